This design comes from an exercise in tuning for small area on the open sky130 flow, not from production work. Function was checked by simulation only, so behaviour that the tests miss may differ from the original. The runs stand in the order in which they began. Some may have run side by side, so a run need not build on the results above it, and the first need not be the original design. The series may have gaps, and a smaller design here may also do less where the tests do not look. Power figures rest on the tool's default switching activity, not on a simulated workload.

==> design/flow/design.v <==
module top(
    input	wire		    clk		,
    input	wire		    rst_n	,
    input   wire            dq_in   ,
    output  wire            dq_oe   ,
    input   wire            rx      ,
    output  wire            tx      ,
    output  wire            SH_CP   ,
    output  wire            ST_CP   ,
    output  wire            DS      
);
    wire    [1:0]   key_out     ;
    wire    [24:0]  temp_data   ;
    wire    [5:0]   dot         ;
    wire            tx_idle     ;
    wire            tx_done     ;
    wire    [7:0]   tx_data     ;
    wire            tx_start    ;
    wire    [7:0]   sel         ;
    wire    [7:0]   seg         ;
    wire    [1:0]   ratio_num   ;
    wire            ratio_en    ;
    wire            sign        ;
    ds18b20_ctrl #(.TIME_750ms(28'd99_999)) ds18b20_ctrl_inst(
        .clk            (clk            ),
        .rst_n          (rst_n          ),
        .ratio_num      (ratio_num      ), 
        .ratio_en       (ratio_en       ), 
        .dq             (dq_in          ),
        .dq_oe_o        (dq_oe          ),
        .sign           (sign           ), 
        .dot            (dot            ), 
        .temp_data      (temp_data      )  
    );
    seg_driver seg_driver_inst(
          .clk		    (clk		    ),
          .rst_n	        (rst_n	        ),
           .seg_value      (temp_data      ), 
           .dot            (dot            ), 
          .sel	        (sel	        ), 
          .seg	        (seg	        )  
    );
    data_ctrl #(.TIME_1s(28'd399_999)) data_ctrl_inst(
             .clk            (clk	        ),
             .rst_n          (rst_n	        ),
             .rx             (rx             ), 
             .sign           (sign           ),
             .temp_data      (temp_data      ), 
             .ratio_num      (ratio_num      ), 
             .ratio_en       (ratio_en       ), 
             .tx             (tx             )
    );
    HC595_Driver u_HC595_Driver(
        .clk            (clk                ),
        .rst_n          (rst_n              ),
        .Data           ({seg,sel }         ),
        .S_EN           (1'b1               ),
        .SH_CP          (SH_CP              ),
        .ST_CP          (ST_CP              ),
        .DS             (DS                 )
    );
endmodule
module ds18b20_ctrl(
    input	wire		    clk		    ,
    input	wire		    rst_n	    ,
    input   wire            dq          ,
    output  wire            dq_oe_o     ,
    input   wire    [1:0]   ratio_num   , 
    input   wire            ratio_en    ,
    output  wire            sign        ,
    output  reg     [5:0]   dot         ,
    output  reg     [24:0]  temp_data
);
    parameter   TIME_750ms  = 28'd37_499_999    ; 
    parameter   TIME_1ms   = 20'd49_999        ; 
    localparam 
                IDLE        = 8'b00_000_001,
                INIT        = 8'b00_000_010,
                SKROM       = 8'b00_000_100,
                SET         = 8'b00_001_000,
                CONVERT     = 8'b00_010_000,
                WAIT        = 8'b00_100_000,
                READ        = 8'b01_000_000,
                READ_TEMP   = 8'b10_000_000;
    localparam 
                SKIP_ROM            =   8'hcc       ,
                WRITE_SCRATCHPAD    =   8'h4e       , 
                CONVERT_T           =   8'h44       , 
                READ_SCRATCHPAD     =   8'hbe       , 
                temp_hight          =   8'h2d       , 
                temp_low            =   8'hf6       ; 
    reg     [7:0]   cstate,nstate   ;
    wire            idle2init       ;
    wire            init2skrom      ;
    wire            init2idle       ;
    wire            skrom2set       ;
    wire            set2idle        ;
    wire            skrom2convert   ;
    wire            convert2wait    ;
    wire            wait2idle       ;
    wire            skrom2read      ;
    wire            read2read_temp  ;
    wire            read_temp2idle  ;
    reg     [1:0]   cmd             ; 
    wire    [2:0]   cmd_ok          ;
    wire            dq_in           ; 
    wire            dq_out          ;
    wire            dq_oe           ;
    wire    [15:0]  rec_data        ; 
    reg     [7:0]   send_data       ; 
    wire            end_init        ; 
    wire            end_bit         ; 
    reg     [19:0]  cnt_1ms         ; 
    wire            add_cnt_1ms     ;
    wire            end_cnt_1ms     ;
    reg     [27:0]  cnt_750ms       ; 
    wire            add_cnt_750ms   ;
    wire            end_cnt_750ms   ;
    wire    [10:0]  neg_mag         ;
    reg             convert_read    ; 
    reg             set_flag        ; 
    reg     [7:0]   ratio           ;
    reg     [1:0]   set_byte        ; 
    wire            add_byte        ;
    wire            end_byte        ;
    one_wire one_wire_inst(
      .clk		(clk	    ),
      .rst_n	    (rst_n	    ),
      .cmd	    (cmd	    ),
      .dq_in	    (dq_in	    ),
       .data       (send_data  ),
      .end_init   (end_init   ),
      .end_bit    (end_bit    ),
       .cmd_ok     (cmd_ok     ),
       .rec_data   (rec_data   ),
      .dq_out	    (dq_out	    ),
      .dq_oe	    (dq_oe	    )    	
    );
    always @(posedge clk or negedge rst_n) begin
        if (!rst_n) begin
            cstate <= IDLE;
        end
        else begin
            cstate <= nstate;
        end
    end
    always @(*) begin
        case (cstate)
            IDLE    :begin
                if (idle2init) begin
                    nstate = INIT;
                end
                else begin
                    nstate = IDLE;
                end
            end
            INIT    :begin
                if (init2idle) begin
                    nstate = IDLE;
                end
                else if (init2skrom) begin
                    nstate = SKROM;
                end
                else begin
                    nstate = INIT;
                end
            end
            SKROM   :begin
                if (skrom2set) begin
                    nstate = SET;
                end
                else if (skrom2convert) begin
                    nstate = CONVERT;
                end
                else if (skrom2read) begin
                    nstate = READ;
                end
                else begin
                    nstate = SKROM;
                end
            end
            SET     :begin
                if (set2idle) begin
                    nstate = IDLE;
                end
                else begin
                    nstate = SET;
                end
            end
            CONVERT :begin
                if (convert2wait) begin
                    nstate = WAIT;
                end
                else begin
                    nstate = CONVERT;
                end
            end
            WAIT    :begin
                if (wait2idle) begin
                    nstate = IDLE;
                end
                else begin
                    nstate = WAIT;
                end
            end
            READ    :begin
                if (read2read_temp) begin
                    nstate = READ_TEMP;
                end
                else begin
                    nstate = READ;
                end
            end
            READ_TEMP:begin
                if (read_temp2idle) begin
                    nstate = IDLE;
                end
                else begin
                    nstate = READ_TEMP;
                end
            end
            default: nstate = IDLE;
        endcase
    end
    assign idle2init        = cstate == IDLE        && end_cnt_1ms                  ;
    assign init2idle        = cstate == INIT        && !cmd_ok[0]    && end_init    ;
    assign init2skrom       = cstate == INIT        && cmd_ok[0]     && end_init    ;
    assign skrom2set        = cstate == SKROM       && set_flag      && end_bit     ;
    assign set2idle         = cstate == SET         && end_byte                     ;
    assign skrom2convert    = cstate == SKROM       && !convert_read && end_bit     ;
    assign convert2wait     = cstate == CONVERT     && cmd_ok[1]                    ;
    assign wait2idle        = cstate == WAIT        && end_cnt_750ms                ;
    assign skrom2read       = cstate == SKROM       && convert_read  && end_bit     ;
    assign read2read_temp   = cstate == READ        && cmd_ok[1]                    ;
    assign read_temp2idle   = cstate == READ_TEMP   && cmd_ok[2]                    ;
    always @(posedge clk or negedge rst_n) begin
        if (!rst_n) begin
            set_flag <= 1'b0;
        end
        else if (ratio_en) begin
            set_flag <= 1'b1;
        end
        else if (set2idle) begin
            set_flag <= 1'b0;
        end
        else begin
            set_flag <= set_flag;
        end
    end
    always @(*) begin
        case (ratio_num)
            2'd0: ratio = 8'h7f;
            2'd1: ratio = 8'h5f;
            2'd2: ratio = 8'h3f;
            2'd3: ratio = 8'h1f;
            default: ratio = 8'h7f;
        endcase
    end
    always @(posedge clk or negedge rst_n) begin
        if (!rst_n) begin
            set_byte <= 2'd0;
        end
        else begin
            if (add_byte) begin
                if (end_byte) begin
                    set_byte <= 2'd0;
                end
                else begin
                    set_byte <= set_byte + 2'd1;
                end
            end
            else begin
                set_byte <= set_byte;
            end
        end
    end
    assign add_byte = cstate == SET && end_bit;
    assign end_byte = add_byte && set_byte == 2'd3;
    always @(posedge clk or negedge rst_n) begin
        if (!rst_n) begin
            send_data <= 8'h0;
        end
        else begin
            case (nstate)
                IDLE,INIT,WAIT,READ_TEMP    : send_data <= 8'h0             ;
                SKROM                       : send_data <= SKIP_ROM         ;
                CONVERT                     : send_data <= CONVERT_T        ;
                READ                        : send_data <= READ_SCRATCHPAD  ;
                SET                         :begin
                    case (set_byte)
                        2'd0: send_data <= WRITE_SCRATCHPAD ;
                        2'd1: send_data <= temp_hight       ;
                        2'd2: send_data <= temp_low         ;
                        2'd3: send_data <= ratio            ;
                        default: send_data <= send_data;
                    endcase
                end
                default : send_data <= 8'h0  ;
            endcase
        end
    end
    always @(posedge clk or negedge rst_n) begin
        if (!rst_n) begin
            cmd <= 2'd0;
        end
        else if (idle2init) begin
            cmd <= 2'd1;
        end
        else if (init2skrom || skrom2convert || skrom2read || skrom2set || add_byte) begin
            cmd <= 2'd2;
        end
        else if (read2read_temp) begin
            cmd <= 2'd3;
        end
        else begin
            cmd <= 2'd0;
        end
    end
    always @(posedge clk or negedge rst_n) begin
        if (!rst_n) begin
            cnt_1ms <= 20'd0;
        end
        else begin
            if (add_cnt_1ms) begin
                if (end_cnt_1ms) begin
                    cnt_1ms <= 20'd0;
                end
                else begin
                    cnt_1ms <= cnt_1ms + 20'd1;
                end
            end
            else begin
                cnt_1ms <= cnt_1ms;
            end
        end
    end
    assign add_cnt_1ms = cstate == IDLE;
    assign end_cnt_1ms = add_cnt_1ms && cnt_1ms == TIME_1ms;
    always @(posedge clk or negedge rst_n) begin
        if (!rst_n) begin
            cnt_750ms <= 28'd0;
        end
        else begin
            if (add_cnt_750ms) begin
                if (end_cnt_750ms) begin
                    cnt_750ms <= 28'd0;
                end
                else begin
                    cnt_750ms <= cnt_750ms + 28'd1;
                end
            end
            else begin
                cnt_750ms <= cnt_750ms;
            end
        end
    end
    assign add_cnt_750ms = cstate == WAIT;
    assign end_cnt_750ms = add_cnt_750ms && cnt_750ms == TIME_750ms;
    always @(posedge clk or negedge rst_n) begin
        if (!rst_n) begin
            convert_read <= 1'b0;
        end
        else if (set2idle) begin
            convert_read <= 1'b0;
        end
        else if (wait2idle) begin
            convert_read <= 1'b1;
        end
        else if (read_temp2idle) begin
            convert_read <= 1'b0;
        end
        else begin
            convert_read <= convert_read;
        end
    end
    always @(posedge clk or negedge rst_n) begin
        if (!rst_n) begin
            temp_data <= 25'd0;
        end
        else if (!rec_data[15]) begin
            temp_data <= rec_data[10:0] * 11'd625 ;
            dot <= 6'b111_101;
        end
        else if (rec_data[15]) begin
            temp_data <= neg_mag * 11'd625  ;
            dot <= 6'b111_101;
        end
        else begin
            temp_data <= temp_data;
            dot <= dot;
        end
    end
    assign neg_mag = ~rec_data[10:0] + 11'd1;
    assign dq_in = dq;
    assign dq_oe_o = dq_oe;
    assign sign = rec_data[15];
endmodule
module one_wire(
    input	wire		    clk		,
    input	wire		    rst_n	,
    input	wire	[1:0]   cmd	    ,
    input	wire            dq_in	,
    input   wire    [7:0]   data    ,
    output  reg     [2:0]   cmd_ok  ,
    output  reg     [15:0]  rec_data,
    output  reg             end_init,
    output  reg             end_bit ,
    output	reg             dq_out	,
    output	reg		        dq_oe	        	
);
    parameter   TIME_1000us = 16'd49999 ; 
    parameter   TIME_500us  = 16'd24999 ; 
    parameter   TIME_80us   = 12'd3999  ; 
    parameter   TIME_70us   = 12'd3499  ; 
    parameter   TIME_60us   = 12'd2999  ; 
    parameter   TIME_12us   = 12'd599   ; 
    parameter   TIME_7us    = 12'd349   ; 
    parameter   TIME_3us    = 8'd150    ; 
    reg     [15:0]  cnt_1000us      ;
    wire            add_cnt_1000us  ;
    wire            end_cnt_1000us  ;
    reg     [15:0]  cnt_60us        ;
    wire            add_cnt_60us    ;
    wire            end_cnt_60us    ;
    reg     [15:0]  cnt_us          ; 
    wire            add_cnt_us      ;
    wire            end_cnt_us      ;
    reg     [3:0]   cnt_bit         ; 
    wire            add_cnt_bit     ;
    wire            end_cnt_bit     ;
    reg             start_flag      ; 
    reg     [1:0]   cmd_r           ;
    reg             cnt_byte        ; 
    always @(posedge clk or negedge rst_n) begin
        if (!rst_n) begin
            cmd_r <= 2'd0;
        end
        else begin
            case (cmd)
                2'd0: cmd_r <= cmd_r;
                2'd1: cmd_r <= 2'd1 ;
                2'd2: cmd_r <= 2'd2 ;
                2'd3: cmd_r <= 2'd3 ;
                default: cmd_r <= 2'd0;
            endcase
        end
    end
    always @(posedge clk or negedge rst_n) begin
        if (!rst_n) begin
            cnt_1000us <= 16'd0;
        end
        else if (cmd_r != 2'd1) begin
            cnt_1000us <= 16'd0;
        end
        else begin
            if (add_cnt_1000us) begin
                if (end_cnt_1000us) begin
                    cnt_1000us <= 16'd0;
                end
                else begin
                    cnt_1000us <= cnt_1000us + 16'd1;
                end
            end
            else begin
                cnt_1000us <= cnt_1000us;
            end
        end
    end
    assign add_cnt_1000us = cmd_r == 2'd1;
    assign end_cnt_1000us = add_cnt_1000us && cnt_1000us == TIME_1000us;
    always @(posedge clk or negedge rst_n) begin
        if (!rst_n) begin
            cnt_60us <= 16'd0;
        end
        else if (cmd_r != 2'd1) begin
            cnt_60us <= 16'd0;
        end
        else begin
            if (add_cnt_60us) begin
                if (end_cnt_60us) begin
                    cnt_60us <= 16'd0;
                end
                else begin
                    cnt_60us <= cnt_60us + 16'd1;
                end
            end
            else begin
                cnt_60us <= cnt_60us;
            end
        end
    end
    assign add_cnt_60us = cnt_1000us > TIME_500us && dq_in == 1'b0;
    assign end_cnt_60us = add_cnt_60us && end_cnt_1000us;
    always @(posedge clk or negedge rst_n) begin
        if (!rst_n) begin
            end_init <= 1'b0;
        end
        else if (end_cnt_1000us) begin
            end_init <= 1'b1;
        end
        else begin
            end_init <= 1'b0;
        end
    end
    always @(posedge clk or negedge rst_n) begin
        if (!rst_n) begin
            start_flag <= 1'b0;
        end
        else if (end_cnt_bit) begin
            start_flag <= 1'b0;
        end
        else if (cnt_byte) begin
            start_flag <= 1'b1;
        end
        else if (cmd == 2'd2 || cmd == 2'd3) begin
            start_flag <= 1'b1;
        end
        else begin
            start_flag <= start_flag;
        end
    end
    always @(posedge clk or negedge rst_n) begin
        if (!rst_n) begin
            cnt_us <= 15'd0;
        end
        else begin
            if (add_cnt_us) begin
                if (end_cnt_us) begin
                    cnt_us <= 15'd0;
                end
                else begin
                    cnt_us <= cnt_us + 15'd1;
                end
            end
            else begin
                cnt_us <= cnt_us;
            end
        end
    end
    assign add_cnt_us = start_flag;
    assign end_cnt_us = add_cnt_us && cnt_us == TIME_80us;
    always @(posedge clk or negedge rst_n) begin
        if (!rst_n) begin
            cnt_bit <= 3'd0;
        end
        else if (add_cnt_bit) begin
            if (end_cnt_bit) begin
                cnt_bit <= 3'd0;
            end
            else begin
                cnt_bit <= cnt_bit + 3'd1;
            end
        end
        else begin
            cnt_bit <= cnt_bit;
        end
    end
    assign add_cnt_bit = end_cnt_us;
    assign end_cnt_bit = add_cnt_bit && cnt_bit >= 3'd7;
    always @(posedge clk or negedge rst_n) begin
        if (!rst_n) begin
            end_bit <= 1'b0;
        end
        else if (end_cnt_bit) begin
            end_bit <= 1'b1;
        end
        else begin
            end_bit <= 1'b0;
        end
    end
    always @(*) begin
        if (cmd_r == 2'd1) begin
            if (cnt_1000us <= TIME_500us) begin
                dq_oe   = 1'b1;
                dq_out  = 1'b0;
            end
            else begin
                dq_oe   = 1'b0;
                dq_out  = 1'b0;
            end
        end
        else if (cmd_r == 2'd2) begin
            if (data[cnt_bit]) begin  
                if (cnt_us <= TIME_7us) begin  
                    dq_oe  = 1'b1;
                    dq_out = 1'b0;
                end
                else begin
                    dq_oe  = 1'b0;
                    dq_out = 1'b0;
                end
            end
            else begin  
                if (cnt_us <= TIME_70us) begin  
                    dq_oe  = 1'b1;
                    dq_out = 1'b0;
                end
                else begin
                    dq_oe  = 1'b0;
                    dq_out = 1'b0;  
                end
            end
        end
        else if (cmd_r == 2'd3) begin
            if (cnt_us <= TIME_3us) begin
                dq_oe  = 1'b1;
                dq_out = 1'b0;
            end
            else begin
                dq_oe  = 1'b0;
                dq_out = 1'b0;
            end
        end
        else begin
            dq_oe  = 1'b0;
            dq_out = 1'b0;
        end
    end
    always @(posedge clk or negedge rst_n) begin
        if (!rst_n) begin
            cnt_byte <= 1'b0;
        end
        else if (cmd_r != 2'd3) begin
            cnt_byte <= 1'b0;
        end
        else if (end_cnt_bit && cmd_r == 2'd3) begin
            cnt_byte <= ~cnt_byte;
        end
        else begin
            cnt_byte <= cnt_byte;
        end
    end
    always @(posedge clk or negedge rst_n) begin
        if (!rst_n) begin
            rec_data <= 16'd0;
        end
        else if (cmd_r == 2'd3) begin
            if (cnt_us == TIME_12us) begin
                case (cnt_byte)
                    1'b0: rec_data[cnt_bit] <= dq_in;
                    1'b1: rec_data[ 8 + cnt_bit] <= dq_in;   
                    default: rec_data <= 16'd0;
                endcase
            end
        end
    end
    always @(posedge clk or negedge rst_n) begin
        if (!rst_n) begin
            cmd_ok <= 2'd0;
        end
        else if (cmd_r == 2'd1) begin
            if (end_cnt_1000us && cnt_60us >= TIME_60us) begin
                cmd_ok[0] <= 1'b1;
            end
            else begin
                cmd_ok <= 2'd0;
            end
        end
        else if (cmd_r == 2'd2) begin
            if (end_cnt_bit) begin
                cmd_ok[1] <= 1'b1;
            end
            else begin
                cmd_ok <= 2'd0;
            end
        end
        else if (cmd_r == 2'd3) begin
            if (cnt_byte && end_cnt_bit) begin
                cmd_ok[2] <= 1'b1;
            end
            else begin
                cmd_ok <= 2'd0;
            end
        end
        else begin
            cmd_ok <= 2'd0;
        end
    end
endmodule
module data_ctrl(
    input	wire		    clk		    ,
    input	wire		    rst_n	    ,
    input   wire            rx          ,
    input   wire            sign        ,
    input	wire	[24:0]  temp_data   ,
    output  reg     [1:0]   ratio_num   ,
    output  reg             ratio_en    ,
    output	wire			tx	
);
    parameter TIME_1s   = 28'd49_999_999;
    parameter BIT_NUM   = 5'd16;
    localparam 
                ASCII0  = 8'h30, 
                ASCII1  = 8'h31, 
                ASCII2  = 8'h32, 
                ASCII3  = 8'h33, 
                ASCII4  = 8'h34, 
                ASCII5  = 8'h35, 
                ASCII6  = 8'h36, 
                ASCII7  = 8'h37, 
                ASCII8  = 8'h38, 
                ASCII9  = 8'h39, 
                ASCIIdot= 8'h2e, 
                ASCIIhx = 8'h0A, 
                ASCIIw  = 8'hCE, 
                ASCIIe  = 8'hC2,
                ASCIId  = 8'hB6, 
                ASCIIu  = 8'hC8,
                ASCIImh = 8'h3A, 
                ASCIISHE= 8'hA1, 
                ASCIISHI= 8'hE6,
                ASCIIA  = 8'h41, 
                ASCIIB  = 8'h42, 
                ASCIIC  = 8'h43, 
                ASCIIa  = 8'h61, 
                ASCIIb  = 8'h62, 
                ASCIIc  = 8'h63, 
                ASCIIFU = 8'h2D, 
                ASCIIZHE= 8'h2B; 
    reg             tx_start        ;           
    reg     [7:0]   tx_data         ;
    wire            tx_done         ;
    wire            tx_idle         ;
    wire    [1:0]   choose          ;
    wire            rx_done         ;
    wire    [7:0]   rx_data         ;
    reg     [7:0]   rx_data_r       ;
    reg     [5:0]   cnt_bit         ;
    wire            add_cnt_bit     ;
    wire            end_cnt_bit     ;
    reg     [27:0]  cnt_1s          ; 
    wire            add_cnt_1s      ;
    wire            end_cnt_1s      ;
    reg     [24:0]  temp_data_r     ; 
    reg     [7:0]   number          ;
    reg             start_flag      ;
    uart_rx#(
        .CLK_FREQ   (50_000_000 ),  
        .BIT_W      (8          )
    )uart_rx_inst(
          .clk        (clk            ),
          .rst_n      (rst_n          ),
          .rx         (rx             ),
          .BAUD       (115200         ),  
          .key        (1'b0           ),
          .tx_idle    (tx_idle        ),
          .choose     (choose         ),
          .rx_data    (rx_data        ),
          .rx_done    (rx_done        )
    );
    uart_tx#(
        .CLK_FREQ   (28'd50_000_000 ),  
        .BIT_W      (4'd8           )
    )uart_tx_inst(
          .clk        (clk            ),
          .rst_n	    (rst_n	        ),
          .BAUD       (115200         ),  
          .tx_start   (tx_start       ),
          .choose     (choose         ),
          .tx_data    (tx_data        ),
          .tx_idle    (tx_idle        ), 
          .tx_done    (tx_done        ), 
          .tx	    	(tx	    	    )
    );
    always @(posedge clk or negedge rst_n) begin
        if (!rst_n) begin
            rx_data_r <= 8'h0;
        end
        else if (rx_done) begin
            rx_data_r <= rx_data;
        end
        else begin
            rx_data_r <= rx_data_r;
        end
    end
    always @(posedge clk or negedge rst_n) begin
        if (!rst_n) begin
            ratio_num <= 2'd0;
        end
        else begin
            case (rx_data_r)
                ASCII9: ratio_num <= 2'd3;
                ASCIIA,ASCIIa: ratio_num <= 2'd2;
                ASCIIB,ASCIIb: ratio_num <= 2'd1;
                ASCIIC,ASCIIc: ratio_num <= 2'd0;
                default: ratio_num <= ratio_num;
            endcase
        end
    end
    always @(posedge clk or negedge rst_n) begin
        if (!rst_n) begin
            ratio_en <= 1'b0;
        end
        else if (rx_done) begin
            ratio_en <= 1'b1;
        end
        else begin
            ratio_en <= 1'b0;
        end
    end
    always @(posedge clk or negedge rst_n) begin
        if (!rst_n) begin
            cnt_1s <= 28'd0;
        end
        else begin
            if (add_cnt_1s) begin
                if (end_cnt_1s) begin
                    cnt_1s <= 28'd0;
                end
                else begin
                    cnt_1s <= cnt_1s + 28'd1;
                end
            end
            else begin
                cnt_1s <= cnt_1s;
            end
        end
    end
    assign add_cnt_1s = 1'b1;
    assign end_cnt_1s = add_cnt_1s && cnt_1s == TIME_1s;
    always @(posedge clk or negedge rst_n) begin
        if (!rst_n) begin
            tx_start <= 1'b0;
        end
        else if (end_cnt_bit) begin
            tx_start <= 1'b0;
        end
        else if (end_cnt_1s) begin
            tx_start <= 1'b1;
        end
        else begin
            tx_start <= tx_start;
        end
    end
    always @(posedge clk or negedge rst_n) begin
        if (!rst_n) begin
            temp_data_r <= 25'd0;
        end
        else if(end_cnt_bit) begin
            temp_data_r <= temp_data;
        end
        else begin
            temp_data_r <= temp_data_r;
        end
    end
    always @(posedge clk or negedge rst_n)begin 
		if(!rst_n)begin
			start_flag <= 1'b0;
		end  
		else if(end_cnt_bit)begin
			start_flag <= 1'b0;
		end  
		else if(tx_start)begin
			start_flag <= 1'b1;
		end
		else begin
			start_flag <= start_flag;
		end
	end
    always @(posedge clk or negedge rst_n) begin
        if (!rst_n) begin
            cnt_bit <= 5'd0;
        end
        else begin
            if (add_cnt_bit) begin
                if (end_cnt_bit) begin
                    cnt_bit <= 5'd0;
                end
                else begin
                    cnt_bit <= cnt_bit + 5'd1;
                end
            end
            else begin
                cnt_bit <= cnt_bit;
            end
        end
    end
    assign add_cnt_bit = tx_done && start_flag;
    assign end_cnt_bit = add_cnt_bit && cnt_bit == BIT_NUM - 1;
    always @(posedge clk or negedge rst_n) begin
        if (!rst_n) begin
            number <= 5'd0;
        end
        else begin 
            case (cnt_bit)
                5'd0    : number = 8'd30; 
                5'd1    : number = 8'd31;
                5'd2    : number = 8'd32; 
                5'd3    : number = 8'd33;
                5'd4    : number = 8'd34; 
                5'd5    : number = sign?8'd37:8'd38; 
                5'd6    : number = temp_data_r / 100000     ;
                5'd7    : number = temp_data_r / 10000  % 10;
                5'd8    : number = 8'd20; 
                5'd9    : number = temp_data_r / 1000   % 10;
                5'd10   : number = temp_data_r / 100    % 10;
                5'd11   : number = temp_data_r / 10     % 10;
                5'd12   : number = temp_data_r          % 10;
                5'd13   : number = 8'd35; 
                5'd14   : number = 8'd36;
                5'd15   : number = 8'd21; 
                default: number = number;
            endcase
        end
    end
    always @(*) begin
        case (number)
            8'd0    : tx_data <= ASCII0     ;
            8'd1    : tx_data <= ASCII1     ;
            8'd2    : tx_data <= ASCII2     ;
            8'd3    : tx_data <= ASCII3     ;
            8'd4    : tx_data <= ASCII4     ;
            8'd5    : tx_data <= ASCII5     ;
            8'd6    : tx_data <= ASCII6     ;
            8'd7    : tx_data <= ASCII7     ;
            8'd8    : tx_data <= ASCII8     ;
            8'd9    : tx_data <= ASCII9     ;
            8'd20   : tx_data <= ASCIIdot   ;
            8'd21   : tx_data <= ASCIIhx    ;
            8'd30   : tx_data <= ASCIIw     ;
            8'd31   : tx_data <= ASCIIe     ;
            8'd32   : tx_data <= ASCIId     ;
            8'd33   : tx_data <= ASCIIu     ;
            8'd34   : tx_data <= ASCIImh    ;
            8'd35   : tx_data <= ASCIISHE   ;
            8'd36   : tx_data <= ASCIISHI   ;
            8'd37   : tx_data <= ASCIIFU    ;
            8'd38   : tx_data <= ASCIIZHE   ;
            default: tx_data <= 8'h0;
        endcase
    end
endmodule
module seg_driver(
    input	wire		    clk		    ,
    input	wire		    rst_n	    ,
    input   wire    [24:0]  seg_value   ,
    input   wire    [5:0]   dot         ,
    output	reg     [7:0]	sel	        ,
    output	reg		[7:0]	seg	
);
    parameter   TIME_200us   = 9999;
    localparam  N0          = 8'b1100_0000  ,
                N1          = 8'b1111_1001  ,
                N2          = 8'b1010_0100  ,
                N3          = 8'b1011_0000  ,
                N4          = 8'b1001_1001  ,
                N5          = 8'b1001_0010  ,
                N6          = 8'b1000_0010  ,
                N7          = 8'b1111_1000  ,
                N8          = 8'b1000_0000  ,
                N9          = 8'b1001_0000  ,
                NA          = 8'b1000_1000  ,
                NB          = 8'b1000_0011  ,
                NC          = 8'b1100_0110  ,
                ND          = 8'b1010_0001  ,
                NE          = 8'b1000_0110  ,
                NF          = 8'b1000_1110  ;
    reg     [25:0]  cnt_200us        ;
    wire            add_cnt_200us    ;
    wire            end_cnt_200us    ;
    reg             dot_r           ;
    wire    [3:0] 	sel0            ; 
    wire    [3:0] 	sel1            ; 
    wire    [3:0] 	sel2            ; 
    wire    [3:0] 	sel3            ; 
    wire    [3:0] 	sel4            ; 
    wire    [3:0] 	sel5            ; 
    reg     [4:0]   number          ;
    always@(posedge clk or negedge rst_n)begin
        if (!rst_n) begin
            cnt_200us <= 26'd0;
        end
        else begin
            if (add_cnt_200us) begin
                if (end_cnt_200us) begin
                    cnt_200us <= 26'd0;
                end
                else begin
                    cnt_200us <= cnt_200us + 26'd1;
                end
            end
            else begin
                cnt_200us <= cnt_200us;
            end
        end
    end
    assign add_cnt_200us = 1'b1;
    assign end_cnt_200us = add_cnt_200us && cnt_200us == TIME_200us;
    always@(posedge clk or negedge rst_n)begin
        if(!rst_n)begin
            sel <= 8'b00_000_001;                
        end 
        else if(end_cnt_200us)begin
            sel<={sel[6:0],sel[7]};       
        end 
        else begin
            sel <= sel;                      
        end 
    end
    assign sel0    = seg_value % 10             ;    
    assign sel1    = seg_value /10      % 10    ;    
    assign sel2    = seg_value /100     % 10    ;    
    assign sel3    = seg_value /1000    % 10    ;    
    assign sel4    = seg_value /10000   % 10    ;    
    assign sel5    = seg_value /100000          ;    
    always @(*) begin
        case(sel)
            8'b00_000_001: begin
                number = sel0   ;
                dot_r = dot[5];
            end
            8'b00_000_010: begin
                number = sel1   ;
                dot_r = dot[4]  ;
            end
            8'b00_000_100: begin
                number = sel2   ;
                dot_r = dot[3]  ;
            end
            8'b00_001_000: begin
                number = sel3   ;
                dot_r = dot[2]  ;
            end
            8'b00_010_000: begin
                number = sel4   ;
                dot_r = dot[1]  ;
            end
            8'b00_100_000: begin
                number = sel5   ;
                dot_r = dot[0]  ;
            end
            default: begin   
                number = 4'd0  ;
                dot_r = 1'b1;
            end
        endcase 
    end
    always@(posedge clk or negedge rst_n)begin
        if(!rst_n)begin
            seg <= N0; 
        end
        else begin
            case(number)
                5'd0    :	seg <= {dot_r,N0[6:0]};     
                5'd1    :	seg <= {dot_r,N1[6:0]};     
                5'd2    : 	seg <= {dot_r,N2[6:0]};     
                5'd3    : 	seg <= {dot_r,N3[6:0]};     
                5'd4    : 	seg <= {dot_r,N4[6:0]};     
                5'd5    : 	seg <= {dot_r,N5[6:0]};     
                5'd6    : 	seg <= {dot_r,N6[6:0]};     
                5'd7    : 	seg <= {dot_r,N7[6:0]};     
                5'd8    : 	seg <= {dot_r,N8[6:0]};     
                5'd9    :   seg <= {dot_r,N9[6:0]};     
                5'd10   :   seg <= {dot_r,NA[6:0]};
                5'd11   :   seg <= {dot_r,NB[6:0]};
                5'd12   :   seg <= {dot_r,NC[6:0]};
                5'd13   :   seg <= {dot_r,ND[6:0]};
                5'd14   :   seg <= {dot_r,NE[6:0]};
                5'd15   :   seg <= {dot_r,NF[6:0]};
                default:	seg <= {dot_r,N0[6:0]};     
            endcase 
        end
    end
endmodule
module HC595_Driver (
    input           clk     ,
    input           rst_n   ,
    input   [15:0]  Data    ,
    input           S_EN    ,
    output  reg     SH_CP   ,
    output  reg     ST_CP   ,
    output  reg     DS
);
    parameter CNT_MAX = 4;  
    reg [15:0]  divider_cnt; 
    reg [15:0]  r_data;
    always@(posedge clk or negedge rst_n)
    if(!rst_n)
        divider_cnt <= 16'd0;
    else if(divider_cnt == CNT_MAX)
        divider_cnt <= 16'd0;
    else
        divider_cnt <= divider_cnt + 1'b1;
    wire sck_pluse;
    assign sck_pluse = (divider_cnt == CNT_MAX);
    reg [4:0]SHCP_EDGE_CNT; 
   always@(posedge clk or negedge rst_n)
    if(!rst_n)
        SHCP_EDGE_CNT <= 5'd0;
    else if(sck_pluse)begin
        if(SHCP_EDGE_CNT ==  5'd31)
            SHCP_EDGE_CNT <= 5'd0;
        else
            SHCP_EDGE_CNT <= SHCP_EDGE_CNT + 1'd1;
    end
    else
        SHCP_EDGE_CNT <= SHCP_EDGE_CNT;
    always @(posedge clk) begin
        if (S_EN) begin
            r_data <= Data;
        end
        else begin
            r_data <= r_data;
        end
    end
    always@(posedge clk or negedge rst_n)
    if(!rst_n)begin
        SH_CP <= 1'b0;
        ST_CP <= 1'b0;
        DS <= 1'b0;
    end
    else begin
        case(SHCP_EDGE_CNT)
            5'd0:begin SH_CP <= 1'b0; ST_CP <= 1'b1; DS <= r_data[15]; end
            5'd1:begin SH_CP <= 1'b1; ST_CP <= 1'b0;end
            5'd2:begin SH_CP <= 1'b0; DS <= r_data[14];end
            5'd3:begin SH_CP <= 1'b1; end
            5'd4:begin SH_CP <= 1'b0; DS <= r_data[13];end
            5'd5:begin SH_CP <= 1'b1; end
            5'd6:begin SH_CP <= 1'b0; DS <= r_data[12];end
            5'd7:begin SH_CP <= 1'b1; end
            5'd8:begin SH_CP <= 1'b0; DS <= r_data[11];end
            5'd9:begin SH_CP <= 1'b1; end
            5'd10:begin SH_CP <= 1'b0; DS <= r_data[10];end
            5'd11:begin SH_CP <= 1'b1; end
            5'd12:begin SH_CP <= 1'b0; DS <= r_data[9];end
            5'd13:begin SH_CP <= 1'b1; end
            5'd14:begin SH_CP <= 1'b0; DS <= r_data[8];end
            5'd15:begin SH_CP <= 1'b1; end
            5'd16:begin SH_CP <= 1'b0; DS <= r_data[7];end
            5'd17:begin SH_CP <= 1'b1; end
            5'd18:begin SH_CP <= 1'b0; DS <= r_data[6];end
            5'd19:begin SH_CP <= 1'b1; end
            5'd20:begin SH_CP <= 1'b0; DS <= r_data[5];end
            5'd21:begin SH_CP <= 1'b1; end
            5'd22:begin SH_CP <= 1'b0; DS <= r_data[4];end
            5'd23:begin SH_CP <= 1'b1; end
            5'd24:begin SH_CP <= 1'b0; DS <= r_data[3];end
            5'd25:begin SH_CP <= 1'b1; end
            5'd26:begin SH_CP <= 1'b0; DS <= r_data[2];end
            5'd27:begin SH_CP <= 1'b1; end
            5'd28:begin SH_CP <= 1'b0; DS <= r_data[1];end
            5'd29:begin SH_CP <= 1'b1; end
            5'd30:begin SH_CP <= 1'b0; DS <= r_data[0];end
            5'd31:begin SH_CP <= 1'b1; end
        endcase
    end
endmodule
module uart_tx#(
    parameter   CLK_FREQ    =   28'd50_000_000,  
    parameter   BIT_W       =   4'd8
)(
    input	wire		            clk		    ,
    input	wire		            rst_n	    ,
    input   wire    [31:0]          BAUD        , 
    input   wire    [1:0]           choose      ,
    input	wire                    tx_start	, 
    input	wire    [BIT_W - 1:0]   tx_data	    , 
    output	reg		    	        tx_idle	    , 
    output  reg                     tx_done     , 
    output	reg		    	        tx	    	  
);
    localparam     
                IDLE  = 4'b0001 ,
                START = 4'b0010 ,
                SEND  = 4'b0100 ,
                STOP  = 4'b1000 ;
    reg     [3:0]       cstate,nstate   ; 
    wire                idle2start      ;
    wire                start2send      ;
    wire                send2stop       ;
    wire                stop2idle       ;
    wire    [31:0]      MAX_BAUD        ;
    reg     [BIT_W:0]   data_r          ; 
    reg     [23:0]      cnt_baud        ; 
    wire                add_cnt_baud    ;
    wire                end_cnt_baud    ;
    reg     [3:0]       cnt_bit         ; 
    wire                add_cnt_bit     ;
    wire                end_cnt_bit     ;
    assign MAX_BAUD = CLK_FREQ / BAUD - 1;
    always @(posedge clk or negedge rst_n) begin
        if (!rst_n) begin
            cstate <= IDLE;
        end
        else begin
            cstate <= nstate;
        end
    end
    always @(*) begin
        case (cstate)
            IDLE :begin
                if (idle2start) begin
                    nstate = START;
                end
                else begin
                    nstate = IDLE;
                end
            end
            START:begin
                if (start2send) begin
                    nstate = SEND;
                end
                else begin
                    nstate = START;
                end
            end
            SEND :begin
                if (send2stop) begin
                    nstate = STOP;
                end
                else begin
                    nstate = SEND;
                end
            end
            STOP :begin
                if (stop2idle) begin
                    nstate = IDLE;
                end
                else begin
                    nstate = STOP;
                end
            end 
            default: nstate = IDLE;
        endcase
    end
    assign idle2start   = cstate == IDLE    && (tx_start    && tx_idle  );
    assign start2send   = cstate == START   && (end_cnt_baud            );
    assign send2stop    = cstate == SEND    && (end_cnt_bit             );
    assign stop2idle    = cstate == STOP    && (end_cnt_baud            );
    always @(posedge clk or negedge rst_n) begin
        if (!rst_n) begin
            data_r <= 8'd0;
        end
        else if (cstate == START) begin
            data_r <= tx_data;
        end
        else begin
            data_r <= data_r;
        end
    end
    always @(posedge clk or negedge rst_n) begin
        if (!rst_n) begin
            tx_idle <= 1'd1;
        end
        else if (cstate == START) begin
            tx_idle <= 1'b0;
        end
        else if (cstate == STOP && end_cnt_baud) begin
            tx_idle <= 1'd1;
        end
        else begin
            tx_idle <= tx_idle;
        end
    end
    always @(posedge clk or negedge rst_n) begin
        if (!rst_n) begin
            tx_done <= 1'b0;
        end
        else if (cstate == IDLE) begin
            tx_done <= 1'b0;
        end
        else if (cstate == STOP && end_cnt_baud) begin
            tx_done <= 1'b1;
        end
        else begin
            tx_done <= tx_done;
        end
    end
    always @(posedge clk or negedge rst_n) begin
        if (!rst_n) begin
            cnt_baud <= 24'd0;
        end
        else begin
            if (add_cnt_baud) begin
                if (end_cnt_baud) begin
                    cnt_baud <= 24'd0;
                end
                else begin
                    cnt_baud <= cnt_baud + 24'd1;
                end
            end
            else begin
                cnt_baud <= 24'd0;
            end
        end
    end
    assign add_cnt_baud = cstate != IDLE;
    assign end_cnt_baud = add_cnt_baud && cnt_baud == MAX_BAUD;
    always @(posedge clk or negedge rst_n) begin
        if (!rst_n) begin
            cnt_bit <= 4'd0;
        end
        else begin
            if (add_cnt_bit) begin
                if (end_cnt_bit) begin
                    cnt_bit <= 4'd0;
                end
                else begin
                    cnt_bit <= cnt_bit + 4'd1;
                end
            end
            else begin
                cnt_bit <= cnt_bit;
            end
        end
    end
    assign add_cnt_bit = (cstate == SEND) && end_cnt_baud;
    assign end_cnt_bit = add_cnt_bit && cnt_bit == BIT_W -1;
    always @(posedge clk or negedge rst_n) begin
        if (!rst_n) begin
            tx <= 1'b1;
        end
        else begin
            case (cstate)
                IDLE    : tx <= 1'b1;
                START   : tx <= 1'b0;
                SEND    : tx <= data_r[cnt_bit];
                STOP    : tx <= 1'b1;
                default: tx <= 1'b1;
            endcase
        end
    end
endmodule
module uart_rx#(
    parameter   CLK_FREQ    =   50_000_000,  
    parameter   BIT_W   =   8
)(
    input	wire		            clk		    ,
    input	wire		            rst_n	    ,
    input   wire    [31:0]          BAUD        , 
    input	wire                    rx	        , 
    input   wire                    key         , 
    input   wire                    tx_idle     ,
    output	reg     [BIT_W  :0]     rx_data	    , 
    output  reg     [1:0]           choose      , 
    output	reg		    	        rx_done	      
);
    localparam     
                IDLE    = 4'b0001   ,
                START   = 4'b0010   ,
                RECEIVE = 4'b0100   ,
                STOP    = 4'b1000   ;
    reg     [3:0]       cstate,nstate   ; 
    wire                idle2start      ; 
    wire                start2receive   ;
    wire                start2idle      ;
    wire                receive2stop    ;
    wire                receive2idle    ;
    wire                stop2idle       ;
    wire    [31:0]      MAX_BAUD        ; 
    wire    [23:0]      HALF_BAUD       ; 
    reg                 rx_r0           ; 
    reg                 rx_r1           ;
    reg                 rx_r2           ;
    wire                nedge           ; 
    reg     [23:0]      cnt_baud        ; 
    wire                add_cnt_baud    ;
    wire                end_cnt_baud    ;
    reg     [3:0]       cnt_bit         ; 
    wire                add_cnt_bit     ;
    wire                end_cnt_bit     ;
    reg                 check           ; 
    wire                add_choose      ;
    wire                end_choose      ;
    wire                check_bit       ; 
    assign check_bit = 1'b0;
    assign MAX_BAUD = CLK_FREQ / BAUD - 1;
    assign HALF_BAUD = MAX_BAUD / 2 - 1;
    always @(posedge clk or negedge rst_n) begin
        if (!rst_n) begin
            rx_r0 <= 1'b0;
            rx_r1 <= 1'b0;
            rx_r2 <= 1'b0;
        end
        else begin
            rx_r0 <= rx;
            rx_r1 <= rx_r0;
            rx_r2 <= rx_r1;
        end
    end
    assign nedge = (~rx_r1)&&rx_r2;
    always @(posedge clk or negedge rst_n) begin
        if (!rst_n) begin
            cstate <= IDLE;
        end
        else begin
            cstate <= nstate;
        end
    end
    always @(*) begin
        case (cstate)
            IDLE :begin
                if (idle2start) begin
                    nstate = START;
                end
                else begin
                    nstate = IDLE;
                end
            end
            START:begin
                if (start2receive) begin
                    nstate = RECEIVE;
                end
                else if (start2idle) begin
                    nstate = IDLE;
                end
                else begin
                    nstate = START;
                end
            end
            RECEIVE :begin
                if (receive2stop) begin
                    nstate = STOP;
                end
                else begin
                    nstate = RECEIVE;
                end
            end
            STOP :begin
                if (stop2idle) begin
                    nstate = IDLE;
                end
                else begin
                    nstate = STOP;
                end
            end 
            default: nstate = IDLE; 
        endcase
    end
    assign idle2start       = cstate == IDLE    && (nedge                           );
    assign start2receive    = cstate == START   && (end_cnt_baud  && check          );
    assign start2idle       = cstate == START   && (check == 1'b0                   );
    assign receive2stop     = cstate == RECEIVE && (end_cnt_bit                     );
    assign stop2idle        = cstate == STOP    && (end_cnt_baud  || check == 1'b0  );
    always @(posedge clk or negedge rst_n) begin
        if (!rst_n) begin
            choose <= 2'd0;
        end
        else begin
            if (add_choose) begin
                if (end_choose) begin
                    choose <= 2'd0;
                end
                else begin
                    choose <= choose + 2'd1;
                end
            end
            else begin
                choose <= choose;
            end
        end
    end
    assign add_choose = cstate == IDLE && key;
    assign end_choose = add_choose && choose == 2'd2;
    always @(posedge clk or negedge rst_n) begin
        if (!rst_n) begin
            cnt_bit <= 4'd0;
        end
        else if (check == 1'b0) begin
            cnt_bit <= 4'd0;
        end
        else begin
            if (add_cnt_bit) begin
                if (end_cnt_bit) begin
                    cnt_bit <= 4'd0;
                end
                else begin
                    cnt_bit <= cnt_bit + 4'd1;
                end
            end
            else begin
                cnt_bit <= cnt_bit;
            end
        end
    end
    assign add_cnt_bit = (cstate == RECEIVE) && end_cnt_baud;
    assign end_cnt_bit = add_cnt_bit && ((choose== 2'b0) ?( (cnt_bit == BIT_W -1) ? 1'b1:1'b0 ) :( (cnt_bit == BIT_W ) ? 1'b1:1'b0 ));
    always @(posedge clk or negedge rst_n) begin
        if (!rst_n) begin
            rx_data <= 8'd0;
        end
        else if (check == 1'b0) begin
            rx_data <= 8'd0;
        end
        else begin
            case (cstate)
                IDLE    : begin
                    rx_data <= 8'h00;
                end
                START   : begin
                    rx_data <= 8'h00;
                end
                RECEIVE : begin
                    if (cnt_baud == HALF_BAUD) begin
                        rx_data[cnt_bit] = rx_r2;
                    end
                    else begin
                        rx_data <= rx_data;
                    end
                end
                STOP    : begin
                    rx_data <= rx_data;
                end
                default: rx_data <= rx_data; 
            endcase
        end
    end
    always @(posedge clk or negedge rst_n) begin
        if (!rst_n) begin
            check <= 1'd1;
        end
        else begin
            case (cstate)
                IDLE,RECEIVE    : check <= 1'b1;
                START   : begin
                    if (cnt_baud == HALF_BAUD) begin
                        if (rx_r2 == 1'b0) begin
                            check <= 1'b1;
                        end
                        else begin
                            check <= 1'b0;
                        end
                    end
                    else begin
                        check <= check;
                    end
                end
                STOP    : begin
                    if (cnt_baud == HALF_BAUD) begin
                        if (rx_r2 == 1'b1) begin
                            check <= 1'b1;
                        end
                        else begin
                            check <= 1'b0;
                        end
                    end
                    else if ((choose != 2'd0) && (check_bit != rx_data[BIT_W])) begin
                        check <= 1'b0;
                    end
                    else begin
                        check <= check;
                    end
                end
                default: check <= check;
            endcase
        end
    end
    always @(posedge clk or negedge rst_n) begin
        if (!rst_n) begin
            rx_done <= 1'b0;
        end
        else if (cstate == IDLE) begin
            rx_done <= 1'b0;
        end
        else if(cstate == STOP && end_cnt_baud) begin
            rx_done <=  1'b1;
        end
        else begin
            rx_done <= rx_done;
        end
    end
    always @(posedge clk or negedge rst_n) begin
        if (!rst_n) begin
            cnt_baud <= 24'd0;
        end
        else if (cstate == IDLE) begin
            cnt_baud <= 24'd0;
        end
        else begin
            if (add_cnt_baud) begin
                if (end_cnt_baud) begin
                    cnt_baud <= 24'd0;
                end
                else begin
                    cnt_baud <= cnt_baud + 24'd1;
                end
            end
            else begin
                cnt_baud <= 24'd0;
            end
        end
    end
    assign add_cnt_baud = cstate != IDLE;
    assign end_cnt_baud = add_cnt_baud && cnt_baud == MAX_BAUD;
endmodule
==> design/flow/run.sh <==
#!/bin/bash
# synth_recipe.tcl (not shown) runs the flow's synth.tcl, then flattens the netlist and writes it again
# the make line also repeats each setting of config.mk as NAME=value (left out here)
make -C /OpenROAD-flow-scripts/flow DESIGN_CONFIG=/design/flow/config.mk WORK_HOME=/design/flow/orfs CLKGATE_MAP_FILE= SYNTH_SCRIPT=/design/flow/synth_recipe.tcl finish
==> design/flow/config.mk <==
export PLATFORM = sky130hd
export DESIGN_NAME = top
export DESIGN_NICKNAME = top
export VERILOG_FILES = /design/flow/design.v
export SDC_FILE = /design/flow/constraint.sdc
export NUM_CORES = 4
export LEC_CHECK = 0
export CAP_MARGIN = 20
export CORE_MARGIN = 2
export CORE_UTILIZATION = 40
export SLEW_MARGIN = 20
==> design/flow/constraint.sdc <==
create_clock -name core_clock -period 100.0 [get_ports {clk}]
set_input_delay 20.0000 -clock core_clock [delete_from_list [all_inputs] [get_ports {clk}]]
set_output_delay 20.0000 -clock core_clock [all_outputs]
set_load 0.01 [all_outputs]
==> results of run 1 <==
## registers in the layout, summed over array words and instances (netlist names), 12 cells and up
| register | flops |
|---|---|
| ds18b20_ctrl_inst.cnt_1ms | 20 |
| seg_driver_inst.cnt_200us | 26 |
| u_HC595_Driver.r_data | 16 |
| ds18b20_ctrl_inst.one_wire_inst.cnt_1000us | 16 |
| ds18b20_ctrl_inst.one_wire_inst.cnt_60us | 16 |
| ds18b20_ctrl_inst.one_wire_inst.cnt_us | 16 |
| u_HC595_Driver.divider_cnt | 16 |
| data_ctrl_inst.uart_tx_inst.cnt_baud | 24 |
| ds18b20_ctrl_inst.temp_data | 21 |
| ds18b20_ctrl_inst.one_wire_inst.rec_data | 12 |
| data_ctrl_inst.uart_rx_inst.cnt_baud | 24 |
| data_ctrl_inst.temp_data_r | 21 |
| ds18b20_ctrl_inst.cnt_750ms | 28 |
| data_ctrl_inst.cnt_1s | 28 |
## metrics by stage
step / utilization / instance area, µm²
floorplan: - / 69100
global placement: 0.417 / 71600
detailed placement: 0.417 / 71600
CTS: 0.427 / 73200
global route: 0.430 / 73700
finish: 0.430 / 73700
## worst reg2reg max path, delay by kind of cell, from the launching register on
kind | cells | cell delay [ns]
adder cells (fa/ha/maj) | 30 | 8.96
AO/OA/AOI/OAI | 245 | 52.54
XOR/XNOR | 1 | 0.17
AND/OR/NAND/NOR | 103 | 24.48
buffers and inverters | 23 | 3.21
flip-flops | 1 | 0.43
multiplexers | 11 | 3.35
## logic make-up (layout without fill, tap and decap cells)
group,Yosys count,after routing,synth area share
buffers and inverters,717,607,0.0402
multiplexers,260,260,0.0418
adder cells (fa/ha/maj),789,789,0.147
XOR/XNOR,598,598,0.0762
other,1,22,0.0000543
flip-flops,410,410,0.148
AND/OR/NAND/NOR,3709,3710,0.270
AO/OA/AOI/OAI,2814,2815,0.278
## repair_timing
item	4_1_cts	5_1_grt
buffers inserted	0	17
endpoints found under the setup margin	0	15
resized for setup	0	82
## layout make-up
| cell class | count | area, µm² | share of cell area |
|---|---|---|---|
| clock buffers | 61 | 1320 | 0.0179 |
| clock inverters | 27 | 348 | 0.00472 |
| inverters | 399 | 1510 | 0.0204 |
| multi-input cells | 8194 | 56500 | 0.767 |
| flip-flops and latches | 410 | 10200 | 0.138 |
| well taps | 2310 | 2890 | 0.0392 |
| repair buffers | 120 | 935 | 0.0127 |
## metal layers
layer  up-vias  global-route usage  share of wire  wire length [µm]
li1      34600                   -              -                 -
met1     32900               0.304           0.48             95600
met2      1553               0.370           0.46             91800
met3       251              0.0144          0.040              8010
met4         0              0.0532          0.022              4340
met5         -                   0              0                 0
## Yosys cell counts, types with 32 or more instances
master	n
nor2_1	912
a21o_1	129
a21boi_0	43
a21oi_1	605
o31ai_1	213
nor3_1	530
and3_1	107
a211oi_1	76
o21a_1	383
or4_1	52
o31a_1	36
and2_1	96
nor3b_1	32
buf_2	32
o21bai_1	47
xnor2_1	384
a31oi_1	98
o21ai_0	475
mux2_2	149
or2_2	124
clkbuf_1	251
o22ai_1	47
nand2b_1	72
inv_1	393
nor2b_1	69
nand2_1	852
ha_1	739
nand3b_1	35
nand3_1	283
o211ai_1	107
fa_1	39
nor4_1	97
nand4_1	139
dfrtp_1	385
xor2_1	212
mux2i_1	101
or3_1	121
o21ai_1	48
## worst max-delay path by stage
stage                                 startpoint  slack, ns                     end
after floorplan           seg_driver_inst.sel[5]       9.48  seg_driver_inst.seg[0]
after global placement    seg_driver_inst.sel[5]       3.84  seg_driver_inst.seg[1]
after detailed placement  seg_driver_inst.sel[5]       0.70  seg_driver_inst.seg[1]
after CTS                 seg_driver_inst.sel[5]       0.34  seg_driver_inst.seg[1]
after global routing      seg_driver_inst.sel[5]      -0.02  seg_driver_inst.seg[0]
final                     seg_driver_inst.sel[5]       6.88  seg_driver_inst.seg[0]
==> results.cfg, run 1 <==
[outcome]
status = timing/DRC/antenna clean

[drt]
drc = 0
ant_nets = 0
first_pass_iters = 6
vias = 69200
wl_per_cell_um = 17.3
dr.first_iter.drc_count = 4699
drt_wl_total_mm = 200
viasPerCell = 6.01

[worst_hold_path]
hold_class = flip-flop to flip-flop
holdCritStartpoint = data_ctrl_inst.uart_rx_inst.rx_r0
holdPathStages = 0
hold_end = data_ctrl_inst.uart_rx_inst.rx_r1

[sta]
hold_ws_ns = 0.368
hold_viol_final = 0
worst_pin_slew_ns = 1.21
worst_slew_margin_rel = 0.189
clock-skew-final_ns = 0.0213
fin_ws_ns = 6.88
finalCritPeriodShare = 0.931
max_freq_mhz = 10.7
setup_viol = 0
setup_tns_ns = 0
final_max_slew_viol_count = 0
layout_min_cycle_time_ns = 93.12

[global_route]
grt_overflow = 0
grt_pass1_vias = 65300
antenna_found_initial = 2
grt_pass1_wl_mm = 330
grt_max_degree = 77
grt_usage = 0.220

[critical_path]
worstPathRequired_ns = 100.52
critical_path.slowest_cell = or4_1
rrSetupSlack_ns = 6.88
end_kind = flip-flop
crit_type = flip-flop to flip-flop
critical_path.max_stage_delay_ns = 0.74
arrival_ns = 93.65
cp-start-kind = flip-flop
cp.depth = 413
cp.buffers_inverters = 23
r2r_start = seg_driver_inst.sel[5]
cp_common_cell = o21a_1
r2r-end = seg_driver_inst.seg[0]
critPathTopFamily = compound AO/OA/AOI/OAI gates
r2r.worst_path.cells = 413
cp_max_fo = 39

[final_layout]
diodes = 0
final_cell_mix = nor2_1 (906), nand2_1 (842), ha_1 (739)
final_cells = 11500
fill_cells = 17500
final_common_cell = nor2_1
drive_above_1_share = 0.0778
layout.nets = 9955
synthToLayoutAreaGrowth_pct = 6.85

[synth]
synth-seq-area-share = 0.148
synth.distinct_cells = 143
yosys_warnings = 8
syn-mean-instance-area_um2 = 7.42
ys.flop_type = dfrtp_1
ys_seq_elements = 410
yosys.area.top_type = dfrtp_1
synthTopCellsByArea = dfrtp_1 (14%), ha_1 (13%), nor2_1 (5.0%), xnor2_1 (4.9%), nand2_1 (4.6%)
synthCells = 9298
synthArstFlopShare = 0.961
synth-edff-count = 0
yosysTopAreaCellShare = 0.140
netlist_area_um2 = 69000

[clock_tree]
clock_sinks = 410
cts_made_buffers = 48
clk_latency_ns = 0.61
cts_buffer_depth = 3
cts_tree = yes
hold_buffers = 0
root_buffer = clkbuf_16
path_clk_slew_ns = 0.06
htree_num_levels = 2

[placement]
dp.cells = 11400
dp_slack_ns = 0.703
io_buffers = 8
gp_congestion = 0.929
dp_hpwl_mm = 156

[job]
cap_violations = 0

[floorplan]
core_area_um2 = 172000
ios = 9
die_y_um = 419
initial_core_util = 0.402
rows = 152
dieArea_um2 = 176000
die_w_um = 419
Power of run 1 is left out: the tool's default activity adds up to more than one toggle a clock period on the data nets, which glitch-free logic cannot reach.
==> run 2, diff against run 1 <==
==> design/flow/design.v (replaced) <==
module top(
    input  wire clk,
    input  wire rst_n,
    input  wire dq_in,
    output wire dq_oe,
    input  wire rx,
    output wire tx,
    output wire SH_CP,
    output wire ST_CP,
    output wire DS
);
    reg [2:0]  d;
    reg [11:0] b;
    reg [2:0]  p1;
    reg [2:0]  m5;
    wire d_end  = (d == 3'd4);
    wire b_end  = (b == 12'd3999);
    wire t200   = (d == 3'd0) && (b == 12'd0 || b == 12'd2000);    
    wire w200   = d_end && (b == 12'd1999 || b_end);                 
    wire end_1s = w200 && p1 == 3'd7 && m5 == 3'd4;                  
    always @(posedge clk or negedge rst_n)
        if (!rst_n) begin
            d <= 3'd0; b <= 12'd0; p1 <= 3'd7; m5 <= 3'd4;
        end else begin
            d <= d_end ? 3'd0 : d + 3'd1;
            if (d_end) b <= b_end ? 12'd0 : b + 12'd1;
            if (t200) begin
                p1 <= p1 + 3'd1;
                if (p1 == 3'd7) m5 <= (m5 == 3'd4) ? 3'd0 : m5 + 3'd1;
            end
        end
    localparam S_IDLE = 3'd0, S_INIT = 3'd1, S_SKROM = 3'd2, S_SET = 3'd3,
               S_CONV = 3'd4, S_WAIT = 3'd5, S_READ = 3'd6, S_RDT = 3'd7;
    reg [2:0]  cs;
    reg        set_flag, convert_read;
    reg [1:0]  set_byte;
    reg [1:0]  cmd;
    reg [16:0] cw;           
    reg [1:0]  cmd_r;
    reg [15:0] cnt_1000us;
    reg [11:0] cnt_60;       
    reg        end_init, end_bit, start_flag, cnt_byte;
    reg [11:0] cnt_us;
    reg [2:0]  cnt_bit;
    reg [2:0]  cmd_ok;
    reg [1:0]  ratio_num;
    reg        ratio_en;
    reg [11:0] R;            
    reg        samp;
    wire st_idle = cs == S_IDLE;
    wire st_init = cs == S_INIT;
    wire st_skrom = cs == S_SKROM;
    wire st_set  = cs == S_SET;
    wire st_conv = cs == S_CONV;
    wire st_wait = cs == S_WAIT;
    wire st_read = cs == S_READ;
    wire st_rdt  = cs == S_RDT;
    wire end_1ms  = st_idle && cw == 17'd49999;
    wire end_750  = st_wait && cw == 17'd99999;
    wire init2idle  = st_init && !cmd_ok[0] && end_init;
    wire init2skrom = st_init && cmd_ok[0] && end_init;
    wire skrom2set  = st_skrom && set_flag && end_bit;
    wire skrom2conv = st_skrom && !convert_read && end_bit;
    wire skrom2read = st_skrom && convert_read && end_bit;
    wire add_byte   = st_set && end_bit;
    wire set2idle   = add_byte && set_byte == 2'd3;
    wire conv2wait  = st_conv && cmd_ok[1];
    wire read2rdt   = st_read && cmd_ok[1];
    wire rdt2idle   = st_rdt && cmd_ok[2];
    reg [2:0] ns;
    always @(*) begin
        ns = cs;
        case (cs)
            S_IDLE:  if (end_1ms) ns = S_INIT;
            S_INIT:  if (init2idle) ns = S_IDLE; else if (init2skrom) ns = S_SKROM;
            S_SKROM: if (skrom2set) ns = S_SET; else if (skrom2conv) ns = S_CONV;
                     else if (skrom2read) ns = S_READ;
            S_SET:   if (set2idle) ns = S_IDLE;
            S_CONV:  if (conv2wait) ns = S_WAIT;
            S_WAIT:  if (end_750) ns = S_IDLE;
            S_READ:  if (read2rdt) ns = S_RDT;
            S_RDT:   if (rdt2idle) ns = S_IDLE;
        endcase
    end
    reg [7:0] sd;            
    always @(*) begin
        case (cs)
            S_SKROM: sd = 8'hcc;
            S_CONV:  sd = 8'h44;
            S_READ:  sd = 8'hbe;
            S_SET: case (set_byte)
                2'd0: sd = 8'h4e;
                2'd1: sd = 8'h2d;
                2'd2: sd = 8'hf6;
                default: sd = {1'b0, ~ratio_num, 5'h1f};
            endcase
            default: sd = 8'h00;
        endcase
    end
    always @(posedge clk or negedge rst_n)
        if (!rst_n) begin
            cs <= S_IDLE; set_flag <= 1'b0; convert_read <= 1'b0;
            set_byte <= 2'd0; cmd <= 2'd0; cw <= 17'd0;
        end else begin
            cs <= ns;
            if (ratio_en) set_flag <= 1'b1;
            else if (set2idle) set_flag <= 1'b0;
            if (set2idle) convert_read <= 1'b0;
            else if (end_750) convert_read <= 1'b1;
            else if (rdt2idle) convert_read <= 1'b0;
            if (add_byte) set_byte <= set_byte + 2'd1;
            if (end_1ms) cmd <= 2'd1;
            else if (init2skrom || skrom2set || skrom2conv || skrom2read || add_byte) cmd <= 2'd2;
            else if (read2rdt) cmd <= 2'd3;
            else cmd <= 2'd0;
            if (st_idle) cw <= end_1ms ? 17'd0 : cw + 17'd1;
            else if (st_wait) cw <= end_750 ? 17'd0 : cw + 17'd1;
        end
    wire end_1000    = cmd_r == 2'd1 && cnt_1000us == 16'd49999;
    wire add_60      = cnt_1000us > 16'd24999 && !dq_in;
    wire end_us      = start_flag && cnt_us == 12'd3999;
    wire end_cnt_bit = end_us && cnt_bit == 3'd7;
    wire rd_slot     = cmd_r == 2'd3;
    wire [3:0] idx   = {cnt_byte, cnt_bit};
    assign dq_oe = (cmd_r == 2'd1) ? (cnt_1000us <= 16'd24999) :
                   (cmd_r == 2'd2) ? (sd[cnt_bit] ? (cnt_us <= 12'd349) : (cnt_us <= 12'd3499)) :
                   (cmd_r == 2'd3) ? (cnt_us <= 12'd150) : 1'b0;
    always @(posedge clk or negedge rst_n)
        if (!rst_n) begin
            cmd_r <= 2'd0; cnt_1000us <= 16'd0; cnt_60 <= 12'd0; end_init <= 1'b0;
            start_flag <= 1'b0; cnt_us <= 12'd0; cnt_bit <= 3'd0; end_bit <= 1'b0;
            cnt_byte <= 1'b0; cmd_ok <= 3'd0;
        end else begin
            if (cmd != 2'd0) cmd_r <= cmd;
            if (cmd_r != 2'd1) cnt_1000us <= 16'd0;
            else cnt_1000us <= end_1000 ? 16'd0 : cnt_1000us + 16'd1;
            if (cmd_r != 2'd1) cnt_60 <= 12'd0;
            else if (add_60) cnt_60 <= end_1000 ? 12'd0 : (cnt_60 == 12'd2999) ? cnt_60 : cnt_60 + 12'd1;
            end_init <= end_1000;
            if (end_cnt_bit) start_flag <= 1'b0;
            else if (cnt_byte || cmd[1]) start_flag <= 1'b1;
            if (start_flag) cnt_us <= end_us ? 12'd0 : cnt_us + 12'd1;
            if (end_us) cnt_bit <= cnt_bit + 3'd1;
            end_bit <= end_cnt_bit;
            if (!rd_slot) cnt_byte <= 1'b0;
            else if (end_cnt_bit) cnt_byte <= ~cnt_byte;
            if (cmd_r == 2'd1) begin
                if (end_1000 && cnt_60 >= 12'd2999) cmd_ok[0] <= 1'b1; else cmd_ok <= 3'd0;
            end else if (cmd_r == 2'd2) begin
                if (end_cnt_bit) cmd_ok[1] <= 1'b1; else cmd_ok <= 3'd0;
            end else if (cmd_r == 2'd3) begin
                if (cnt_byte && end_cnt_bit) cmd_ok[2] <= 1'b1; else cmd_ok <= 3'd0;
            end else cmd_ok <= 3'd0;
        end
    always @(posedge clk)
        if (rd_slot && cnt_us == 12'd599) samp <= dq_in;
    integer i;
    always @(posedge clk or negedge rst_n)
        if (!rst_n) R <= 12'd0;
        else if (rd_slot && cnt_us == 12'd602) begin
            for (i = 0; i < 11; i = i + 1)
                if (idx == i) R[i] <= samp;
            if (idx == 4'd15) R[11] <= samp;
        end
    wire sign_live = (rd_slot && idx == 4'd15 && cnt_us >= 12'd600 && cnt_us <= 12'd602) ? samp : R[11];
    wire [10:0] mag = R[11] ? (~R[10:0] + 11'd1) : R[10:0];
    wire [3:0]  fr  = mag[3:0];
    wire [6:0]  nn  = mag[10:4];
    wire [3:0]  d5  = nn / 7'd10;
    wire [3:0]  d4  = nn % 7'd10;
    function [3:0] fdig;     
        input [3:0] f;
        input [1:0] k;
        begin
            case (k)
                2'd0: fdig = f[0] ? 4'd5 : 4'd0;
                2'd1: case (f[1:0]) 2'd0: fdig = 4'd0; 2'd1: fdig = 4'd2; 2'd2: fdig = 4'd5; default: fdig = 4'd7; endcase
                2'd2: case (f[2:0]) 3'd0: fdig = 4'd0; 3'd1: fdig = 4'd6; 3'd2: fdig = 4'd2; 3'd3: fdig = 4'd8;
                                    3'd4: fdig = 4'd5; 3'd5: fdig = 4'd1; 3'd6: fdig = 4'd7; default: fdig = 4'd3; endcase
                default: case (f) 4'd0, 4'd1: fdig = 4'd0; 4'd2, 4'd3: fdig = 4'd1; 4'd4: fdig = 4'd2;
                                  4'd5, 4'd6: fdig = 4'd3; 4'd7: fdig = 4'd4; 4'd8, 4'd9: fdig = 4'd5;
                                  4'd10, 4'd11: fdig = 4'd6; 4'd12: fdig = 4'd7; 4'd13, 4'd14: fdig = 4'd8;
                                  default: fdig = 4'd9; endcase
            endcase
        end
    endfunction
    function [6:0] segtab;
        input [3:0] n;
        case (n)
            4'd0: segtab = 7'h40; 4'd1: segtab = 7'h79; 4'd2: segtab = 7'h24; 4'd3: segtab = 7'h30;
            4'd4: segtab = 7'h19; 4'd5: segtab = 7'h12; 4'd6: segtab = 7'h02; 4'd7: segtab = 7'h78;
            4'd8: segtab = 7'h00; 4'd9: segtab = 7'h10; 4'd10: segtab = 7'h08; 4'd11: segtab = 7'h03;
            4'd12: segtab = 7'h46; 4'd13: segtab = 7'h21; 4'd14: segtab = 7'h06; default: segtab = 7'h0e;
        endcase
    endfunction
    reg [3:0] num;
    always @(*) begin
        case (p1)
            3'd0, 3'd1, 3'd2, 3'd3: num = fdig(fr, p1[1:0]);
            3'd4: num = d4;
            3'd5: num = d5;
            default: num = 4'd0;
        endcase
    end
    wire [2:0] bi     = ~b[3:1];
    wire       dot_r  = (p1 != 3'd4) | (d == 3'd1 && b == 12'd0);
    wire [7:0] segv   = {dot_r, segtab(num)};
    wire       segbit = segv[bi];
    wire       selbit = (p1 == bi);
    reg sh_r, st_r, ds_r;
    always @(posedge clk or negedge rst_n)
        if (!rst_n) begin
            sh_r <= 1'b0; st_r <= 1'b0; ds_r <= 1'b0;
        end else begin
            sh_r <= b[0];
            st_r <= (b[4:0] == 5'd0);
            if (!b[0]) ds_r <= b[4] ? selbit : segbit;
        end
    assign SH_CP = sh_r;
    assign ST_CP = st_r;
    assign DS    = ds_r;
    localparam R_IDLE = 2'd0, R_START = 2'd1, R_RECV = 2'd2, R_STOP = 2'd3;
    reg        rx0, rx1, rx2;
    reg [1:0]  rs;
    reg [8:0]  rcnt;
    reg [2:0]  rbit;
    reg        chk, rx_done, ratio_en2;
    reg [7:0]  rxd;
    wire nedge = ~rx1 & rx2;
    wire end_r = rs != R_IDLE && rcnt == 9'd433;
    wire half  = rcnt == 9'd215;
    always @(posedge clk or negedge rst_n)
        if (!rst_n) begin
            rx0 <= 1'b0; rx1 <= 1'b0; rx2 <= 1'b0; rs <= R_IDLE; rcnt <= 9'd0; rbit <= 3'd0;
            chk <= 1'b1; rx_done <= 1'b0; ratio_en <= 1'b0; ratio_en2 <= 1'b0; ratio_num <= 2'd0;
        end else begin
            rx0 <= rx; rx1 <= rx0; rx2 <= rx1;
            rcnt <= (rs == R_IDLE || end_r) ? 9'd0 : rcnt + 9'd1;
            case (rs)
                R_IDLE:  if (nedge) rs <= R_START;
                R_START: if (end_r && chk) rs <= R_RECV; else if (!chk) rs <= R_IDLE;
                R_RECV:  if (end_r && rbit == 3'd7) rs <= R_STOP;
                default: if (end_r || !chk) rs <= R_IDLE;
            endcase
            if (!chk) rbit <= 3'd0;
            else if (rs == R_RECV && end_r) rbit <= rbit + 3'd1;
            case (rs)
                R_IDLE, R_RECV: chk <= 1'b1;
                R_START: if (half) chk <= ~rx2;
                default: if (half) chk <= rx2;
            endcase
            if (rs == R_IDLE) rx_done <= 1'b0;
            else if (rs == R_STOP && end_r) rx_done <= 1'b1;
            ratio_en <= rx_done;
            ratio_en2 <= ratio_en;
            if (ratio_en2)
                case (rxd)
                    8'h39: ratio_num <= 2'd3;
                    8'h41, 8'h61: ratio_num <= 2'd2;
                    8'h42, 8'h62: ratio_num <= 2'd1;
                    8'h43, 8'h63: ratio_num <= 2'd0;
                    default: ;
                endcase
        end
    always @(posedge clk)
        if (rs == R_RECV && half) rxd[rbit] <= rx2;
    localparam T_IDLE = 2'd0, T_START = 2'd1, T_SEND = 2'd2, T_STOP = 2'd3;
    reg [1:0]  ts;
    reg [8:0]  tcnt;
    reg [2:0]  tbit;
    reg        tx_done, tx_r, tx_start, sign_l;
    reg [3:0]  bcnt;
    reg [11:0] mr;           
    wire end_t = ts != T_IDLE && tcnt == 9'd433;
    wire add_b = tx_done && tx_start;
    wire end_b = add_b && bcnt == 4'd15;
    reg [7:0] tbyte;
    always @(*) begin
        case (bcnt)
            4'd0:  tbyte = 8'hce;
            4'd1:  tbyte = 8'hc2;
            4'd2:  tbyte = 8'hb6;
            4'd3:  tbyte = 8'hc8;
            4'd4:  tbyte = 8'h3a;
            4'd5:  tbyte = sign_l ? 8'h2d : 8'h2b;
            4'd6:  tbyte = (mr[11:8] > 4'd9) ? 8'h00 : {4'h3, mr[11:8]};
            4'd7:  tbyte = {4'h3, mr[7:4]};
            4'd8:  tbyte = 8'h2e;
            4'd9:  tbyte = {4'h3, fdig(mr[3:0], 2'd3)};
            4'd10: tbyte = {4'h3, fdig(mr[3:0], 2'd2)};
            4'd11: tbyte = {4'h3, fdig(mr[3:0], 2'd1)};
            4'd12: tbyte = {4'h3, fdig(mr[3:0], 2'd0)};
            4'd13: tbyte = 8'ha1;
            4'd14: tbyte = 8'he6;
            default: tbyte = 8'h0a;
        endcase
    end
    always @(posedge clk or negedge rst_n)
        if (!rst_n) begin
            ts <= T_IDLE; tcnt <= 9'd0; tbit <= 3'd0; tx_done <= 1'b0; tx_r <= 1'b1;
            tx_start <= 1'b0; bcnt <= 4'd0; mr <= 12'd0;
        end else begin
            tcnt <= (ts == T_IDLE || end_t) ? 9'd0 : tcnt + 9'd1;
            case (ts)
                T_IDLE:  if (tx_start) ts <= T_START;
                T_START: if (end_t) ts <= T_SEND;
                T_SEND:  if (end_t && tbit == 3'd7) ts <= T_STOP;
                default: if (end_t) ts <= T_IDLE;
            endcase
            if (ts == T_SEND && end_t) tbit <= tbit + 3'd1;
            if (ts == T_IDLE) tx_done <= 1'b0;
            else if (ts == T_STOP && end_t) tx_done <= 1'b1;
            case (ts)
                T_START: tx_r <= 1'b0;
                T_SEND:  tx_r <= tbyte[tbit];
                default: tx_r <= 1'b1;
            endcase
            if (end_b) tx_start <= 1'b0;
            else if (end_1s) tx_start <= 1'b1;
            if (add_b) bcnt <= bcnt + 4'd1;
            if (ts == T_START && tcnt == 9'd1 && !tx_start) mr <= {d5, d4, fr};
        end
    always @(posedge clk)
        if (ts == T_START && tcnt == 9'd432) sign_l <= sign_live;
    assign tx = tx_r;
endmodule
==> run 2 against run 1 <==
  * Maximum frequency increased to 4.0 times the previous value
  * Synthesized area is 83% lower
  * Critical path depth down 400
  * Routed wire length shrank 88%
  * Die area shrank 82%
  * Sequential share of layout area up 22 points
  * Hold slack worse by 0.012 ns
  * Utilization is 0.48 points higher
  * Via count decreased by 87%
  * Final cell count decreased by 85%
  * Highest routed layer unchanged
==> results.cfg, run 2 <==
[clock_tree]
clk_latency_ns = 0.44
htree_num_levels = 4
hold_buffers = 0
cts_made_buffers = 17
clock_sinks = 180
cts_tree = yes
cts_buffer_depth = 2
cts_resized = 0
post_cts_buffers = 0
path_clk_slew_ns = 0.07
root_buffer = clkbuf_16

[sta]
hold_viol_final = 0
worst_slew_margin_rel = 0.422
rsz0062_at_grt = no
layout_min_cycle_time_ns = 23.46
max_freq_mhz = 42.6
clock-skew-final_ns = 0.00902
finalCritPeriodShare = 0.235
final_max_slew_viol_count = 0
worst_pin_slew_ns = 0.867
fin_ws_ns = 76.54
setup_tns_ns = 0
hold_ws_ns = 0.356
setup_viol = 0

[floorplan]
initial_core_util = 0.404
core_area_um2 = 29500
ios = 9
die_w_um = 177
die_y_um = 177
dieArea_um2 = 31200
rows = 63

[synth]
yosys.area.top_type = dfrtp_1
synth-seq-area-share = 0.383
yosysTopAreaCellShare = 0.345
synthTopCellsByCount = dfrtp_1 (164), nand2_1 (149), nor2_1 (146)
synthCells = 1342
yosys_warnings = 1
synthArstFlopShare = 0.944
netlist_area_um2 = 11900
ys_seq_elements = 180
synthMostInstantiatedCell = dfrtp_1
ys.flop_type = dfrtp_1
syn-mean-instance-area_um2 = 8.88
synth-edff-count = 10
synth.distinct_cells = 100
synthTopCellsByArea = dfrtp_1 (34%), ha_1 (8.1%), nand2_1 (4.7%), nor2_1 (4.6%), o21ai_0 (3.9%)

[final_layout]
final_cells = 1721
final_cell_mix = dfrtp_1 (164), nand2_1 (149), nor2_1 (146)
largest_reg_flops = 17
synthToLayoutAreaGrowth_pct = 7.56
final_area_um2 = 12800
diodes = 0
layout.nets = 1399
regMostFlops = cw
drive_above_1_share = 0.0706
fin_util = 0.435
final_common_cell = dfrtp_1
top_regs = cw x17, cnt_1000us x16

[global_route]
grt_pass1_vias = 8778
grt_pass1_wl_mm = 42.3
grt_usage = 0.163
grt_overflow = 0
grt_max_degree = 70
antenna_found_initial = 0

[critical_path]
cp.buffers_inverters = 2
worstPathRequired_ns = 80.00
critical_path.slowest_cell = clkdlybuf4s50_1
path_cells = inv_1 -> ha_1 -> o31ai_1 -> nand2_1 -> a22oi_1 -> a21oi_1 -> a311o_1 -> nand2_1 -> o21ai_0 -> a21oi_1 -> a21oi_1 -> o311ai_0 -> clkdlybuf4s50_1
r2r-end = ds_r
cp_max_fo = 5
rrSetupSlack_ns = 91.50
arrival_ns = 3.46
critPathTopFamily = compound AO/OA/AOI/OAI gates
end_kind = output pin
critical_path.max_stage_delay_ns = 0.61
r2r.worst_path.cells = 30
crit_type = flip-flop to output pin
cp_common_cell = a21oi_1
cp-start-kind = flip-flop
r2r_start = R[0]

[drt]
first_pass_iters = 5
dr.first_iter.drc_count = 586
drc = 0
wl_per_cell_um = 14.2
ant_nets = 0
viasPerCell = 5.41
vias = 9315
drt_wl_total_mm = 24.4

[worst_hold_path]
hold_class = flip-flop to flip-flop
hold_end = rx1
holdCritStartpoint = rx0
holdPathStages = 0

[placement]
place_area_um2 = 12300
dp_hpwl_mm = 17.3
gp_congestion = 0.830
io_buffers = 8
dp_slack_ns = 77.00
dp.cells = 1689

[pwr]
power_mw = 0.144
pwr_density_cell_nw_per_um2 = 11.2
ir_worst_vdd_mv = 0.0107
p_leak_nw = 5.36

[outcome]
status = timing/DRC/antenna clean

[job]
cap_violations = 0
## run 2: worst max path at each step
stage	start	to	slack, ns	cells past startpoint
after floorplan	set_byte[0]	dq_oe	77.63	12
after global placement	set_byte[0]	dq_oe	76.89	13
after detailed placement	set_byte[0]	dq_oe	77.00	13
after CTS	set_byte[0]	dq_oe	76.48	13
after global routing	set_byte[0]	dq_oe	76.28	13
final	set_byte[0]	dq_oe	76.54	13
## run 2: layout make-up
cell class,instances,area [µm²]
multi-input combinational,1042,6870
inverter,65,244
clock inverter,11,98.8
tap,390,488
fill,2927,16700
timing repair buffer,12,111
clock buffer,21,440
sequential,180,4560
## run 2: worst register-to-register path, delay by kind of cell, from the launching register on
| family | cells | cell delay (ns) |
|---|---|---|
| buf+inv | 3 | 0.58 |
| xor+xnor | 2 | 0.31 |
| mux | 1 | 0.28 |
| simple gates | 4 | 1.10 |
| flops | 1 | 0.47 |
| compound gates | 15 | 4.18 |
| fa+ha+maj | 5 | 1.43 |
## run 2: kinds of logic (layout without fill, tap and decap cells)
logic type / Yosys count / after routing / share of synthesized area
flip-flops: 180 / 180 / 0.383
AND/OR/NAND/NOR: 549 / 549 / 0.229
XOR/XNOR: 87 / 87 / 0.0668
buffers and inverters: 120 / 109 / 0.0410
adder cells (fa/ha/maj): 77 / 77 / 0.0809
AO/OA/AOI/OAI: 287 / 287 / 0.161
multiplexers: 42 / 42 / 0.0385
## run 2: power by group
group / leakage (nW) / switching, mW / internal, mW
registers: 2.37 / 0.000996 / 0.0741
clock network: 0.258 / 0.0306 / 0.0325
logic: 2.73 / 0.00394 / 0.00177
## run 2: layer usage
layer  part of all wire  GRT usage  vias to the layer above  routed length, µm
li1                   -          -                     4733                  -
met1               0.50      0.230                     4416              12200
met2               0.46      0.259                      146              11100
met3              0.033     0.0289                       20                814
met4              0.011     0.0410                        0                275
met5                  0          0                        -                  0
==> run 3, diff against run 2 <==
--- a/design/flow/design.v
+++ b/design/flow/design.v
@@ -35,14 +35,12 @@
     reg        set_flag, convert_read;
     reg [1:0]  set_byte;
     reg [1:0]  cmd;
-    reg [16:0] cw;           
+    reg [16:0] C;
     reg [1:0]  cmd_r;
-    reg [15:0] cnt_1000us;
     reg [11:0] cnt_60;       
     reg        end_init, end_bit, start_flag, cnt_byte;
-    reg [11:0] cnt_us;
     reg [2:0]  cnt_bit;
-    reg [2:0]  cmd_ok;
+    reg        ok;
     reg [1:0]  ratio_num;
     reg        ratio_en;
     reg [11:0] R;            
@@ -55,18 +53,22 @@
     wire st_wait = cs == S_WAIT;
     wire st_read = cs == S_READ;
     wire st_rdt  = cs == S_RDT;
-    wire end_1ms  = st_idle && cw == 17'd49999;
-    wire end_750  = st_wait && cw == 17'd99999;
-    wire init2idle  = st_init && !cmd_ok[0] && end_init;
-    wire init2skrom = st_init && cmd_ok[0] && end_init;
+    wire pres    = cmd_r == 2'd1;
+    wire c_49999 = C[15:0] == 16'd49999;
+    wire end_1000 = pres && c_49999;
+    wire xb       = cmd_r == 2'd2 && !convert_read;
+    wire end_1ms  = st_idle && (pres ? (C[15:0] == 16'd0) : xb ? (C == 17'd21998) : c_49999);
+    wire end_750  = st_wait && C == 17'd99999;
+    wire init2idle  = st_init && !ok && end_init;
+    wire init2skrom = st_init && ok && end_init;
     wire skrom2set  = st_skrom && set_flag && end_bit;
     wire skrom2conv = st_skrom && !convert_read && end_bit;
     wire skrom2read = st_skrom && convert_read && end_bit;
     wire add_byte   = st_set && end_bit;
     wire set2idle   = add_byte && set_byte == 2'd3;
-    wire conv2wait  = st_conv && cmd_ok[1];
-    wire read2rdt   = st_read && cmd_ok[1];
-    wire rdt2idle   = st_rdt && cmd_ok[2];
+    wire conv2wait  = st_conv && ok;
+    wire read2rdt   = st_read && ok;
+    wire rdt2idle   = st_rdt && ok;
     reg [2:0] ns;
     always @(*) begin
         ns = cs;
@@ -97,10 +99,17 @@
             default: sd = 8'h00;
         endcase
     end
+    wire [11:0] cu   = C[11:0];                        
+    wire end_us      = start_flag && cu == 12'd3999;
+    wire end_cnt_bit = end_us && cnt_bit == 3'd7;
+    wire rd_slot     = start_flag && cmd_r == 2'd3;
+    wire [3:0] idx   = {cnt_byte, cnt_bit};
+    wire add_60      = C[15:0] > 16'd24999 && !dq_in;
     always @(posedge clk or negedge rst_n)
         if (!rst_n) begin
             cs <= S_IDLE; set_flag <= 1'b0; convert_read <= 1'b0;
-            set_byte <= 2'd0; cmd <= 2'd0; cw <= 17'd0;
+            set_byte <= 2'd0; cmd <= 2'd0; C <= 17'd0;
+            cmd_r <= 2'd0; start_flag <= 1'b0; cnt_bit <= 3'd0; cnt_byte <= 1'b0;
         end else begin
             cs <= ns;
             if (ratio_en) set_flag <= 1'b1;
@@ -113,56 +122,46 @@
             else if (init2skrom || skrom2set || skrom2conv || skrom2read || add_byte) cmd <= 2'd2;
             else if (read2rdt) cmd <= 2'd3;
             else cmd <= 2'd0;
-            if (st_idle) cw <= end_1ms ? 17'd0 : cw + 17'd1;
-            else if (st_wait) cw <= end_750 ? 17'd0 : cw + 17'd1;
-        end
-    wire end_1000    = cmd_r == 2'd1 && cnt_1000us == 16'd49999;
-    wire add_60      = cnt_1000us > 16'd24999 && !dq_in;
-    wire end_us      = start_flag && cnt_us == 12'd3999;
-    wire end_cnt_bit = end_us && cnt_bit == 3'd7;
-    wire rd_slot     = cmd_r == 2'd3;
-    wire [3:0] idx   = {cnt_byte, cnt_bit};
-    assign dq_oe = (cmd_r == 2'd1) ? (cnt_1000us <= 16'd24999) :
-                   (cmd_r == 2'd2) ? (sd[cnt_bit] ? (cnt_us <= 12'd349) : (cnt_us <= 12'd3499)) :
-                   (cmd_r == 2'd3) ? (cnt_us <= 12'd150) : 1'b0;
-    always @(posedge clk or negedge rst_n)
-        if (!rst_n) begin
-            cmd_r <= 2'd0; cnt_1000us <= 16'd0; cnt_60 <= 12'd0; end_init <= 1'b0;
-            start_flag <= 1'b0; cnt_us <= 12'd0; cnt_bit <= 3'd0; end_bit <= 1'b0;
-            cnt_byte <= 1'b0; cmd_ok <= 3'd0;
-        end else begin
+            if (pres) C <= (cmd[1] || c_49999) ? 17'd0 : C + 17'd1;
+            else if (st_idle) begin
+                if (xb && start_flag) C <= (end_us && cnt_bit != 3'd7) ? 17'd0 : C + 17'd1;
+                else if (xb) C <= (C == 17'd0 || end_1ms) ? 17'd0 : C + 17'd1;
+                else C <= c_49999 ? 17'd0 : C + 17'd1;
+            end
+            else if (st_wait) C <= end_750 ? 17'd0 : C + 17'd1;
+            else if (start_flag) C <= end_us ? 17'd0 : C + 17'd1;
             if (cmd != 2'd0) cmd_r <= cmd;
-            if (cmd_r != 2'd1) cnt_1000us <= 16'd0;
-            else cnt_1000us <= end_1000 ? 16'd0 : cnt_1000us + 16'd1;
-            if (cmd_r != 2'd1) cnt_60 <= 12'd0;
-            else if (add_60) cnt_60 <= end_1000 ? 12'd0 : (cnt_60 == 12'd2999) ? cnt_60 : cnt_60 + 12'd1;
-            end_init <= end_1000;
             if (end_cnt_bit) start_flag <= 1'b0;
             else if (cnt_byte || cmd[1]) start_flag <= 1'b1;
-            if (start_flag) cnt_us <= end_us ? 12'd0 : cnt_us + 12'd1;
             if (end_us) cnt_bit <= cnt_bit + 3'd1;
-            end_bit <= end_cnt_bit;
-            if (!rd_slot) cnt_byte <= 1'b0;
+            if (cmd_r != 2'd3) cnt_byte <= 1'b0;
             else if (end_cnt_bit) cnt_byte <= ~cnt_byte;
-            if (cmd_r == 2'd1) begin
-                if (end_1000 && cnt_60 >= 12'd2999) cmd_ok[0] <= 1'b1; else cmd_ok <= 3'd0;
-            end else if (cmd_r == 2'd2) begin
-                if (end_cnt_bit) cmd_ok[1] <= 1'b1; else cmd_ok <= 3'd0;
-            end else if (cmd_r == 2'd3) begin
-                if (cnt_byte && end_cnt_bit) cmd_ok[2] <= 1'b1; else cmd_ok <= 3'd0;
-            end else cmd_ok <= 3'd0;
         end
+    always @(posedge clk) begin
+        if (!pres) cnt_60 <= 12'd0;
+        else if (add_60) cnt_60 <= end_1000 ? 12'd0 : (cnt_60 == 12'd2999) ? cnt_60 : cnt_60 + 12'd1;
+        end_init <= end_1000;
+        end_bit <= end_cnt_bit;
+        ok <= pres ? (end_1000 && cnt_60 >= 12'd2999) :
+              (cmd_r == 2'd2) ? end_cnt_bit :
+              (cmd_r == 2'd3) ? (cnt_byte && end_cnt_bit) : 1'b0;
+    end
+    assign dq_oe = pres ? (C[15:0] <= 16'd24999) :
+                   (cmd_r == 2'd0) ? 1'b0 :
+                   !start_flag ? 1'b1 :
+                   (cmd_r == 2'd2) ? (sd[cnt_bit] ? (cu <= 12'd349) : (cu <= 12'd3499)) :
+                   (cu <= 12'd150);
     always @(posedge clk)
-        if (rd_slot && cnt_us == 12'd599) samp <= dq_in;
+        if (rd_slot && cu == 12'd599) samp <= dq_in;
     integer i;
     always @(posedge clk or negedge rst_n)
         if (!rst_n) R <= 12'd0;
-        else if (rd_slot && cnt_us == 12'd602) begin
+        else if (rd_slot && cu == 12'd602) begin
             for (i = 0; i < 11; i = i + 1)
                 if (idx == i) R[i] <= samp;
             if (idx == 4'd15) R[11] <= samp;
         end
-    wire sign_live = (rd_slot && idx == 4'd15 && cnt_us >= 12'd600 && cnt_us <= 12'd602) ? samp : R[11];
+    wire sign_live = (rd_slot && idx == 4'd15 && cu >= 12'd600 && cu <= 12'd602) ? samp : R[11];
     wire [10:0] mag = R[11] ? (~R[10:0] + 11'd1) : R[10:0];
     wire [3:0]  fr  = mag[3:0];
     wire [6:0]  nn  = mag[10:4];
@@ -208,14 +207,11 @@
     wire       segbit = segv[bi];
     wire       selbit = (p1 == bi);
     reg sh_r, st_r, ds_r;
-    always @(posedge clk or negedge rst_n)
-        if (!rst_n) begin
-            sh_r <= 1'b0; st_r <= 1'b0; ds_r <= 1'b0;
-        end else begin
-            sh_r <= b[0];
-            st_r <= (b[4:0] == 5'd0);
-            if (!b[0]) ds_r <= b[4] ? selbit : segbit;
-        end
+    always @(posedge clk) begin
+        sh_r <= b[0];
+        st_r <= (b[4:0] == 5'd0);
+        if (!b[0]) ds_r <= b[4] ? selbit : segbit;
+    end
     assign SH_CP = sh_r;
     assign ST_CP = st_r;
     assign DS    = ds_r;
@@ -225,17 +221,16 @@
     reg [8:0]  rcnt;
     reg [2:0]  rbit;
     reg        chk, rx_done, ratio_en2;
-    reg [7:0]  rxd;
+    reg        rb0, rb1, a9, aL;
     wire nedge = ~rx1 & rx2;
     wire end_r = rs != R_IDLE && rcnt == 9'd433;
     wire half  = rcnt == 9'd215;
     always @(posedge clk or negedge rst_n)
         if (!rst_n) begin
-            rx0 <= 1'b0; rx1 <= 1'b0; rx2 <= 1'b0; rs <= R_IDLE; rcnt <= 9'd0; rbit <= 3'd0;
-            chk <= 1'b1; rx_done <= 1'b0; ratio_en <= 1'b0; ratio_en2 <= 1'b0; ratio_num <= 2'd0;
+            rx0 <= 1'b0; rx1 <= 1'b0; rx2 <= 1'b0; rs <= R_IDLE; rbit <= 3'd0;
+            rx_done <= 1'b0; ratio_en <= 1'b0; ratio_en2 <= 1'b0; ratio_num <= 2'd0;
         end else begin
             rx0 <= rx; rx1 <= rx0; rx2 <= rx1;
-            rcnt <= (rs == R_IDLE || end_r) ? 9'd0 : rcnt + 9'd1;
             case (rs)
                 R_IDLE:  if (nedge) rs <= R_START;
                 R_START: if (end_r && chk) rs <= R_RECV; else if (!chk) rs <= R_IDLE;
@@ -244,26 +239,61 @@
             endcase
             if (!chk) rbit <= 3'd0;
             else if (rs == R_RECV && end_r) rbit <= rbit + 3'd1;
-            case (rs)
-                R_IDLE, R_RECV: chk <= 1'b1;
-                R_START: if (half) chk <= ~rx2;
-                default: if (half) chk <= rx2;
-            endcase
             if (rs == R_IDLE) rx_done <= 1'b0;
             else if (rs == R_STOP && end_r) rx_done <= 1'b1;
             ratio_en <= rx_done;
             ratio_en2 <= ratio_en;
-            if (ratio_en2)
-                case (rxd)
-                    8'h39: ratio_num <= 2'd3;
-                    8'h41, 8'h61: ratio_num <= 2'd2;
-                    8'h42, 8'h62: ratio_num <= 2'd1;
-                    8'h43, 8'h63: ratio_num <= 2'd0;
-                    default: ;
-                endcase
+            if (ratio_en2) begin
+                if (a9) ratio_num <= 2'd3;
+                else if (aL && (rb0 || rb1)) ratio_num <= ~{rb1, rb0};
+            end
         end
-    always @(posedge clk)
-        if (rs == R_RECV && half) rxd[rbit] <= rx2;
+    always @(posedge clk) begin
+        rcnt <= (rs == R_IDLE || end_r) ? 9'd0 : rcnt + 9'd1;
+        case (rs)
+            R_IDLE, R_RECV: chk <= 1'b1;
+            R_START: if (half) chk <= ~rx2;
+            default: if (half) chk <= rx2;
+        endcase
+        if (rs == R_RECV && half) begin
+            case (rbit)
+                3'd0: begin rb0 <= rx2; a9 <= rx2; aL <= 1'b1; end
+                3'd1: begin rb1 <= rx2; a9 <= a9 & ~rx2; end
+                3'd2: begin a9 <= a9 & ~rx2; aL <= aL & ~rx2; end
+                3'd3, 3'd4: begin a9 <= a9 & rx2; aL <= aL & ~rx2; end
+                3'd5: a9 <= a9 & rx2;
+                3'd6: begin a9 <= a9 & ~rx2; aL <= aL & rx2; end
+                default: begin a9 <= a9 & ~rx2; aL <= aL & ~rx2; end
+            endcase
+        end
+    end
+    report u_report(.clk(clk), .rst_n(rst_n), .end_1s(end_1s), .sign_live(sign_live),
+                    .dig({d5, d4, fr}), .tx(tx));
+endmodule
+module report(
+    input  wire        clk,
+    input  wire        rst_n,
+    input  wire        end_1s,       
+    input  wire        sign_live,    
+    input  wire [11:0] dig,          
+    output wire        tx
+);
+    function [3:0] fdig;     
+        input [3:0] f;
+        input [1:0] k;
+        begin
+            case (k)
+                2'd0: fdig = f[0] ? 4'd5 : 4'd0;
+                2'd1: case (f[1:0]) 2'd0: fdig = 4'd0; 2'd1: fdig = 4'd2; 2'd2: fdig = 4'd5; default: fdig = 4'd7; endcase
+                2'd2: case (f[2:0]) 3'd0: fdig = 4'd0; 3'd1: fdig = 4'd6; 3'd2: fdig = 4'd2; 3'd3: fdig = 4'd8;
+                                    3'd4: fdig = 4'd5; 3'd5: fdig = 4'd1; 3'd6: fdig = 4'd7; default: fdig = 4'd3; endcase
+                default: case (f) 4'd0, 4'd1: fdig = 4'd0; 4'd2, 4'd3: fdig = 4'd1; 4'd4: fdig = 4'd2;
+                                  4'd5, 4'd6: fdig = 4'd3; 4'd7: fdig = 4'd4; 4'd8, 4'd9: fdig = 4'd5;
+                                  4'd10, 4'd11: fdig = 4'd6; 4'd12: fdig = 4'd7; 4'd13, 4'd14: fdig = 4'd8;
+                                  default: fdig = 4'd9; endcase
+            endcase
+        end
+    endfunction
     localparam T_IDLE = 2'd0, T_START = 2'd1, T_SEND = 2'd2, T_STOP = 2'd3;
     reg [1:0]  ts;
     reg [8:0]  tcnt;
@@ -297,10 +327,9 @@
     end
     always @(posedge clk or negedge rst_n)
         if (!rst_n) begin
-            ts <= T_IDLE; tcnt <= 9'd0; tbit <= 3'd0; tx_done <= 1'b0; tx_r <= 1'b1;
+            ts <= T_IDLE; tbit <= 3'd0;
             tx_start <= 1'b0; bcnt <= 4'd0; mr <= 12'd0;
         end else begin
-            tcnt <= (ts == T_IDLE || end_t) ? 9'd0 : tcnt + 9'd1;
             case (ts)
                 T_IDLE:  if (tx_start) ts <= T_START;
                 T_START: if (end_t) ts <= T_SEND;
@@ -308,19 +337,20 @@
                 default: if (end_t) ts <= T_IDLE;
             endcase
             if (ts == T_SEND && end_t) tbit <= tbit + 3'd1;
-            if (ts == T_IDLE) tx_done <= 1'b0;
-            else if (ts == T_STOP && end_t) tx_done <= 1'b1;
-            case (ts)
-                T_START: tx_r <= 1'b0;
-                T_SEND:  tx_r <= tbyte[tbit];
-                default: tx_r <= 1'b1;
-            endcase
             if (end_b) tx_start <= 1'b0;
             else if (end_1s) tx_start <= 1'b1;
             if (add_b) bcnt <= bcnt + 4'd1;
-            if (ts == T_START && tcnt == 9'd1 && !tx_start) mr <= {d5, d4, fr};
+            if (ts == T_START && tcnt == 9'd1 && !tx_start) mr <= dig;
         end
-    always @(posedge clk)
+    always @(posedge clk) begin
+        tcnt <= (ts == T_IDLE || end_t) ? 9'd0 : tcnt + 9'd1;
+        tx_done <= ts == T_STOP && end_t;
+        case (ts)
+            T_START: tx_r <= 1'b0;
+            T_SEND:  tx_r <= tbyte[tbit];
+            default: tx_r <= 1'b1;
+        endcase
         if (ts == T_START && tcnt == 9'd432) sign_l <= sign_live;
+    end
     assign tx = tx_r;
 endmodule
--- a/design/flow/config.mk
+++ b/design/flow/config.mk
@@ -5,7 +5,8 @@
 export SDC_FILE = /design/flow/constraint.sdc
 export NUM_CORES = 4
 export LEC_CHECK = 0
+export ABC_AREA = 1
 export CAP_MARGIN = 20
 export CORE_MARGIN = 2
-export CORE_UTILIZATION = 40
+export CORE_UTILIZATION = 70
 export SLEW_MARGIN = 20
==> run 3 against run 2 <==
  * Total power decreased by 8.7%
  * Sequential cell count shrank 34
  * Cell area fell by 16%
  * Sequential power is 17% lower
  * Utilization rose by 34 points
  * Clock power shrank 1%
  * Register-to-register slack better by 2.7 ns
  * Hold slack better by 0.017 ns
  * Largest cell class unchanged
==> results.cfg, run 3 <==
[outcome]
status = timing/DRC/antenna clean

[worst_hold_path]
hold_class = flip-flop to flip-flop

[final_layout]
final_cell_mix = inv_1 (225), nand2_1 (210), nor2_1 (173)
final_common_cell = inv_1
diodes = 0
largest_reg_flops = 17
layout.nets = 1441
drive_above_1_share = 0.0718
synthToLayoutAreaGrowth_pct = 8.26
regMostFlops = C
fin_util = 0.775

[pwr]
p_leak_nw = 4.91
power_mw = 0.131
pwr_density_cell_nw_per_um2 = 12.3
ir_worst_vdd_mv = 0.0154

[critical_path]
cp-start-kind = flip-flop
worstPathRequired_ns = 80.00
critical_path.max_stage_delay_ns = 0.57
crit_type = flip-flop to output pin
cp_max_fo = 6
critical_path.slowest_cell = clkdlybuf4s50_1
arrival_ns = 3.10
cp_common_cell = nand2_1
critPathTopFamily = compound AO/OA/AOI/OAI gates
cp.buffers_inverters = 3
end_kind = output pin
path_cells = inv_1 -> ha_1 -> inv_1 -> nand2_1 -> o22ai_1 -> o32ai_1 -> nand2_1 -> o2111ai_1 -> nand2_1 -> o21ai_0 -> a31oi_1 -> o21ai_0 -> nand3_1 -> nand2_1 -> o21ai_0 -> clkdlybuf4s50_1

[job]
cap_violations = 0

[drt]
first_pass_iters = 8
drt_wl_total_mm = 22.1
ant_nets = 0
viasPerCell = 5.72
wl_per_cell_um = 14.2
drc = 0
dr.first_iter.drc_count = 608
vias = 8924

[floorplan]
ios = 9
core_area_um2 = 13800
die_y_um = 123
rows = 43
die_w_um = 123
dieArea_um2 = 15100
initial_core_util = 0.716

[global_route]
grt_usage = 0.307
grt_overflow = 0
use_met3 = 0.0637
grt_pass1_vias = 8421
grt_most_used_layer = met2
grt_max_degree = 69
grt_pass1_wl_mm = 37.2
antenna_found_initial = 0
use_met1 = 0.378
met2_usage = 0.536

[sta]
rsz0062_at_grt = no
max_freq_mhz = 43.3
setup_viol = 0
fin_ws_ns = 76.90
setup_tns_ns = 0
finalCritPeriodShare = 0.231
worst_pin_slew_ns = 1.03
hold_ws_ns = 0.373
worst_slew_margin_rel = 0.312
hold_viol_final = 0
layout_min_cycle_time_ns = 23.10
clock-skew-final_ns = 0.00827
final_max_slew_viol_count = 0

[placement]
dp_hpwl_mm = 16.4
gp_congestion = 0.948
dp_slack_ns = 77.49
io_buffers = 8

[clock_tree]
cts_buffer_depth = 2
cts_resized = 0
cts_made_buffers = 17
clock_sinks = 146
post_cts_buffers = 0
hold_buffers = 0
root_buffer = clkbuf_16
cts_tree = yes
htree_num_levels = 4
clk_latency_ns = 0.43
path_clk_slew_ns = 0.06

[synth]
ys.flop_type = dfrtp_1
synth-edff-count = 8
synthCells = 1354
syn-mean-instance-area_um2 = 7.31
netlist_area_um2 = 9900
synthTopCellsByArea = dfrtp_1 (25%), ha_1 (9.0%), inv_1 (8.5%), nand2_1 (8.0%), dfxtp_1 (7.5%)
yosysTopAreaCellShare = 0.245
synth-seq-area-share = 0.355
ys_seq_elements = 146
yosys.area.top_type = dfrtp_1
synthMostInstantiatedCell = inv_1
yosys_warnings = 2
synthTopCellsByCount = inv_1 (225), nand2_1 (210), nor2_1 (173)
synth.distinct_cells = 61
synthArstFlopShare = 0.692
-- run 3: cell count changes in the layout (fill, tap and decap cells not counted), sizes merged, moves of 27 or more --
cell,change
nor2,+27
nand3,+49
nand2,+88
inv,+173
dfxtp,+37
dfrtp,-67
xnor2,-41
-- run 3: logic make-up after synthesis --
kind of cell / count (synthesis) / synth area share
simple gates: 618 / 0.286
buf+inv: 254 / 0.0986
compound gates: 240 / 0.148
flops: 146 / 0.355
fa+ha+maj: 71 / 0.0898
xor+xnor: 23 / 0.0204
mux: 2 / 0.00228
-- run 3: final timing paths --
path,startpoint,slack (ns),depth (start not counted),to
setup / recovery,set_byte[0],76.90,16,dq_oe
min in group asynchronous,rst_n,19.51,1,C[15]
setup reg to reg,R[0],94.22,46,ds_r
hold / removal,rx0,0.37,0,rx1
hold reg to reg,rx0,0.37,0,rx1
max in group asynchronous,rst_n,79.23,2,b[5]
-- run 3: worst reg2reg max path, delay by kind of cell, from the launching register on --
family / cells / cell delay (ns)
buffers and inverters: 8 / 0.75
DFF: 1 / 0.52
adders and majority gates: 5 / 1.15
AOI/OAI and AO/OA: 1 / 0.33
and+or+nand+nor: 32 / 2.75
-- run 3: report_power, final --
| part | leakage (nW) | internal (mW) | switching, mW |
|---|---|---|---|
| clock network | 0.275 | 0.0349 | 0.0274 |
| logic | 2.91 | 0.00210 | 0.00468 |
| registers | 1.73 | 0.0609 | 0.00130 |
-- run 3: layout make-up --
| cell class | count | area, µm² |
|---|---|---|
| clock buffer | 17 | 425 |
| fill | 1057 | 3110 |
| tap | 180 | 225 |
| clock inverter | 15 | 146 |
| timing repair buffer | 11 | 100 |
| multi-input combinational | 954 | 5410 |
| sequential | 146 | 3510 |
| inverter | 236 | 891 |
-- run 3: layer usage --
| layer | vias up | part of all wire |
|---|---|---|
| met5 | - | 0 |
| met4 | 0 | 0.022 |
| met3 | 44 | 0.042 |
| met2 | 226 | 0.49 |
| met1 | 4140 | 0.44 |
| li1 | 4514 | - |
-- run 3: metrics by stage --
stage	area (µm²)	std cells
after floorplan	9900	1354
after global placement	10100	1527
after detailed placement	10100	1527
after CTS	10700	1559
after global routing	10700	1559
final	10700	1559
==> run 4, diff against run 3 <==
--- a/design/flow/design.v
+++ b/design/flow/design.v
@@ -38,7 +38,7 @@
     reg [16:0] C;
     reg [1:0]  cmd_r;
     reg [11:0] cnt_60;       
-    reg        end_init, end_bit, start_flag, cnt_byte;
+    reg        start_flag, cnt_byte;
     reg [2:0]  cnt_bit;
     reg        ok;
     reg [1:0]  ratio_num;
@@ -59,6 +59,8 @@
     wire xb       = cmd_r == 2'd2 && !convert_read;
     wire end_1ms  = st_idle && (pres ? (C[15:0] == 16'd0) : xb ? (C == 17'd21998) : c_49999);
     wire end_750  = st_wait && C == 17'd99999;
+    wire end_init   = pres && C == 17'd0;
+    wire end_bit    = !start_flag && cmd == 2'd0;
     wire init2idle  = st_init && !ok && end_init;
     wire init2skrom = st_init && ok && end_init;
     wire skrom2set  = st_skrom && set_flag && end_bit;
@@ -66,9 +68,9 @@
     wire skrom2read = st_skrom && convert_read && end_bit;
     wire add_byte   = st_set && end_bit;
     wire set2idle   = add_byte && set_byte == 2'd3;
-    wire conv2wait  = st_conv && ok;
-    wire read2rdt   = st_read && ok;
-    wire rdt2idle   = st_rdt && ok;
+    wire conv2wait  = st_conv && end_bit;
+    wire read2rdt   = st_read && end_bit;
+    wire rdt2idle   = st_rdt && end_bit && !cnt_byte;
     reg [2:0] ns;
     always @(*) begin
         ns = cs;
@@ -123,6 +125,7 @@
             else if (read2rdt) cmd <= 2'd3;
             else cmd <= 2'd0;
             if (pres) C <= (cmd[1] || c_49999) ? 17'd0 : C + 17'd1;
+            else if (cmd == 2'd1) C <= 17'h10000;
             else if (st_idle) begin
                 if (xb && start_flag) C <= (end_us && cnt_bit != 3'd7) ? 17'd0 : C + 17'd1;
                 else if (xb) C <= (C == 17'd0 || end_1ms) ? 17'd0 : C + 17'd1;
@@ -140,11 +143,7 @@
     always @(posedge clk) begin
         if (!pres) cnt_60 <= 12'd0;
         else if (add_60) cnt_60 <= end_1000 ? 12'd0 : (cnt_60 == 12'd2999) ? cnt_60 : cnt_60 + 12'd1;
-        end_init <= end_1000;
-        end_bit <= end_cnt_bit;
-        ok <= pres ? (end_1000 && cnt_60 >= 12'd2999) :
-              (cmd_r == 2'd2) ? end_cnt_bit :
-              (cmd_r == 2'd3) ? (cnt_byte && end_cnt_bit) : 1'b0;
+        ok <= end_1000 && cnt_60 >= 12'd2999;
     end
     assign dq_oe = pres ? (C[15:0] <= 16'd24999) :
                    (cmd_r == 2'd0) ? 1'b0 :
@@ -218,13 +217,28 @@
     localparam R_IDLE = 2'd0, R_START = 2'd1, R_RECV = 2'd2, R_STOP = 2'd3;
     reg        rx0, rx1, rx2;
     reg [1:0]  rs;
-    reg [8:0]  rcnt;
+    function [8:0] lfsr_step;
+        input [8:0] v;
+        lfsr_step = {v[7:0], v[8] ^ v[4]};
+    endfunction
+    function [8:0] lfsr_at;      
+        input integer n;
+        integer k;
+        reg [8:0] v;
+        begin
+            v = 9'h001;
+            for (k = 0; k < n; k = k + 1) v = lfsr_step(v);
+            lfsr_at = v;
+        end
+    endfunction
+    localparam [8:0] L215 = lfsr_at(215), L433 = lfsr_at(433);
+    reg [8:0]  rcnt;         
     reg [2:0]  rbit;
     reg        chk, rx_done, ratio_en2;
     reg        rb0, rb1, a9, aL;
     wire nedge = ~rx1 & rx2;
-    wire end_r = rs != R_IDLE && rcnt == 9'd433;
-    wire half  = rcnt == 9'd215;
+    wire end_r = rs != R_IDLE && rcnt == L433;
+    wire half  = rcnt == L215;
     always @(posedge clk or negedge rst_n)
         if (!rst_n) begin
             rx0 <= 1'b0; rx1 <= 1'b0; rx2 <= 1'b0; rs <= R_IDLE; rbit <= 3'd0;
@@ -249,7 +263,7 @@
             end
         end
     always @(posedge clk) begin
-        rcnt <= (rs == R_IDLE || end_r) ? 9'd0 : rcnt + 9'd1;
+        rcnt <= (rs == R_IDLE || end_r) ? 9'h001 : lfsr_step(rcnt);
         case (rs)
             R_IDLE, R_RECV: chk <= 1'b1;
             R_START: if (half) chk <= ~rx2;
@@ -296,12 +310,27 @@
     endfunction
     localparam T_IDLE = 2'd0, T_START = 2'd1, T_SEND = 2'd2, T_STOP = 2'd3;
     reg [1:0]  ts;
-    reg [8:0]  tcnt;
+    function [8:0] lfsr_step;
+        input [8:0] v;
+        lfsr_step = {v[7:0], v[8] ^ v[4]};
+    endfunction
+    function [8:0] lfsr_at;      
+        input integer n;
+        integer k;
+        reg [8:0] v;
+        begin
+            v = 9'h001;
+            for (k = 0; k < n; k = k + 1) v = lfsr_step(v);
+            lfsr_at = v;
+        end
+    endfunction
+    localparam [8:0] L1 = lfsr_at(1), L432 = lfsr_at(432), L433 = lfsr_at(433);
+    reg [8:0]  tcnt;         
     reg [2:0]  tbit;
     reg        tx_done, tx_r, tx_start, sign_l;
     reg [3:0]  bcnt;
     reg [11:0] mr;           
-    wire end_t = ts != T_IDLE && tcnt == 9'd433;
+    wire end_t = ts != T_IDLE && tcnt == L433;
     wire add_b = tx_done && tx_start;
     wire end_b = add_b && bcnt == 4'd15;
     reg [7:0] tbyte;
@@ -340,17 +369,17 @@
             if (end_b) tx_start <= 1'b0;
             else if (end_1s) tx_start <= 1'b1;
             if (add_b) bcnt <= bcnt + 4'd1;
-            if (ts == T_START && tcnt == 9'd1 && !tx_start) mr <= dig;
+            if (ts == T_START && tcnt == L1 && !tx_start) mr <= dig;
         end
     always @(posedge clk) begin
-        tcnt <= (ts == T_IDLE || end_t) ? 9'd0 : tcnt + 9'd1;
+        tcnt <= (ts == T_IDLE || end_t) ? 9'h001 : lfsr_step(tcnt);
         tx_done <= ts == T_STOP && end_t;
         case (ts)
             T_START: tx_r <= 1'b0;
             T_SEND:  tx_r <= tbyte[tbit];
             default: tx_r <= 1'b1;
         endcase
-        if (ts == T_START && tcnt == 9'd432) sign_l <= sign_live;
+        if (ts == T_START && tcnt == L432) sign_l <= sign_live;
     end
     assign tx = tx_r;
 endmodule
--- a/design/flow/config.mk
+++ b/design/flow/config.mk
@@ -8,5 +8,6 @@
 export ABC_AREA = 1
 export CAP_MARGIN = 20
 export CORE_MARGIN = 2
-export CORE_UTILIZATION = 70
+export CORE_UTILIZATION = 80
+export CTS_BUF_LIST = sky130_fd_sc_hd__clkbuf_4 sky130_fd_sc_hd__clkbuf_8
 export SLEW_MARGIN = 20
==> run 4 against run 3 <==
  * Non-clock buffer count unchanged
  * Largest power group is now sequential cells
  * Clock skew increased by 0.0073 ns
  * Still clean
  * Utilization is 8.8 points higher
  * Largest cell class unchanged
  * Highest routed layer unchanged
  * Final cell count shrank 3.6%
==> results.cfg, run 4 <==
[critical_path]
worstPathRequired_ns = 80.00
arrival_ns = 3.05
rrSetupSlack_ns = 94.09
r2r_start = R[0]
cp-start-kind = flip-flop
end_kind = output pin
r2r.worst_path.cells = 45
cp_max_fo = 6
crit_type = flip-flop to output pin
r2r-end = ds_r

[sta]
hold_viol_final = 0
setup_viol = 0
clock-skew-final_ns = 0.0156
finalCritPeriodShare = 0.231
max_freq_mhz = 43.4
worst_slew_margin_rel = 0.553
rsz0062_at_grt = no
final_max_slew_viol_count = 0
setup_tns_ns = 0
worst_pin_slew_ns = 0.665
layout_min_cycle_time_ns = 23.05

[clock_tree]
post_cts_buffers = 0
clock_sinks = 144
cts_tree = yes
path_clk_slew_ns = 0.08
clk_latency_ns = 0.46
cts_made_buffers = 17
cts_buffer_depth = 2
htree_num_levels = 4
root_buffer = clkbuf_8
hold_buffers = 0
cts_resized = 0

[global_route]
grt_max_degree = 79
grt_overflow = 0
grt_pass1_vias = 8646
antenna_found_initial = 0
grt_usage = 0.363
grt_pass1_wl_mm = 38.4

[synth]
syn-mean-instance-area_um2 = 7.27
yosys.area.top_type = dfrtp_1
ys_seq_elements = 144
synth.distinct_cells = 60
yosys_warnings = 2
synthArstFlopShare = 0.701
synth-edff-count = 8
synthTopCellsByArea = dfrtp_1 (25%), inv_1 (8.8%), ha_1 (8.6%), nand2_1 (8.5%), dfxtp_1 (7.3%)
synthMostInstantiatedCell = inv_1
synth-seq-area-share = 0.360
netlist_area_um2 = 9660
synthTopCellsByCount = inv_1 (227), nand2_1 (218), nor2_1 (169)
synthCells = 1329
ys.flop_type = dfrtp_1
yosysTopAreaCellShare = 0.251

[final_layout]
regMostFlops = C
final_area_um2 = 10300
largest_reg_flops = 17
fin_util = 0.863
synthToLayoutAreaGrowth_pct = 6.43
fill_cells = 715
final_cell_mix = inv_1 (227), nand2_1 (218), nor2_1 (169)
layout.nets = 1413
final_common_cell = inv_1
drive_above_1_share = 0.0686
diodes = 0

[floorplan]
rows = 40
initial_core_util = 0.811
ios = 9
dieArea_um2 = 13000
core_area_um2 = 11900
die_y_um = 114
die_w_um = 114

[worst_hold_path]
hold_end = rx1
holdCritStartpoint = rx0
hold_class = flip-flop to flip-flop
holdPathStages = 0

[drt]
drc = 0
first_pass_iters = 6
viasPerCell = 6.04
dr.first_iter.drc_count = 972
vias = 9078
wl_per_cell_um = 15.1
ant_nets = 0
drt_wl_total_mm = 22.6

[pwr]
p_leak_nw = 4.75
comb_power_share = 0.074
p_clk_frac = 0.393
ir_worst_vdd_mv = 0.0135
swShare = 0.275
power_mw = 0.116
pwr_density_cell_nw_per_um2 = 11.3
internal-power_mw = 0.0842
p_switching_mw = 0.0319
p_seq_frac = 0.532

[placement]
place_area_um2 = 9860
io_buffers = 8
gp_congestion = 0.966
dp_hpwl_mm = 16.4

[outcome]
status = timing/DRC/antenna clean

[job]
cap_violations = 0
## run 4: cell types whose count changed after synthesis, moves of 4 or more
cell,delta
nor2_1,-4
ha_1,-5
a211oi_1,-6
nand4_1,+5
nand3_1,-6
nand2_1,+8
nor4_1,+4
o221ai_1,-5
nor3_1,-5
## run 4: logic make-up after synthesis
kind of cell               share of synthesized area
AOI/OAI and AO/OA                              0.138
xor gates and xnor gates                      0.0216
adders and majority gates                     0.0855
buffers and inverters                         0.0989
DFF                                            0.360
muxes                                        0.00570
and+or+nand+nor                                0.291
## run 4: power groups by stage
stage	Sequential (mW)	Combinational [mW]	Clock (mW)
3_5_place_dp	0.0628	0.00801	0
6_report	0.0618	0.00863	0.0457
2_1_floorplan	0.0625	0.00534	0
4_1_cts	0.0617	0.00839	0.0461
3_3_place_gp	0.0628	0.00726	0
5_1_grt	0.0619	0.00957	0.0482
## run 4: worst max path at each step
stage	startpoint	slack (ns)	to	cells after the start
floorplan	set_byte[0]	78.17	dq_oe	11
global placement	set_byte[0]	77.53	dq_oe	13
detailed placement	set_byte[0]	77.47	dq_oe	13
CTS	set_byte[0]	76.96	dq_oe	13
global route	cs[1]	76.68	dq_oe	13
finish	set_byte[0]	76.95	dq_oe	13
## run 4: worst max-delay path, cell delays in order, from the launching register on
cell and delay, ns:
dfrtp_1 0.47, inv_1 0.12, ha_1 0.32, nand2_1 0.09, nand4_1 0.09, a211o_1 0.31
nand4_1 0.08, o22ai_1 0.11, a21oi_1 0.14, o31ai_1 0.08, nand3_1 0.08, nand2_1 0.05
o21ai_0 0.10, clkdlybuf4s50_1 0.58
## run 4: area by class of cell
| type | count | area [µm²] | share of cell area |
|---|---|---|---|
| Clock buffer | 20 | 263 | 0.0256 |
| Clock inverter | 12 | 124 | 0.0121 |
| Inverter | 235 | 887 | 0.0863 |
| Multi-Input combinational cell | 934 | 5230 | 0.509 |
| Sequential cell | 144 | 3470 | 0.338 |
| Tap cell | 147 | 184 | 0.0179 |
| Timing Repair Buffer | 11 | 118 | 0.0114 |
## run 4: routing by layer
layer,vias to the layer above,track usage,share of wire
li1,4415,-,-
met1,4198,0.457,0.42
met2,399,0.621,0.49
met3,66,0.0685,0.061
met4,0,0.142,0.027
met5,-,0,0
## run 4: through the flow
step / instances / setup slack, ns / hold WS, ns
final: 1503 / 76.95 / 0.354
after global routing: 1503 / 76.68 / 0.370
after detailed placement: 1469 / 77.47 / 0.336
after global placement: 1469 / 77.53 / 0.336
after floorplan: 1329 / 78.17 / 0.331
after CTS: 1501 / 76.96 / 0.355
==> run 5, diff against run 4 <==
--- a/design/flow/config.mk
+++ b/design/flow/config.mk
@@ -9,5 +9,5 @@
 export CAP_MARGIN = 20
 export CORE_MARGIN = 2
 export CORE_UTILIZATION = 80
-export CTS_BUF_LIST = sky130_fd_sc_hd__clkbuf_4 sky130_fd_sc_hd__clkbuf_8
+export CTS_BUF_LIST = sky130_fd_sc_hd__clkbuf_8
 export SLEW_MARGIN = 20
==> run 5 against run 4 <==
  * Critical path depth stayed put
  * Sequential share of layout area about the same
  * Still clean
  * Final cell count unchanged
  * Largest cell class unchanged
  * Total power down 0.91%
  * Critical endpoint unchanged
  * Cell area about the same
  * Clock power is 2% lower
  * Hold slack better by 0.0067 ns
  * Utilization is 0.063 points lower
  * Die area is the same
==> results.cfg, run 5 <==
[synth]
ys.flop_type = dfrtp_1
syn-mean-instance-area_um2 = 7.27
synth-adder-area-share = 0.0855
synth_xor_area_frac = 0.0216
synth_top_family_by_area = simple AND/OR/NAND/NOR gates
synth-edff-count = 8
synthTopCellsByArea = dfrtp_1 (25%), inv_1 (8.8%), ha_1 (8.6%), nand2_1 (8.5%), dfxtp_1 (7.3%)
synth.distinct_cells = 60
synthArstFlopShare = 0.701
ys_seq_elements = 144
netlist_area_um2 = 9660
synth_compound_area_frac = 0.138
synth-seq-area-share = 0.360
yosys_warnings = 2
synthCells = 1329
yosysTopAreaCellShare = 0.251
synthSimpleGateAreaFrac = 0.291
yosys.area.top_type = dfrtp_1
muxShareOfSynthArea = 0.00570
synthTopCellsByCount = inv_1 (227), nand2_1 (218), nor2_1 (169)
synthMostInstantiatedCell = inv_1

[pwr]
p_clk_frac = 0.391
power_mw = 0.115
ir_worst_vdd_mv = 0.0171
comb_power_share = 0.073
internal-power_mw = 0.0834
swShare = 0.275
p_switching_mw = 0.0316
pwr_density_cell_nw_per_um2 = 11.2
p_seq_frac = 0.537
p_leak_nw = 4.75

[job]
cap_violations = 0

[clock_tree]
hold_buffers = 0
path_clk_slew_ns = 0.09
root_buffer = clkbuf_8
clock_sinks = 144
cts_tree = yes
cts_resized = 0
clk_latency_ns = 0.46
cts_buffer_depth = 2
htree_num_levels = 4
post_cts_buffers = 0
cts_made_buffers = 17

[drt]
dr.first_iter.drc_count = 1074
wl_per_cell_um = 15.0
drc = 0
ant_nets = 0
viasPerCell = 6.02
first_pass_iters = 7
vias = 9043
drt_wl_total_mm = 22.5

[placement]
io_buffers = 8
dp.cells = 1469
gp_congestion = 0.966
place_area_um2 = 9860
dp_hpwl_mm = 16.4

[sta]
rsz0062_at_grt = no
layout_min_cycle_time_ns = 23.04
setup_viol = 0
clock-skew-final_ns = 0.0150
worst_slew_margin_rel = 0.555
final_max_slew_viol_count = 0
worst_pin_slew_ns = 0.662
max_freq_mhz = 43.4
hold_ws_ns = 0.361
setup_tns_ns = 0
finalCritPeriodShare = 0.230
hold_viol_final = 0

[floorplan]
rows = 40
ios = 9
core_area_um2 = 11900
initial_core_util = 0.811
die_y_um = 114
dieArea_um2 = 13000
die_w_um = 114

[critical_path]
r2r_start = R[0]
cp-start-kind = flip-flop
cp_max_fo = 5
r2r-end = ds_r
rrSetupSlack_ns = 94.09
arrival_ns = 3.04
worstPathRequired_ns = 80.00
crit_type = flip-flop to output pin
end_kind = output pin
r2r.worst_path.cells = 45

[final_layout]
fill_cells = 715
final_common_cell = inv_1
largest_reg_flops = 17
final_cell_mix = inv_1 (229), nand2_1 (218), nor2_1 (169)
synthToLayoutAreaGrowth_pct = 6.35
final_cells = 1503
diodes = 0
regMostFlops = C
drive_above_1_share = 0.0671
layout.nets = 1413
final_area_um2 = 10300

[worst_hold_path]
hold_class = flip-flop to flip-flop
holdPathStages = 0
holdCritStartpoint = rx0
hold_end = rx1

[global_route]
grt_pass1_vias = 8668
grt_pass1_wl_mm = 38.0
grt_overflow = 0
grt_usage = 0.357
antenna_found_initial = 0
grt_max_degree = 79

[outcome]
status = timing/DRC/antenna clean
[run 5: cell counts after synthesis]
Identical to the previous run, type by type.
[run 5: cells by family (layout without fill, tap and decap cells)]
group	after synthesis	count (layout)
compound gates	226	226
xor+xnor	23	23
fa+ha+maj	66	66
buf+inv	251	278
flops	144	144
mux	5	5
simple gates	614	614
[run 5: worst max-delay path by stage]
stage	to	slack [ns]	cells after the start	from
finish	dq_oe	76.96	13	C[11]
global route	dq_oe	76.68	13	cs[1]
CTS	dq_oe	76.96	13	set_byte[0]
detailed placement	dq_oe	77.47	13	set_byte[0]
global placement	dq_oe	77.53	13	set_byte[0]
floorplan	dq_oe	78.17	11	set_byte[0]
[run 5: area by class of cell]
cell class	instances	area, µm²	area share
flip-flops and latches	144	3470	0.338
repair buffers	11	118	0.0115
clock inverters	14	131	0.0128
multi-input cells	934	5230	0.509
inverters	235	887	0.0864
well taps	147	184	0.0179
clock buffers	18	248	0.0241
[run 5: routing by layer]
layer / vias up / share of wire / GRT usage
met4: 0 / 0.027 / 0.137
met1: 4209 / 0.43 / 0.451
li1: 4410 / - / -
met3: 72 / 0.059 / 0.0696
met5: - / 0 / 0
met2: 352 / 0.49 / 0.612
[run 5: power by group through the flow]
| stage | Combinational [mW] | Sequential (mW) | Clock [mW] |
|---|---|---|---|
| after floorplan | 0.00534 | 0.0625 | 0 |
| after global placement | 0.00726 | 0.0628 | 0 |
| after detailed placement | 0.00801 | 0.0628 | 0 |
| after CTS | 0.00818 | 0.0617 | 0.0452 |
| after global routing | 0.00935 | 0.0619 | 0.0472 |
| final | 0.00840 | 0.0617 | 0.0449 |
[run 5: critical path, stage by stage, from the launching register on]
cell	delay, ns
dfrtp_1	0.42
nor2_1	0.29
inv_1	0.11
nor2_1	0.21
inv_1	0.12
nor2_1	0.18
nand4_1	0.11
o21a_1	0.13
a21oi_1	0.13
o31ai_1	0.08
nand3_1	0.08
nand2_1	0.05
o21ai_0	0.10
clkdlybuf4s50_1	0.58
[run 5: metrics by stage]
stage                      util  setup WS [ns]
after floorplan               -          78.17
after global placement    0.828          77.53
after detailed placement  0.828          77.47
after CTS                 0.859          76.96
after global routing      0.862          76.68
final                     0.862          76.96

==> re-timing with driven ports <==
The results above use ideal ports. As a check the final layouts listed here were re-extracted and re-timed, cells and wires unchanged. Step 1 (the two cells are an assumption about what drives the block):
set clk [get_ports {clk}]
set_driving_cell -lib_cell sky130_fd_sc_hd__clkbuf_16 $clk
set_driving_cell -lib_cell sky130_fd_sc_hd__buf_2 [delete_from_list [all_inputs] $clk]
Step 2 moves the port delays by t, midway between the first and last clock arrival at a register: inputs arrive t later, outputs are due t later. That takes back most of the time a late clock gives input paths. a / b / c = ideal ports / drivers / drivers and shift; a / b = the first two.
run | t, ns | setup slack, ns | clock arrival spread, ns | slew at the worst register clock pin (ns)
run 1 | 0.671 | 6.876 / 6.876 / 6.876 | 0.028 / 0.028 | 0.07 / 0.07
run 2 | 0.476 | 76.542 / 76.495 / 76.972 | 0.013 / 0.013 | 0.07 / 0.07
run 3 | 0.473 | 76.897 / 76.852 / 77.325 | 0.009 / 0.008 | 0.07 / 0.07
run 4 | 0.494 | 76.948 / 76.909 / 77.403 | 0.015 / 0.016 | 0.09 / 0.09
run 5 | 0.495 | 76.956 / 76.917 / 77.412 | 0.016 / 0.016 | 0.09 / 0.09
After both steps every run listed still meets setup and hold.
